This design comes from an exercise in tuning for small area on the open sky130 flow, not from production work.
The RTL was checked by simulation tests, not by an equivalence proof against the original design.
Runs are listed by start time; runs that overlapped did not see each other's results, and the first one shown may already differ from the original design.
Not every run is shown, and edits may drop behaviour that the tests do not exercise. The clock port is modelled as an ideal driver; clocking choices that lean on that would not hold on a real chip.

$ cat flow/config.mk
export PLATFORM = sky130hd
export DESIGN_NAME = cache_system_2way
export DESIGN_NICKNAME = cache_system_2way
export VERILOG_FILES = /design/flow/design.v
export SDC_FILE = /design/flow/constraint.sdc
export NUM_CORES = 4
export LEC_CHECK = 0
export CAP_MARGIN = 20
export CORE_MARGIN = 2
export CORE_UTILIZATION = 40
export SLEW_MARGIN = 20
$ cat flow/constraint.sdc
create_clock -name core_clock -period 10.0 [get_ports {clk}]
set_input_delay 2.0000 -clock core_clock [delete_from_list [all_inputs] [get_ports {clk}]]
set_output_delay 2.0000 -clock core_clock [all_outputs]
set_load 0.01 [all_outputs]
$ cat flow/design.v
`timescale 1ns/1ps
module cache_system_2way #(
    parameter ADDR_WIDTH = 11,
    parameter DATA_WIDTH = 32,   
    parameter L1_BLOCK_SIZE  = 16,
    parameter L1_CACHE_SIZE  = 256,
    parameter L1_NUM_WAYS    = 2,
    parameter L1_NUM_SETS    = L1_CACHE_SIZE / (L1_BLOCK_SIZE * L1_NUM_WAYS),
    parameter L1_INDEX_WIDTH = clog2(L1_NUM_SETS),
    parameter L1_OFFSET_WIDTH= clog2(L1_BLOCK_SIZE),
    parameter L1_TAG_WIDTH   = ADDR_WIDTH - L1_INDEX_WIDTH - L1_OFFSET_WIDTH,
    parameter L2_BLOCK_SIZE  = 16,
    parameter L2_CACHE_SIZE  = 512,
    parameter L2_NUM_WAYS    = 2,
    parameter L2_NUM_SETS    = L2_CACHE_SIZE / (L2_BLOCK_SIZE * L2_NUM_WAYS),
    parameter L2_INDEX_WIDTH = clog2(L2_NUM_SETS),
    parameter L2_OFFSET_WIDTH= clog2(L2_BLOCK_SIZE),
    parameter L2_TAG_WIDTH   = ADDR_WIDTH - L2_INDEX_WIDTH - L2_OFFSET_WIDTH
)(
    input clk,                                       
    input rst,                                       
    input [ADDR_WIDTH-1:0] addr,                     
    input read,                                      
    input [DATA_WIDTH-1:0] mem_rdata,                
    output reg [DATA_WIDTH-1:0] read_data,           
    output reg l1_hit,                               
    output reg l2_hit                                
);
    function integer clog2;
        input integer value;
        integer i;
        begin
            clog2 = 0;
            for (i = value - 1; i > 0; i = i >> 1)
                clog2 = clog2 + 1;
        end
    endfunction
    function integer lru_select;
        input bit_val;
        begin
            if (bit_val) lru_select = 0;
            else lru_select = 1;
        end
    endfunction
    wire [L1_TAG_WIDTH-1:0]   l1_tag   = addr[ADDR_WIDTH-1 -: L1_TAG_WIDTH];
    wire [L1_INDEX_WIDTH-1:0] l1_index = addr[L1_OFFSET_WIDTH +: L1_INDEX_WIDTH];
    wire [L2_TAG_WIDTH-1:0]   l2_tag   = addr[ADDR_WIDTH-1 -: L2_TAG_WIDTH];
    wire [L2_INDEX_WIDTH-1:0] l2_index = addr[L2_OFFSET_WIDTH +: L2_INDEX_WIDTH];
    reg [DATA_WIDTH-1:0]    l1_data [0:L1_NUM_SETS-1][0:L1_NUM_WAYS-1];
    reg [L1_TAG_WIDTH-1:0]  l1_tags [0:L1_NUM_SETS-1][0:L1_NUM_WAYS-1];
    reg                     l1_valid[0:L1_NUM_SETS-1][0:L1_NUM_WAYS-1];
    reg                     l1_lru  [0:L1_NUM_SETS-1];  
    reg [DATA_WIDTH-1:0]    l2_data [0:L2_NUM_SETS-1][0:L2_NUM_WAYS-1];
    reg [L2_TAG_WIDTH-1:0]  l2_tags [0:L2_NUM_SETS-1][0:L2_NUM_WAYS-1];
    reg                     l2_valid[0:L2_NUM_SETS-1][0:L2_NUM_WAYS-1];
    reg                     l2_lru  [0:L2_NUM_SETS-1];  
    integer i, j, w;
    reg [DATA_WIDTH-1:0] mem_data;
    reg l1_found, l2_found;                          
    always @(posedge clk or posedge rst) begin
        if (rst) begin
            for (i = 0; i < L1_NUM_SETS; i = i + 1) begin
                l1_lru[i] <= 0;
                for (j = 0; j < L1_NUM_WAYS; j = j + 1) begin
                    l1_valid[i][j] <= 0;
                    l1_data[i][j]  <= 0;
                    l1_tags[i][j]  <= 0;
                end
            end
            for (i = 0; i < L2_NUM_SETS; i = i + 1) begin
                l2_lru[i] <= 0;
                for (j = 0; j < L2_NUM_WAYS; j = j + 1) begin
                    l2_valid[i][j] <= 0;
                    l2_data[i][j]  <= 0;
                    l2_tags[i][j]  <= 0;
                end
            end
            l1_hit <= 0;
            l2_hit <= 0;
            read_data <= 0;
        end else if (read) begin
            l1_hit <= 0;
            l2_hit <= 0;
            read_data <= 0;
            l1_found = 0;
            l2_found = 0;
            for (w = 0; w < L1_NUM_WAYS; w = w + 1) begin
                if (l1_valid[l1_index][w] && l1_tags[l1_index][w] == l1_tag) begin
                    l1_found = 1;
                    l1_hit <= 1;
                    read_data <= l1_data[l1_index][w];
                    l1_lru[l1_index] <= (w == 1);  
                end
            end
            if (!l1_found) begin
                for (w = 0; w < L2_NUM_WAYS; w = w + 1) begin
                    if (l2_valid[l2_index][w] && l2_tags[l2_index][w] == l2_tag) begin
                        l2_found = 1;
                        l2_hit <= 1;
                        read_data <= l2_data[l2_index][w];
                        j = lru_select(l1_lru[l1_index]);
                        l1_data[l1_index][j] <= l2_data[l2_index][w];
                        l1_tags[l1_index][j] <= l1_tag;
                        l1_valid[l1_index][j] <= 1;
                        l1_lru[l1_index] <= (j == 1);
                    end
                end
                if (!l2_found) begin
                    mem_data = mem_rdata;  
                    j = lru_select(l2_lru[l2_index]);
                    l2_data[l2_index][j] <= mem_data;
                    l2_tags[l2_index][j] <= l2_tag;
                    l2_valid[l2_index][j] <= 1;
                    l2_lru[l2_index] <= (j == 1);
                    j = lru_select(l1_lru[l1_index]);
                    l1_data[l1_index][j] <= mem_data;
                    l1_tags[l1_index][j] <= l1_tag;
                    l1_valid[l1_index][j] <= 1;
                    l1_lru[l1_index] <= (j == 1);
                    read_data <= mem_data;
                end
            end
        end
    end
endmodule
$ cat flow/run.sh
#!/bin/bash
# synth_recipe.tcl (not shown) runs the flow's synth.tcl, then flattens the netlist and writes it again
# the make line also repeats each setting of config.mk as NAME=value (left out here)
make -C /OpenROAD-flow-scripts/flow DESIGN_CONFIG=/design/flow/config.mk WORK_HOME=/design/flow/orfs CLKGATE_MAP_FILE= SYNTH_SCRIPT=/design/flow/synth_recipe.tcl finish
==> summary.txt, run 1 <==
- 1st-iter DRT viols: 7901
- Final Hold Viols: 0
- Syn_nets: 6743
- Status: complete, no violations
- Die ar.: 0.211 mm²
- Residual DRC: 0
- RR Startpoint: l1_tags[11][0]
- Critical path's top delay family: buffers and inverters
- Crit path cell chain: buf_6 -> buf_4 -> nand2b_1 -> o32ai_1 -> a2111oi_2 -> and3_1 -> or4_1 -> buf_4 -> nor3_4 -> buf_4 -> buf_4 -> mux2_2 -> o21ai_1 -> o21ai_0
- Slew margin rel.: 0.142
- Worst slew pin tran: 1.27 ns
- CP Capture Type: register
- Port buffer count: 75
- CP startpoint: addr[5]
- Die W: 459 µm
- Library cells used by synthesis: 107
- Count of buffer and inverter cells on the critical path: 5
- Synthesized flop and latch total: 1802
- Core Box Area: 0.205 mm²
- Fmax: 0.139 GHz
- Mapped Cells: 6697
- Highest cell delay on the worst timing path: 0.68 ns
- Setup TNS: 0 ns
- Ratio of cells with drive above 1 in the final layout: 0.289
- Cts repair resizes: 0
- Final-report max-slew violation count: 0
- Wire per inst: 33.3 µm
- GRT overflow: 0
- Area growth syn-to-layout: 11.9%
- Fin crit share: 0.721
- Final min period: 7.21 ns
- First-pass GRT wire length: 447000 µm
- Tot GR Track Use: 0.294
- Initial antenna violation count: 15
- # IOs: 80
- Die Ht: 459 µm
- HP Start: l2_valid[2]
- Htree depth: 4
- Max Cap Viol: 0
- Clock net sink count: 1802
- Clock latency on the worst-skew pair: 0.86 ns
- Most used cell along the critical path: buf_4
- Max Root-Sink Buffers: 3
- CTS Buf Count: 192
- Cell Area, Synth: 0.0828 mm²
- EDFF count, synth: 0
- Initial Utilization: 0.403
- Post-CTS setup buffers: 0
- CP startpoint kind: primary input
- Vias/cell: 6.41
- Hold buffer count at CTS: 0
- CP arrival: 7.88 ns
- Hold Path Class: register to register
- Post-route antenna net violation count: 0
- RSZ-0062 raised after global routing: no
- # rows: 166
- Number of global-route vias before repair: 59500
- Via Count: 60500
- Ys flop type: dfrtp_1
- Ys async rst share: 1.00
- Hpwl dp: 184000 µm
- Nets: 6622
- Routability Congestion: 0.898
- Mapped Avg Cell Area: 12.4 µm²
- Setup-failing EPs final: 0
- Crit-path max FO: 44
- Reg clk slew, reported paths: 0.06 ns
- WP data required: 10.67 ns
- Routed Wire Length: 314000 µm
- Slowest library cell on the worst path: o32ai_1
- Largest net degree at the start of global routing: 186
- CTS tree: yes
- DRT Pass-1 Iters: 8
- Sequential area share after synthesis: 0.545
- Root buffer cell: clkbuf_16
- Synth warn: 9
- WS Path Type: primary input to register
- Clk_skew: 0.0518 ns
- Final Core Density: 0.451
synth_stat cells, types with 19 or more instances:
cell | instances | area, µm²
and2_1 | 23 | 144
a21oi_1 | 151 | 756
nor3_1 | 48 | 240
buf_2 | 153 | 766
a31oi_1 | 62 | 388
a221oi_1 | 105 | 920
o2111ai_1 | 20 | 175
o21ai_1 | 42 | 210
a222oi_1 | 46 | 460
o221ai_1 | 25 | 219
o21ai_0 | 359 | 1800
a221o_1 | 19 | 190
buf_4 | 54 | 405
mux2i_1 | 109 | 1090
mux2_2 | 1073 | 12100
dfrtp_1 | 1802 | 45100
and3_1 | 35 | 219
buf_1 | 39 | 146
a22o_1 | 106 | 928
o22ai_1 | 48 | 300
nand4_1 | 45 | 282
buf_6 | 80 | 901
mux2_1 | 201 | 2260
nand2b_1 | 56 | 350
mux2_4 | 117 | 1760
o31ai_1 | 23 | 173
o211ai_1 | 25 | 188
nand3_1 | 75 | 375
mux4_2 | 24 | 541
nor2_1 | 178 | 668
inv_1 | 25 | 93.8
clkbuf_1 | 312 | 1170
a22oi_1 | 303 | 2270
nand2_1 | 587 | 2200
layout make-up:
cell class,instances,area (µm²)
sequential,1802,45100
antenna,8,20.0
clock buffer,292,5780
tap,2688,3360
inverter,26,103
fill,18400,113000
timing repair buffer,327,2940
clock inverter,62,846
multi-input combinational,4227,34500
path summary, 6_finish.rpt:
path	endpoint	slack, ns	depth (start not counted)
worst max-delay path	l1_data[8][12]	2.79	14
worst min-delay path	l2_valid[2]	0.46	1
worst max register to register	l2_data[28][1]	4.86	11
worst min register to register	l2_valid[2]	0.46	1
max in group asynchronous	l2_data[27][6]	6.34	5
min in group asynchronous	l1_data[12][7]	1.57	2
flip-flops by register name (all words and copies together) (netlist names), 8 cells and up:
signal and count:
l1_data 512, l1_lru 8, l1_tags 64, l1_valid 16, l2_data 1024, l2_lru 16
l2_tags 96, l2_valid 32, read_data 32
layout by cell type (no fill, tap or decap), drive strengths merged, types with 13 or more instances in the layout:
cell	synthesis	layout
dfrtp	1802	1802
o211ai	27	27
bufinv	0	14
nand2	612	612
nand3b	13	13
a21boi	17	17
clkbuf	315	294
a22o	106	106
a221oi	107	107
nand2b	56	56
clkdlybuf4s50	0	66
o21ai	403	403
buf	327	259
o22ai	48	48
o22a	14	14
o2111ai	20	20
nor2	181	181
mux2i	109	109
inv	25	27
nand3	80	80
a31oi	67	67
mux4	24	24
nor3	51	51
and3	35	35
o31ai	26	26
and2	25	25
clkinv	1	45
mux2	1391	1391
a221o	19	19
o221ai	27	27
nand4	45	45
a222oi	46	46
a22oi	304	304
nor2b	17	17
a21oi	153	153
cells by family (layout without fill, tap and decap cells):
logic type             after synthesis  in the layout  share of synthesized area
AO/OA/AOI/OAI                     1512           1512                      0.129
XOR/XNOR                            11             11                    0.00135
buffers and inverters              668            707                     0.0425
flip-flops                        1802           1802                      0.545
multiplexers                      1524           1524                      0.214
other                                0              8                          0
AND/OR/NAND/NOR                   1180           1180                     0.0682
stage by stage:
| stage | setup WS [ns] | hold WS (ns) | area [µm²] | instances |
|---|---|---|---|---|
| 4_1_cts | 3.01 | 0.461 | 92500 | 9418 |
| 5_1_grt | 2.71 | 0.475 | 92600 | 9426 |
| 3_3_place_gp | 2.18 | 0.442 | 85800 | 9063 |
| 2_1_floorplan | -17.00 | 0.425 | 82800 | 6697 |
| 3_5_place_dp | 2.14 | 0.447 | 85800 | 9064 |
| 6_report | 2.79 | 0.462 | 92600 | 9432 |
per-layer routing:
| layer | wire length, µm | vias up | global-route usage |
|---|---|---|---|
| met5 | 30 | - | 0 |
| met4 | 17100 | 6 | 0.138 |
| met3 | 31700 | 867 | 0.0695 |
| met2 | 138000 | 3276 | 0.448 |
| met1 | 127000 | 32000 | 0.395 |
| li1 | - | 24400 | - |
Power of run 1 is not shown: the default activity estimate is doubtful for this run.
==> run 2: changes to the inputs <==
==> flow/design.v (replaced) <==
`timescale 1ns/1ps
module cache_system_2way (
    input             clk,
    input             rst,
    input      [10:0] addr,
    input             read,
    input      [31:0] mem_rdata,
    output     [31:0] read_data,
    output reg        l1_hit,
    output reg        l2_hit
);
    wire [3:0] tg1 = addr[10:7];
    wire [2:0] i1  = addr[6:4];
    wire [2:0] tg2 = addr[10:8];
    wire [3:0] i2  = addr[7:4];
    reg [7:0]  m1, f1;
    reg [15:0] m2, f2;
    reg [3:0] t1_0 [0:7];
    reg [3:0] t1_1 [0:7];
    reg [2:0] t2_0 [0:15];
    reg [2:0] t2_1 [0:15];
    wire m1s = m1[i1];
    wire f1s = f1[i1];
    wire m2s = m2[i2];
    wire f2s = f2[i2];
    wire h1_0 = f1s & (t1_0[i1] == tg1);
    wire h1_1 = (f1s | m1s) & (t1_1[i1] == tg1);
    wire hit1 = h1_0 | h1_1;
    wire h2_0 = f2s & (t2_0[i2] == tg2);
    wire h2_1 = (f2s | m2s) & (t2_1[i2] == tg2);
    wire hit2 = h2_0 | h2_1;
    wire v1 = ~m1s;                  
    wire v2 = ~m2s;                  
    wire miss1 = read & ~hit1;       
    wire miss2 = miss1 & ~hit2;      
    reg        p_l2;                 
    reg  [4:0] p_idx;                
    reg        pend;                 
    reg  [3:0] pdst;
    always @(posedge clk or posedge rst) begin
        if (rst) begin
            m1 <= 8'd0;
            f1 <= 8'd0;
            m2 <= 16'd0;
            f2 <= 16'd0;
            l1_hit <= 1'b0;
            l2_hit <= 1'b0;
            p_l2 <= 1'b0;
            p_idx <= 5'd0;
            pend <= 1'b0;
        end else begin
            pend <= miss1;
            if (read) begin
                l1_hit <= hit1;
                l2_hit <= ~hit1 & hit2;
                if (hit1) begin
                    m1[i1] <= h1_1;
                    p_l2 <= 1'b0;
                    p_idx <= {1'b0, i1, h1_1};
                end else begin
                    m1[i1] <= v1;
                    f1[i1] <= f1s | m1s;
                    p_l2 <= 1'b1;
                    if (hit2) begin
                        p_idx <= {i2, h2_1};
                    end else begin
                        p_idx <= {i2, v2};
                        m2[i2] <= v2;
                        f2[i2] <= f2s | m2s;
                    end
                end
            end
        end
    end
    always @(posedge clk) begin
        if (miss1) begin
            pdst <= {i1, v1};
            if (v1) t1_1[i1] <= tg1;
            else    t1_0[i1] <= tg1;
        end
        if (miss2) begin
            if (v2) t2_1[i2] <= tg2;
            else    t2_0[i2] <= tg2;
        end
    end
    wire [31:0] d1 [0:15];
    wire [31:0] d2 [0:31];
    assign read_data = p_l2 ? d2[p_idx] : d1[p_idx[3:0]];
    genvar k;
    generate
        for (k = 0; k < 16; k = k + 1) begin : g_d1
            reg [31:0] q;
            assign d1[k] = q;
            if (k == 0) begin : g_rst
                always @(posedge clk or posedge rst)
                    if (rst)
                        q <= 32'd0;
                    else if (pend && pdst == k)
                        q <= read_data;
            end else begin : g_nrst
                always @(posedge clk)
                    if (pend && pdst == k)
                        q <= read_data;
            end
        end
        for (k = 0; k < 32; k = k + 1) begin : g_d2
            reg [31:0] q;
            assign d2[k] = q;
            always @(posedge clk)
                if (miss2 && {i2, v2} == k)
                    q <= mem_rdata;
        end
    endgenerate
endmodule
==> run 2 against run 1 <==
Against the previous run: fmax is 13% lower; global-route usage is 5.2 points lower; critical endpoint is now read_data[23]; final cell count is 34% lower; worst hold slack better by 0.028 ns; worst setup slack worse by 1.1 ns; largest cell class unchanged; via count is 36% lower; routed wire length is 34% lower; clock skew is 0.00099 ns lower; synthesized area is 20% lower; critical path type is now register to output port; utilization is 1.3 points higher.
==> summary.txt, run 2 <==
- Status: complete, no violations
- Routability Congestion: 0.820
- Cts repair resizes: 0
- CP startpoint kind: register
- Area share of the largest cell type after synthesis: 0.760
- Slowest library cell on the worst path: nor2_4
- # IOs: 80
- EDFF count, synth: 1668
- Biggest regs: g_d2.q: 1024 flops, g_d1.q: 512 flops
- Fmax: 0.120 GHz
- Clk_skew: 0.0508 ns
- DRT Pass-1 Iters: 6
- Final Hold Viols: 0
- Top cells by area, synth: edfxtp_1 76%, a22oi_1 6.2%, dfrtp_1 3.4%
- Max Cap Viol: 0
- WS Path Type: register to output port
- Mapped Avg Cell Area: 17.6 µm²
- Post-CTS setup buffers: 0
- Initial Utilization: 0.404
- Sequential area share after synthesis: 0.794
- Count leader, synth: edfxtp_1
- Crit path cell chain: nand2b_1 -> nor2_4 -> buf_4 -> a22oi_1 -> nand2_1 -> nor4_1 -> a21oi_1 -> nor2_1 -> nor2_1 -> clkdlybuf4s50_1
- Largest net degree at the start of global routing: 64
- HP Start: g_d1[0].q[23]
- Leading cell types in the layout, fill and taps excluded: 1668 x edfxtp_1, 543 x a22oi_1, 174 x clkbuf_16
- Critical path's top delay family: simple AND/OR/NAND/NOR gates
- Tot GR Track Use: 0.242
- RR Startpoint: m2[3]
- Synthesized flop and latch total: 1757
- Most used cell along the critical path: nor2_1
- CTS tree: yes
- Max Root-Sink Buffers: 3
- RSZ-0062 raised after global routing: no
- CP arrival: 6.31 ns
- 1st-iter DRT viols: 5688
- Htree depth: 4
- Nets: 3978
- Library cells used by synthesis: 82
- Wire per inst: 33.1 µm
- WP data required: 8.00 ns
- First-pass GRT wire length: 289000 µm
- Setup TNS: 0 ns
- Slew margin rel.: 0.180
- Syn_nets: 3795
- Hold buffer count at CTS: 0
- Clock net sink count: 1757
- Die W: 410 µm
- Root buffer cell: clkbuf_16
- Vias/cell: 6.24
- Post-route antenna net violation count: 0
- Hpwl dp: 114000 µm
- Area growth syn-to-layout: 15.0%
- Synth cell count leaders: 1668 x edfxtp_1, 543 x a22oi_1, 164 x nor2_1, 148 x clkbuf_1, 140 x nand2_1
- Synth warn: 1
- Hold Path Class: register to register
- Count of buffer and inverter cells on the critical path: 2
- Routed Wire Length: 207000 µm
- Most common cell after layout, fill and taps aside: edfxtp_1
- Largest reg by FF count: g_d2.q
- Port buffer count: 75
- Highest cell delay on the worst timing path: 0.85 ns
- Fin crit share: 0.831
- Clock latency on the worst-skew pair: 0.83 ns
- Ratio of cells with drive above 1 in the final layout: 0.162
- FF-to-FF setup slack: 4.80 ns
- GRT overflow: 0
- Setup-failing EPs final: 0
- Core Box Area: 0.163 mm²
- Number of global-route vias before repair: 37600
- Worst slew pin tran: 1.23 ns
- Final-report max-slew violation count: 0
- Die Ht: 410 µm
- Final min period: 8.31 ns
- Initial antenna violation count: 13
- CP startpoint: p_idx[2]
- Mapped Cells: 3743
- CP Capture Type: output port
- Crit-path max FO: 18
- Residual DRC: 0
- Die ar.: 0.168 mm²
- Ys async rst share: 0.0507
- # rows: 148
- Ys flop type: edfxtp_1
- Largest area contributor in the netlist: edfxtp_1
- Cell Area, Synth: 0.0659 mm²
- CTS Buf Count: 173
- Largest register FFs: 1024
- Reg clk slew, reported paths: 0.06 ns
- Via Count: 38900
-- run 2: cell types whose count changed in the layout (fill, tap and decap cells not counted), sizes merged, moves of 42 or more --
cell	before	now
a31oi	67	8
mux2	1391	112
dfrtp	1802	89
nand2	612	140
nand4	45	89
o21ai	403	19
a22o	106	62
nand2b	56	14
mux2i	109	39
buf	259	174
a22oi	304	543
a21oi	153	59
clkbuf	294	221
edfxtp	0	1668
-- run 2: metrics by stage --
step / cells / setup WS (ns) / area, µm² / hold slack, ns / util
CTS: 6240 / 1.78 / 75800 / 0.491 / 0.464
global placement: 5923 / 2.07 / 70200 / 0.461 / 0.431
floorplan: 3743 / 3.91 / 65900 / 0.449 / -
finish: 6244 / 1.69 / 75800 / 0.490 / 0.464
detailed placement: 5923 / 2.05 / 70200 / 0.473 / 0.431
global route: 6243 / 1.61 / 75800 / 0.497 / 0.464
-- run 2: kinds of logic (layout without fill, tap and decap cells) --
kind of cell	Yosys count	after routing	share of synthesized area
AO/OA/AOI/OAI	953	953	0.112
XOR/XNOR	11	11	0.00146
adder cells (fa/ha/maj)	6	6	0.00114
buffers and inverters	236	561	0.0155
flip-flops	1757	1757	0.794
multiplexers	160	160	0.0281
other	0	1	0
AND/OR/NAND/NOR	620	620	0.0477
-- run 2: per-layer routing --
| metal | vias up | routed length (µm) | track usage |
|---|---|---|---|
| met5 | - | 115 | 0 |
| met4 | 18 | 7880 | 0.0914 |
| met3 | 351 | 20300 | 0.0413 |
| met2 | 2247 | 97800 | 0.387 |
| met1 | 20400 | 80700 | 0.332 |
| li1 | 15900 | - | - |
-- run 2: final timing paths --
kind	endpoint	cells past startpoint
setup / recovery	read_data[23]	10
hold / removal	g_d1[0].q[23]	2
setup reg to reg	g_d2[25].q[8]	9
hold reg to reg	g_d1[0].q[23]	2
max in group asynchronous	p_idx[4]	3
min in group asynchronous	g_d1[0].q[6]	2
-- run 2: final cells by class --
| type | count | area, µm² |
|---|---|---|
| Sequential cell | 1757 | 52300 |
| Inverter | 19 | 73.8 |
| Timing Repair Buffer | 225 | 1850 |
| Clock buffer | 221 | 4580 |
| Multi-Input combinational cell | 1750 | 13300 |
| Antenna cell | 1 | 2.50 |
| Tap cell | 2175 | 2720 |
| Fill cell | 13700 | 87400 |
| Clock inverter | 96 | 928 |
-- run 2: worst min-delay path, stage by stage (launching register included) --
cell and delay, ns:
dfrtp_1 0.34, nand2_1 0.06, o31ai_1 0.06
Power of run 2 is not shown: the default activity estimate is doubtful for this run.
==> run 3: changes to the inputs <==
==> flow/design.v (replaced) <==
`timescale 1ns/1ps
module cache_system_2way (
    input             clk,
    input             rst,
    input      [10:0] addr,
    input             read,
    input      [31:0] mem_rdata,
    output     [31:0] read_data,
    output reg        l1_hit,
    output reg        l2_hit
);
    wire [2:0] tg2 = addr[10:8];     
    wire       b   = addr[7];        
    wire [2:0] s   = addr[6:4];      
    wire [3:0] i2  = addr[7:4];      
    reg [7:0]  m1, f1;               
    reg [15:0] m2, f2;               
    reg [95:0] pp;                   
    reg [23:0] po;                   
    reg [2:0] t2 [0:31];             
    reg [15:0] lb;                   
    reg [15:0] lw;                   
    reg [15:0] lo;                   
    reg [2:0] ot [0:7];              
    wire m1s = m1[s];
    wire f1s = f1[s];
    wire m2s = m2[i2];
    wire f2s = f2[i2];
    wire [11:0] pg = pp[s*12 +: 12];
    wire [2:0]  og = po[s*3 +: 3];
    wire [2:0] t2_0 = t2[{s, b, 1'b0}];
    wire [2:0] t2_1 = t2[{s, b, 1'b1}];
    wire tm0 = (t2_0 == tg2);
    wire tm1 = (t2_1 == tg2);
    wire h2_0 = f2s & tm0;
    wire h2_1 = (f2s | m2s) & tm1;
    wire hit2 = h2_0 | h2_1;
    wire otm = (ot[s] == tg2);
    wire lb0 = lb[{s, 1'b0}], lb1 = lb[{s, 1'b1}];
    wire lw0 = lw[{s, 1'b0}], lw1 = lw[{s, 1'b1}];
    wire lo0 = lo[{s, 1'b0}], lo1 = lo[{s, 1'b1}];
    wire h1_0 = f1s & (lb0 == b) & (lo0 ? otm : (lw0 ? tm1 : tm0));
    wire h1_1 = (f1s | m1s) & (lb1 == b) & (lo1 ? otm : (lw1 ? tm1 : tm0));
    wire hit1 = h1_0 | h1_1;
    wire v1 = ~m1s;                  
    wire v2 = ~m2s;                  
    wire u  = m1s;                   
    wire lo_h = h1_1 ? lo1 : lo0;
    wire lw_h = h1_1 ? lw1 : lw0;
    wire [2:0] slot_l1 = lo_h ? og : pg[{b, lw_h} * 3 +: 3];
    wire [2:0] slot_l2 = pg[{b, h2_1} * 3 +: 3];
    wire [2:0] slot_v  = pg[{b, v2} * 3 +: 3];
    wire lb_u = u ? lb1 : lb0;
    wire lw_u = u ? lw1 : lw0;
    wire lo_u = u ? lo1 : lo0;
    wire keep = (f1s | m1s) & ~lo_u & (lb_u == b) & (lw_u == v2);
    wire miss1 = read & ~hit1;
    wire miss2 = miss1 & ~hit2;
    wire [2:0] slot_w = keep ? og : slot_v;      
    reg [2:0] rg;                    
    reg [2:0] rk;                    
    always @(posedge clk or posedge rst) begin
        if (rst) begin
            m1 <= 8'd0;
            f1 <= 8'd0;
            m2 <= 16'd0;
            f2 <= 16'd0;
            pp <= {8{3'd3, 3'd2, 3'd1, 3'd0}};
            po <= {8{3'd4}};
            l1_hit <= 1'b0;
            l2_hit <= 1'b0;
            rg <= 3'd0;
            rk <= 3'd0;
        end else if (read) begin
            l1_hit <= hit1;
            l2_hit <= ~hit1 & hit2;
            rg <= s;
            if (hit1) begin
                m1[s] <= h1_1;
                rk <= slot_l1;
            end else begin
                m1[s] <= v1;
                f1[s] <= f1s | m1s;
                if (hit2) begin
                    rk <= slot_l2;
                end else begin
                    rk <= slot_w;
                    m2[i2] <= v2;
                    f2[i2] <= f2s | m2s;
                    if (keep) begin
                        pp[{s, b, v2} * 3 +: 3] <= og;
                        po[s*3 +: 3] <= slot_v;
                    end
                end
            end
        end
    end
    always @(posedge clk) begin
        if (miss1) begin
            lb[{s, v1}] <= b;
            lo[{s, v1}] <= 1'b0;
            lw[{s, v1}] <= hit2 ? h2_1 : v2;
        end
        if (miss2) begin
            t2[{s, b, v2}] <= tg2;
            if (keep) begin
                lo[{s, u}] <= 1'b1;
                ot[s] <= v2 ? t2_1 : t2_0;
            end
        end
    end
    wire [31:0] dq [0:39];
    assign read_data = dq[rg * 5 + rk];
    genvar g, k;
    generate
        for (g = 0; g < 8; g = g + 1) begin : g_grp
            for (k = 0; k < 5; k = k + 1) begin : g_slot
                reg [31:0] q;
                assign dq[g * 5 + k] = q;
                if (g == 0 && k == 0) begin : g_rst
                    always @(posedge clk or posedge rst)
                        if (rst)
                            q <= 32'd0;
                        else if (miss2 && s == g && slot_w == k)
                            q <= mem_rdata;
                end else begin : g_nrst
                    always @(posedge clk)
                        if (miss2 && s == g && slot_w == k)
                            q <= mem_rdata;
                end
            end
        end
    endgenerate
endmodule
==> run 3 against run 2 <==
Against the previous run: still clean; count of clock-buffer cells in the layout rose by 18; global-route usage rose by 1.9 points; routed wire length rose by 3.2%; cell area fell by 3.8%; sequential share of layout area fell by 3.7 points; first-iteration DRC count rose by 12%; clock skew rose by 0.032 ns; flip-flop and latch count fell by 133; critical endpoint is now read_data[19]; largest cell class unchanged; highest routed layer unchanged.
==> summary.txt, run 3 <==
- Worst slew pin tran: 1.20 ns
- Library cells used by synthesis: 83
- Root buffer cell: clkbuf_16
- CP Capture Type: output port
- Cell Area, Synth: 0.0631 mm²
- RSZ-0062 raised after global routing: no
- Hpwl dp: 118000 µm
- GRT overflow: 0
- Die Ht: 401 µm
- Leading cell types in the layout, fill and taps excluded: 1400 x edfxtp_1, 397 x a22oi_1, 183 x nand2_1
- Area growth syn-to-layout: 15.4%
- Ys async rst share: 0.128
- Port buffer count: 75
- Slowest library cell on the worst path: nor2_4
- Post-CTS setup buffers: 0
- WP data required: 8.00 ns
- # IOs: 80
- Reg2Reg Depth: 12
- Most common cell after layout, fill and taps aside: edfxtp_1
- Largest reg by FF count: g_grp.g_slot.q
- HP Start: lo[12]
- Status: complete, no violations
- Placed cell area: 0.0676 mm²
- Mapped Cells: 3833
- Core Box Area: 0.157 mm²
- Die W: 401 µm
- WS Path Type: register to output port
- Count leader, synth: edfxtp_1
- Crit path cell chain: ha_1 -> ha_1 -> fa_1 -> a21o_1 -> a21oi_1 -> nand2_1 -> nor2_4 -> buf_4 -> a22oi_1 -> nand4_1 -> nor4_1 -> nand4_1 -> clkdlybuf4s50_1
- Fin crit share: 0.851
- Crit-path max FO: 18
- Nets: 4112
- CP arrival: 6.51 ns
- Htree depth: 4
- Biggest regs: g_grp.g_slot.q: 1280 flops, pp: 96 flops, t2: 96 flops
- Sequential area share after synthesis: 0.754
- Synthesized flop and latch total: 1624
- Cts repair resizes: 0
- Post-route antenna net violation count: 0
- Max Root-Sink Buffers: 3
- First-pass GRT wire length: 299000 µm
- Fmax: 0.117 GHz
- Final Hold Viols: 0
- Initial Utilization: 0.403
- Largest area contributor in the netlist: edfxtp_1
- Clock latency on the worst-skew pair: 0.84 ns
- Final Core Density: 0.465
- Syn_nets: 3908
- CTS tree: yes
- Number of global-route vias before repair: 38700
- Ratio of cells with drive above 1 in the final layout: 0.175
- Critical path's top delay family: simple AND/OR/NAND/NOR gates
- Routed Wire Length: 213000 µm
- Routability Congestion: 0.845
- Reg clk slew, reported paths: 0.06 ns
- Synth warn: 1
- FF-to-FF setup slack: 4.34 ns
- Highest cell delay on the worst timing path: 1.06 ns
- R2r endpoint: g_grp[5].g_slot[4].q[9]
- Wire per inst: 34.2 µm
- Via Count: 40200
- Hold EP: lo[12]
- Count of buffer and inverter cells on the critical path: 2
- DRT Pass-1 Iters: 8
- Tot GR Track Use: 0.261
- EDFF count, synth: 1400
- Largest net degree at the start of global routing: 87
- CTS Buf Count: 165
- Final min period: 8.51 ns
- Max Cap Viol: 0
- 1st-iter DRT viols: 6372
- Initial antenna violation count: 7
- Setup TNS: 0 ns
- Setup-failing EPs final: 0
- Die ar.: 0.161 mm²
- # rows: 145
- Ys flop type: edfxtp_1
- Hold path depth: 1
- Largest register FFs: 1280
- Hold buffer count at CTS: 0
- Design area: 0.0729 mm²
- RR Startpoint: m2[13]
- Final-report max-slew violation count: 0
- Clock net sink count: 1624
- Clk_skew: 0.0831 ns
- Vias/cell: 6.44
- Mapped Avg Cell Area: 16.5 µm²
- CP startpoint kind: register
- Residual DRC: 0
- Hold Path Class: register to register
- Area share of the largest cell type after synthesis: 0.666
- Top cells by area, synth: edfxtp_1 67%, dfrtp_1 6.7%, a22oi_1 4.7%
- Slew margin rel.: 0.201
- Synth cell count leaders: 1400 x edfxtp_1, 397 x a22oi_1, 183 x nand2_1, 168 x dfrtp_1, 164 x clkbuf_1
run 3: cell types whose count changed after synthesis, sizes merged, moves of 40 or more:
cell    change
edfxtp    -268
a22oi     -146
a22o       +88
dfrtp      +79
mux2i      +57
nand2      +43
o21ai      +43
a21oi      -40
dfstp      +40
run 3: logic make-up after synthesis:
group           share of synthesized area
mux                                0.0463
simple gates                       0.0608
fa+ha+maj                         0.00587
flops                               0.754
compound gates                      0.115
xor+xnor                          0.00361
buf+inv                            0.0147
run 3: layout make-up:
class / instances / area [µm²]
fill: 13300 / 83700
sequential: 1624 / 47600
multi-input combinational: 1977 / 15100
clock buffer: 239 / 4590
tap: 2058 / 2570
timing repair buffer: 252 / 2180
clock inverter: 67 / 733
inverter: 17 / 71.3
antenna: 2 / 5.00
run 3: worst register-to-register path, stage by stage, from the launching register on:
cell and delay, ns:
dfrtp_1 0.38, mux2_2 0.30, a221o_1 0.30, a222oi_1 0.92
nand2_1 0.12, nand2_1 0.13, inv_2 0.11, xnor2_1 0.15
nand2_1 0.46, a31oi_1 0.38, nor3b_1 0.73, and4_2 0.94
buf_4 0.39
run 3: routing by layer:
layer	routed length, µm	GRT usage	up-vias
met5	23	0	-
met4	8610	0.0907	4
met3	24000	0.0507	491
met2	97500	0.406	2672
met1	83400	0.366	20800
li1	-	-	16200
run 3: worst max-delay path by stage:
stage                 start                        to  slack, ns  depth (start not counted)
CTS                   rg[0]             read_data[15]       1.49                         14
detailed placement  addr[5]  g_grp[5].g_slot[4].q[18]       1.99                         14
global route          rg[0]             read_data[14]       1.25                         14
floorplan           addr[4]   g_grp[1].g_slot[1].q[0]       2.15                         15
finish                rg[0]             read_data[19]       1.49                         13
global placement    addr[5]  g_grp[5].g_slot[3].q[26]       2.08                         15
run 3: metrics by stage:
step	hold WS, ns	setup slack (ns)	std cells
after floorplan	0.435	2.15	3833
after global placement	0.448	2.08	5925
after detailed placement	0.449	1.99	5928
after CTS	0.463	1.49	6234
after global routing	0.486	1.25	6235
final	0.458	1.49	6236
Power of run 3 is not shown: the default activity estimate is doubtful for this run.
==> run 4: changes to the inputs <==
--- a/flow/design.v
+++ b/flow/design.v
@@ -16,7 +16,6 @@
     reg [7:0]  m1, f1;               
     reg [15:0] m2, f2;               
     reg [95:0] pp;                   
-    reg [23:0] po;                   
     reg [2:0] t2 [0:31];             
     reg [15:0] lb;                   
     reg [15:0] lw;                   
@@ -27,7 +26,7 @@
     wire m2s = m2[i2];
     wire f2s = f2[i2];
     wire [11:0] pg = pp[s*12 +: 12];
-    wire [2:0]  og = po[s*3 +: 3];
+    wire [2:0]  og = pg[2:0] ^ pg[5:3] ^ pg[8:6] ^ pg[11:9] ^ 3'd4;
     wire [2:0] t2_0 = t2[{s, b, 1'b0}];
     wire [2:0] t2_1 = t2[{s, b, 1'b1}];
     wire tm0 = (t2_0 == tg2);
@@ -66,11 +65,10 @@
             m2 <= 16'd0;
             f2 <= 16'd0;
             pp <= {8{3'd3, 3'd2, 3'd1, 3'd0}};
-            po <= {8{3'd4}};
             l1_hit <= 1'b0;
             l2_hit <= 1'b0;
             rg <= 3'd0;
-            rk <= 3'd0;
+            rk <= 3'd7;              
         end else if (read) begin
             l1_hit <= hit1;
             l2_hit <= ~hit1 & hit2;
@@ -87,10 +85,8 @@
                     rk <= slot_w;
                     m2[i2] <= v2;
                     f2[i2] <= f2s | m2s;
-                    if (keep) begin
+                    if (keep)
                         pp[{s, b, v2} * 3 +: 3] <= og;
-                        po[s*3 +: 3] <= slot_v;
-                    end
                 end
             end
         end
@@ -109,25 +105,24 @@
             end
         end
     end
+    reg [31:0] rd_or;
     wire [31:0] dq [0:39];
-    assign read_data = dq[rg * 5 + rk];
+    integer n;
+    always @(*) begin
+        rd_or = 32'd0;
+        for (n = 0; n < 40; n = n + 1)
+            rd_or = rd_or | ({32{rg == n / 5 && rk == n % 5}} & dq[n]);
+    end
+    assign read_data = rd_or;
     genvar g, k;
     generate
         for (g = 0; g < 8; g = g + 1) begin : g_grp
             for (k = 0; k < 5; k = k + 1) begin : g_slot
                 reg [31:0] q;
                 assign dq[g * 5 + k] = q;
-                if (g == 0 && k == 0) begin : g_rst
-                    always @(posedge clk or posedge rst)
-                        if (rst)
-                            q <= 32'd0;
-                        else if (miss2 && s == g && slot_w == k)
-                            q <= mem_rdata;
-                end else begin : g_nrst
-                    always @(posedge clk)
-                        if (miss2 && s == g && slot_w == k)
-                            q <= mem_rdata;
-                end
+                always @(posedge clk)
+                    if (miss2 && s == g && slot_w == k)
+                        q <= mem_rdata;
             end
         end
     endgenerate
==> run 4 against run 3 <==
Against the previous run: critical path depth up 1; sequential share of layout area up 1.0 points; largest cell class unchanged; utilization down 0.26 points; highest routed layer unchanged.
==> summary.txt, run 4 <==
- Status: complete, no violations
- Largest reg by FF count: g_grp.g_slot.q
- Top cells by area, synth: edfxtp_1 70%, a22oi_1 5.1%, dfrtp_1 4.7%
- Worst slew pin tran: 1.16 ns
- Clock latency on the worst-skew pair: 0.82 ns
- Synth cell count leaders: 1432 x edfxtp_1, 419 x a22oi_1, 154 x a22o_1, 153 x nor2_1, 147 x clkbuf_1
- Library cells used by synthesis: 77
- CP startpoint kind: primary input
- Final-report max-slew violation count: 0
- Largest area contributor in the netlist: edfxtp_1
- CP startpoint: addr[7]
- Die W: 397 µm
- Hold buffer count at CTS: 0
- Fin crit share: 0.763
- Leading cell types in the layout, fill and taps excluded: 1432 x edfxtp_1, 419 x a22oi_1, 165 x clkbuf_16
- Ratio of cells with drive above 1 in the final layout: 0.162
- Cts repair resizes: 0
- Wire per inst: 34.7 µm
- RR Startpoint: m2[0]
- 1st-iter DRT viols: 5431
- Critical Path Sink: g_grp[4].g_slot[4].q[26]
- Mapped Cells: 3661
- Biggest regs: g_grp.g_slot.q: 1280 flops, pp: 96 flops, t2: 96 flops
- Ys flop type: edfxtp_1
- Count leader, synth: edfxtp_1
- Syn_nets: 3726
- Most common cell after layout, fill and taps aside: edfxtp_1
- Area growth syn-to-layout: 15.2%
- Setup TNS: 0 ns
- Max Cap Viol: 0
- Clock net sink count: 1600
- Final Core Density: 0.463
- Port buffer count: 75
- EDFF count, synth: 1432
- Reg clk slew, reported paths: 0.06 ns
- Root buffer cell: clkbuf_16
- Crit-path max FO: 46
- Cell Area, Synth: 0.0617 mm²
- Final Hold Viols: 0
- # IOs: 80
- Slew margin rel.: 0.218
- Area share of the largest cell type after synthesis: 0.697
- Sequential area share after synthesis: 0.765
- RSZ-0062 raised after global routing: no
- Fill count: 13100
- Largest net degree at the start of global routing: 81
- FF-to-FF setup slack: 3.93 ns
- WS Path Type: primary input to register
- Routability Congestion: 0.826
- Post-CTS setup buffers: 0
- Fmax: 0.131 GHz
- Post-route antenna net violation count: 0
- Ys async rst share: 0.0950
- R2r endpoint: g_grp[4].g_slot[4].q[26]
- Residual DRC: 0
- Clk_skew: 0.0739 ns
- Core Box Area: 0.154 mm²
- Setup-failing EPs final: 0
- DRT Pass-1 Iters: 6
- Htree depth: 4
- Vias/cell: 6.45
- Die ar.: 0.157 mm²
- Die Ht: 397 µm
- Synthesized flop and latch total: 1600
- Mapped Avg Cell Area: 16.8 µm²
- CP arrival: 8.05 ns
- Tot GR Track Use: 0.261
- Synth warn: 1
- Final min period: 7.63 ns
- Routed Wire Length: 208000 µm
- Number of global-route vias before repair: 37000
- WP data required: 10.42 ns
- Hpwl dp: 111000 µm
- CTS tree: yes
- Max Root-Sink Buffers: 3
- Hold path depth: 2
- Via Count: 38800
- GRT overflow: 0
- # rows: 144
- First-pass GRT wire length: 289000 µm
- Reg2Reg Depth: 11
- CTS Buf Count: 164
- CP Capture Type: register
- Nets: 3898
- Initial antenna violation count: 12
- Initial Utilization: 0.402
- Hold Path Class: register to register
- Worst Hold Slack: 0.446 ns
- Largest register FFs: 1280
==> run 4: changes by cell type after synthesis, moves of 25 or more <==
cell,change
nand3_1,-25
edfxtp_1,+32
nand2_1,-78
a222oi_1,-34
mux2_2,-26
dfrtp_1,-51
a221oi_1,+29
==> run 4: worst max-delay path, stage by stage <==
cell and delay [ns]:
buf_4 0.61, buf_4 0.46, o21ai_0 0.14, a21oi_1 0.15
nand2_1 0.26, o21ai_4 0.25, inv_2 0.30, or2_0 0.45
and3_1 0.33, or2_1 0.36, nor4_2 0.90, nand2_1 0.54
nor2_4 0.78, buf_4 0.46
==> run 4: layer usage <==
layer | up-vias | GRT usage | routed length (µm)
li1 | 15600 | - | -
met1 | 20200 | 0.356 | 79300
met2 | 2553 | 0.421 | 98000
met3 | 449 | 0.0519 | 23500
met4 | 12 | 0.0834 | 7420
met5 | - | 0 | 62
==> run 4: cell families (layout without fill, tap and decap cells) <==
group | Yosys count | after routing | share of synthesized area
adders and majority gates | 19 | 19 | 0.00385
and+or+nand+nor | 637 | 637 | 0.0536
DFF | 1600 | 1600 | 0.765
other | 0 | 1 | 0
muxes | 193 | 193 | 0.0363
buffers and inverters | 236 | 534 | 0.0158
xor gates and xnor gates | 27 | 27 | 0.00383
AOI/OAI and AO/OA | 949 | 949 | 0.122
==> run 4: cell type report <==
class,instances,area (µm²),share of cell area
Clock inverter,84,837,0.0118
Sequential cell,1600,47200,0.664
Multi-Input combinational cell,1825,14100,0.199
Antenna cell,1,2.50,0.0000352
Inverter,24,95.1,0.00134
Clock buffer,208,4310,0.0607
Tap cell,2044,2560,0.0360
Timing Repair Buffer,218,1930,0.0272
==> run 4: worst min-delay path by stage <==
stage | startpoint | end
global placement | lo[8] | lo[8]
CTS | lo[8] | lo[8]
finish | lo[8] | lo[8]
detailed placement | lo[8] | lo[8]
global route | lo[8] | lo[8]
floorplan | lo[8] | lo[8]
==> run 4: through the flow <==
| step | instance area, µm² | instances | setup WS (ns) |
|---|---|---|---|
| floorplan | 61700 | 3661 | 2.18 |
| global placement | 66000 | 5711 | 1.66 |
| detailed placement | 65900 | 5711 | 1.65 |
| CTS | 71100 | 6003 | 2.45 |
| global route | 71000 | 6003 | 2.19 |
| finish | 71000 | 6004 | 2.37 |
Power of run 4 is not shown: the default activity estimate is doubtful for this run.
==> run 5: changes to the inputs <==
==> flow/flow/run.sh (new file) <==
#!/bin/bash
# Own layout flow: the standard flow (standard.sh) with
#  * an area-oriented ABC script in the standard synthesis (flow/area.abc;
#    Yosys's abc command is wrapped so that only its -script argument changes,
#    registers are mapped by dfflibmap before ABC exactly as in standard.sh synth),
#  * clock tree options: no dummy loads, chosen clock buffers and clustering,
#  * a small buffer cell for the port buffers.
# Each tool's output goes to a log file in the work folder (make.log, and
# ORFS's per-step logs under orfs/logs/).
set -euo pipefail
W=$PWD
{
  echo "proc abc {args} {"
  echo "  set i [lsearch -exact \$args -script]"
  echo "  if {\$i >= 0} { lset args [expr {\$i + 1}] {$W/flow/area.abc} }"
  echo "  yosys abc {*}\$args"
  echo "}"
  cat "$W/synth_recipe.tcl"
} > "$W/flow_synth.tcl"

CTS="-sink_clustering_enable -repair_clock_nets -dont_use_dummy_load"
CTS="$CTS $(cat "$W/flow/cts_args.txt")"

bash "$W/standard.sh" \
  "SYNTH_SCRIPT=$W/flow_synth.tcl" \
  "CTS_ARGS=$CTS" \
  "BUFFER_PORTS_ARGS=-buffer_cell sky130_fd_sc_hd__buf_1" \
  "${FLOW_TARGET:-finish}" > "$W/make.log" 2>&1
==> flow/flow/area.abc (new file) <==
&get -n
&st
&syn2
&dch
&nf -R 1000 -p -F 8 -A 8
&put
topo
==> flow/flow/cts_args.txt (new file) <==
-sink_clustering_size 25 -sink_clustering_max_diameter 90 -buf_list {sky130_fd_sc_hd__clkbuf_16}
==> flow/standard.sh (new file) <==
#!/bin/bash
# synth_recipe.tcl (not shown) runs the flow's synth.tcl, then flattens the netlist and writes it again
# the make line also repeats each setting of config.mk as NAME=value (left out here)
make -C /OpenROAD-flow-scripts/flow DESIGN_CONFIG=/design/flow/config.mk WORK_HOME=/design/flow/orfs CLKGATE_MAP_FILE= SYNTH_SCRIPT=/design/flow/synth_recipe.tcl "${@:-finish}"
--- a/flow/config.mk
+++ b/flow/config.mk
@@ -5,7 +5,7 @@
 export SDC_FILE = /design/flow/constraint.sdc
 export NUM_CORES = 4
 export LEC_CHECK = 0
-export CAP_MARGIN = 20
+export CAP_MARGIN = 0
 export CORE_MARGIN = 2
-export CORE_UTILIZATION = 40
-export SLEW_MARGIN = 20
+export CORE_UTILIZATION = 72
+export SLEW_MARGIN = 0
removed: flow/run.sh
==> run 5 against run 4 <==
Against the previous run: cell area shrank 9.1%; worst hold slack gained 0.019 ns; die area shrank 46%; critical endpoint is now g_grp[6].g_slot[2].q[22]; worst setup slack lost 0.20 ns; count of clock-buffer cells in the layout shrank 134; flip-flop and latch count is the same.
==> summary.txt, run 5 <==
- Die W: 292 µm
- Biggest regs: g_grp.g_slot.q: 1280 flops, pp: 96 flops, t2: 96 flops
- Hold buffer count at CTS: 0
- Initial Utilization: 0.726
- Port buffer count: 75
- CP Capture Type: register
- Max Cap Viol: 0
- Core Box Area: 0.0821 mm²
- Final Hold Viols: 0
- HP Start: lo[7]
- Most common cell after layout, fill and taps aside: edfxtp_1
- Root buffer cell: clkbuf_16
- Largest register FFs: 1280
- Routed Wire Length: 154000 µm
- Clock latency on the worst-skew pair: 0.67 ns
- Reg clk slew, reported paths: 0.10 ns
- Most used cell along the critical path: buf_4
- CP startpoint kind: primary input
- Post-CTS setup buffers: 0
- Via Count: 36000
- Cts repair resizes: 0
- Syn_nets: 3547
- Fmax: 0.128 GHz
- Setup TNS: 0 ns
- Fill count: 4389
- Mapped Cells: 3482
- Mapped Avg Cell Area: 17.1 µm²
- WS Path Type: primary input to register
- Post-route antenna net violation count: 0
- CTS Buf Count: 74
- Critical path's top delay family: simple AND/OR/NAND/NOR gates
- EDFF count, synth: 1432
- Status: complete, no violations
- Slowest library cell on the worst path: nor2_4
- Initial antenna violation count: 7
- Max Root-Sink Buffers: 3
- CP arrival: 8.20 ns
- Highest cell delay on the worst timing path: 0.86 ns
- Ys flop type: edfxtp_1
- Top cells by area, synth: edfxtp_1 72%, dfrtp_1 4.9%, a222oi_1 3.7%
- Ys async rst share: 0.0950
- First-pass GRT wire length: 226000 µm
- # rows: 105
- Hpwl dp: 94200 µm
- Worst slew pin tran: 1.11 ns
- RR Startpoint: m2[10]
- Sequential area share after synthesis: 0.791
- Wire per inst: 31.8 µm
- Nets: 3828
- 1st-iter DRT viols: 6056
- Count leader, synth: edfxtp_1
- Synthesized flop and latch total: 1600
- Setup-failing EPs final: 0
- Cell Area, Synth: 0.0596 mm²
- Hold EP: lo[7]
- Final min period: 7.84 ns
- Clock net sink count: 1600
- Synth warn: 1
- Library cells used by synthesis: 45
- Tot GR Track Use: 0.365
- Crit-path max FO: 41
- WP data required: 10.36 ns
- CTS tree: yes
- R2r endpoint: g_grp[6].g_slot[2].q[22]
- GRT overflow: 0
- Residual DRC: 0
- Number of global-route vias before repair: 35400
- Die ar.: 0.0852 mm²
- Die Ht: 292 µm
- FF-to-FF setup slack: 4.46 ns
- RSZ-0062 raised after global routing: no
- Final-report max-slew violation count: 0
- Ratio of cells with drive above 1 in the final layout: 0.107
- Area share of the largest cell type after synthesis: 0.721
- Slew margin rel.: 0.250
- Count of buffer and inverter cells on the critical path: 4
- Leading cell types in the layout, fill and taps excluded: 1432 x edfxtp_1, 418 x nand2_1, 218 x a222oi_1
- Reg2Reg Depth: 11
- Hold path depth: 2
- # IOs: 80
- Largest area contributor in the netlist: edfxtp_1
- Htree depth: 3
- Area growth syn-to-layout: 8.24%
- Synth cell count leaders: 1432 x edfxtp_1, 418 x nand2_1, 218 x a222oi_1, 188 x a22oi_1, 185 x nor2_1
- Fin crit share: 0.784
- Largest net degree at the start of global routing: 81
- Crit path cell chain: clkbuf_4 -> buf_4 -> mux4_2 -> a21oi_1 -> a22o_1 -> buf_4 -> nand2b_1 -> nand2_1 -> nand2_1 -> nor2_1 -> nand3_1 -> nor2_4 -> buf_4
- Largest reg by FF count: g_grp.g_slot.q
- DRT Pass-1 Iters: 7
- Vias/cell: 7.45
- Routability Congestion: 0.993
- Clk_skew: 0.0767 ns
- Hold Path Class: register to register
## run 5: cell types whose count changed after synthesis, moves of 57 or more
cell      change
nand4_1      -57
a22oi_1     -231
a21oi_1      +68
a222oi_1    +217
a22o_1       -66
mux2i_1      -78
o21ai_0     +109
a221oi_1     -99
mux2_2       -93
clkbuf_1    -147
nand2_1     +313
## run 5: final cells by class
cell class	instances	area, µm²	share of cell area
flip-flops and latches	1600	47200	0.731
inverters	15	61.3	0.000950
multi-input cells	1867	12800	0.199
well taps	1070	1340	0.0207
clock buffers	74	1850	0.0287
repair buffers	205	1290	0.0200
diodes	6	15.0	0.000233
## run 5: worst max path at each step
stage	start	endpoint	slack, ns	depth (start not counted)
after floorplan	addr[6]	g_grp[5].g_slot[0].q[0]	1.63	14
after global placement	addr[4]	g_grp[6].g_slot[2].q[20]	1.72	13
after detailed placement	addr[4]	g_grp[6].g_slot[2].q[22]	1.50	13
after CTS	addr[4]	g_grp[6].g_slot[2].q[1]	2.20	13
after global routing	addr[4]	g_grp[6].g_slot[2].q[1]	1.87	13
final	addr[4]	g_grp[6].g_slot[2].q[22]	2.16	13
## run 5: kinds of logic after synthesis
family / share of synthesized area
fa+ha+maj: 0.00399
simple gates: 0.0696
mux: 0.0248
compound gates: 0.104
xor+xnor: 0.00573
flops: 0.791
buf+inv: 0.000944
## run 5: per-layer routing
| metal | routed length [µm] | global-route usage | vias to the layer above |
|---|---|---|---|
| li1 | - | - | 15000 |
| met1 | 55300 | 0.517 | 18100 |
| met2 | 73900 | 0.587 | 2596 |
| met3 | 18800 | 0.0616 | 346 |
| met4 | 5970 | 0.133 | 2 |
| met5 | 11 | 0 | - |
## run 5: tightest hold or removal path, cell delays in order (launching register included)
cell     delay (ns)
dfxtp_1        0.32
o21ai_0        0.06
nand2_1        0.05
## run 5: stage by stage
| step | hold slack [ns] | instances | setup slack, ns | utilization | instance area, µm² |
|---|---|---|---|---|---|
| 2_1_floorplan | 0.431 | 3482 | 1.63 | - | 59600 |
| 3_3_place_gp | 0.443 | 4757 | 1.72 | 0.764 | 62700 |
| 3_5_place_dp | 0.449 | 4757 | 1.50 | 0.764 | 62700 |
| 4_1_cts | 0.465 | 4831 | 2.20 | 0.786 | 64500 |
| 5_1_grt | 0.489 | 4834 | 1.87 | 0.786 | 64600 |
| 6_report | 0.466 | 4837 | 2.16 | 0.786 | 64600 |
Power of run 5 is not shown: the default activity estimate is doubtful for this run.
==> run 6: changes to the inputs <==
--- a/flow/config.mk
+++ b/flow/config.mk
@@ -7,5 +7,5 @@
 export LEC_CHECK = 0
 export CAP_MARGIN = 0
 export CORE_MARGIN = 2
-export CORE_UTILIZATION = 72
+export CORE_UTILIZATION = 80
 export SLEW_MARGIN = 0
==> run 6 against run 5 <==
Against the previous run: worst setup slack got worse by 0.63 ns; critical path type unchanged; first-iteration DRC count rose by 43%; worst hold slack got worse by 0.0019 ns; still clean on timing, DRC and antenna; critical endpoint is now g_grp[6].g_slot[0].q[3]; final cell count fell by 2.3%; cell area fell by 0.33%.
==> summary.txt, run 6 <==
- Die ar.: 0.0768 mm²
- Vias/cell: 8.12
- Htree depth: 3
- Setup-failing EPs final: 0
- Routed Wire Length: 170000 µm
- Ys flop type: edfxtp_1
- Tot GR Track Use: 0.450
- Count leader, synth: edfxtp_1
- Syn_nets: 3547
- Core Box Area: 0.0741 mm²
- Post-route antenna net violation count: 0
- Most used cell along the critical path: nand2_1
- Fin crit share: 0.847
- # IOs: 80
- HP Start: lo[1]
- Fill count: 2950
- Initial antenna violation count: 9
- Mapped Avg Cell Area: 17.1 µm²
- DRT Pass-1 Iters: 14
- Slowest library cell on the worst path: nor2_4
- Residual DRC: 0
- Final Core Density: 0.869
- Clk_skew: 0.0620 ns
- Max Root-Sink Buffers: 3
- R2r endpoint: g_grp[6].g_slot[0].q[3]
- Port buffer count: 75
- Highest cell delay on the worst timing path: 1.08 ns
- Worst slew pin tran: 1.18 ns
- Synth warn: 1
- Wire per inst: 36.0 µm
- Largest area contributor in the netlist: edfxtp_1
- Initial Utilization: 0.805
- First-pass GRT wire length: 249000 µm
- FF-to-FF setup slack: 4.34 ns
- Final Hold Viols: 0
- Largest register FFs: 1280
- Largest reg by FF count: g_grp.g_slot.q
- Die W: 277 µm
- 1st-iter DRT viols: 8690
- Crit path cell chain: clkbuf_4 -> clkinv_1 -> nand2_1 -> o21ai_0 -> nor3_1 -> nor2_1 -> a21oi_1 -> xor2_1 -> nor3_1 -> mux2i_1 -> nand2_1 -> o21ai_0 -> nor3b_1 -> a41oi_1 -> nand2_1 -> nor2_1 -> nand3_1 -> nor2_4
- Number of global-route vias before repair: 38100
- Leading cell types in the layout, fill and taps excluded: 1432 x edfxtp_1, 418 x nand2_1, 218 x a222oi_1
- Die Ht: 277 µm
- Setup TNS: 0 ns
- Sequential area share after synthesis: 0.791
- EDFF count, synth: 1432
- Placed insts: 4648
- Post-CTS setup buffers: 0
- Hold Path Class: register to register
- Area growth syn-to-layout: 7.89%
- Cts repair resizes: 0
- Ys async rst share: 0.0950
- Hold EP: lo[1]
- Area share of the largest cell type after synthesis: 0.721
- Clock net sink count: 1600
- GRT overflow: 0
- Clock latency on the worst-skew pair: 0.68 ns
- Critical path's top delay family: simple AND/OR/NAND/NOR gates
- Ratio of cells with drive above 1 in the final layout: 0.103
- Count of buffer and inverter cells on the critical path: 2
- Slew margin rel.: 0.209
- RSZ-0062 raised after global routing: no
- Mapped Cells: 3482
- Most common cell after layout, fill and taps aside: edfxtp_1
- Status: complete, no violations
- Hold buffer count at CTS: 0
- Library cells used by synthesis: 45
- CP Capture Type: register
- Final std cells w/o fill: 4724
- Hold path depth: 2
- CTS Buf Count: 73
- Via Count: 38400
- Final min period: 8.47 ns
- Final-report max-slew violation count: 0
- # rows: 100
- Largest net degree at the start of global routing: 82
- Synth cell count leaders: 1432 x edfxtp_1, 418 x nand2_1, 218 x a222oi_1, 188 x a22oi_1, 185 x nor2_1
- Nets: 3819
- Reg2Reg Depth: 16
- RR Startpoint: t2[0][1]
- Fmax: 0.118 GHz
- Synthesized flop and latch total: 1600
- CTS tree: yes
- Hpwl dp: 96700 µm
- Max Cap Viol: 0
- WS Path Type: primary input to register
- Routability Congestion: 0.927
- Cell Area, Synth: 0.0596 mm²
- Reg clk slew, reported paths: 0.09 ns
- Biggest regs: g_grp.g_slot.q: 1280 flops, pp: 96 flops, t2: 96 flops
- CP arrival: 8.72 ns
- CP startpoint kind: primary input
- Top cells by area, synth: edfxtp_1 72%, dfrtp_1 4.9%, a222oi_1 3.7%
- Crit-path max FO: 32
- Root buffer cell: clkbuf_16
- WP data required: 10.25 ns
==> run 6: cell families (layout without fill, tap and decap cells) <==
logic type,Yosys count,in the layout,share of synthesized area
flip-flops,1600,1600,0.791
AND/OR/NAND/NOR,924,924,0.0696
AO/OA/AOI/OAI,808,808,0.104
multiplexers,77,77,0.0248
XOR/XNOR,39,39,0.00573
adder cells (fa/ha/maj),19,19,0.00399
buffers and inverters,15,285,0.000944
other,0,3,0
==> run 6: per-layer routing <==
layer	wire length (µm)	up-vias	global-route usage	part of all wire
met5	41	-	0	0.00024
met4	13900	6	0.290	0.082
met3	27100	902	0.115	0.16
met2	78800	4206	0.700	0.46
met1	50300	18300	0.578	0.30
li1	-	15000	-	-
==> run 6: worst max-delay path by stage <==
| stage | start | to | depth (start not counted) |
|---|---|---|---|
| final | addr[4] | g_grp[6].g_slot[0].q[3] | 18 |
| after global routing | addr[4] | g_grp[6].g_slot[0].q[9] | 18 |
| after CTS | addr[4] | g_grp[6].g_slot[0].q[9] | 18 |
| after detailed placement | addr[4] | g_grp[6].g_slot[0].q[22] | 18 |
| after global placement | addr[4] | g_grp[6].g_slot[0].q[29] | 18 |
| after floorplan | addr[6] | g_grp[5].g_slot[0].q[0] | 14 |
==> run 6: area by class of cell <==
| cell class | instances | area [µm²] | share of cell area |
|---|---|---|---|
| repair buffers | 197 | 1240 | 0.0192 |
| inverters | 15 | 61.3 | 0.000953 |
| multi-input cells | 1867 | 12800 | 0.199 |
| clock buffers | 73 | 1830 | 0.0284 |
| diodes | 3 | 7.51 | 0.000117 |
| flip-flops and latches | 1600 | 47200 | 0.733 |
| well taps | 969 | 1210 | 0.0188 |
==> run 6: worst reg2reg max path: stages (launching register included) <==
cell      delay [ns]
edfxtp_1        0.42
mux4_2          0.50
nor3_1          0.19
a21oi_1         0.07
nand2_1         0.13
a21oi_1         0.07
xor2_1          0.15
nor3_1          0.12
mux2i_1         0.15
nand2_1         0.06
o21ai_0         0.12
nor3b_1         0.15
a41oi_1         0.28
nand2_1         0.37
nor2_1          0.69
nand3_1         0.69
nor2_4          1.08
==> run 6: through the flow <==
step,worst slack (ns),hold slack (ns),area [µm²]
2_1_floorplan,1.63,0.431,59600
3_3_place_gp,1.47,0.440,62500
3_5_place_dp,1.21,0.452,62500
4_1_cts,1.78,0.464,64300
5_1_grt,1.23,0.485,64300
6_report,1.53,0.464,64300
Power of run 6 is not shown: the default activity estimate is doubtful for this run.
==> run 7: changes to the inputs <==
--- a/flow/design.v
+++ b/flow/design.v
@@ -15,7 +15,7 @@
     wire [3:0] i2  = addr[7:4];      
     reg [7:0]  m1, f1;               
     reg [15:0] m2, f2;               
-    reg [95:0] pp;                   
+    reg [63:0] pc;                   
     reg [2:0] t2 [0:31];             
     reg [15:0] lb;                   
     reg [15:0] lw;                   
@@ -25,8 +25,21 @@
     wire f1s = f1[s];
     wire m2s = m2[i2];
     wire f2s = f2[i2];
-    wire [11:0] pg = pp[s*12 +: 12];
-    wire [2:0]  og = pg[2:0] ^ pg[5:3] ^ pg[8:6] ^ pg[11:9] ^ 3'd4;
+    wire [7:0] pcs = pc[s*8 +: 8];
+    wire [2:0] og  = (pcs[2:0] > 3'd4) ? 3'd4 : pcs[2:0];
+    wire [1:0] r0  = pcs[4:3];
+    wire [1:0] a1c = (pcs[6:5] == 2'd3) ? 2'd2 : pcs[6:5];
+    wire [1:0] r1  = a1c + {1'b0, a1c >= r0};
+    wire [1:0] rlo = (r0 < r1) ? r0 : r1;
+    wire [1:0] rhi = (r0 < r1) ? r1 : r0;
+    wire [1:0] x1  = {1'b0, pcs[7]} + {1'b0, {1'b0, pcs[7]} >= rlo};
+    wire [1:0] r2  = x1 + {1'b0, x1 >= rhi};
+    wire [1:0] r3  = r0 ^ r1 ^ r2;
+    wire [2:0] p0  = {1'b0, r0} + {2'b0, {1'b0, r0} >= og};
+    wire [2:0] p1  = {1'b0, r1} + {2'b0, {1'b0, r1} >= og};
+    wire [2:0] p2  = {1'b0, r2} + {2'b0, {1'b0, r2} >= og};
+    wire [2:0] p3  = {1'b0, r3} + {2'b0, {1'b0, r3} >= og};
+    wire [11:0] pg = {p3, p2, p1, p0};
     wire [2:0] t2_0 = t2[{s, b, 1'b0}];
     wire [2:0] t2_1 = t2[{s, b, 1'b1}];
     wire tm0 = (t2_0 == tg2);
@@ -56,6 +69,17 @@
     wire miss1 = read & ~hit1;
     wire miss2 = miss1 & ~hit2;
     wire [2:0] slot_w = keep ? og : slot_v;      
+    wire [1:0] ev = {b, v2};
+    wire [2:0] q0 = (ev == 2'd0) ? og : p0;
+    wire [2:0] q1 = (ev == 2'd1) ? og : p1;
+    wire [2:0] q2 = (ev == 2'd2) ? og : p2;
+    wire [2:0] q3 = (ev == 2'd3) ? og : p3;
+    wire [1:0] n0 = q0 - {2'b0, q0 > slot_v};
+    wire [1:0] n1 = q1 - {2'b0, q1 > slot_v};
+    wire [1:0] n2 = q2 - {2'b0, q2 > slot_v};
+    wire [1:0] c1 = n1 - {1'b0, n1 > n0};
+    wire [1:0] c2 = n2 - {1'b0, n2 > n0} - {1'b0, n2 > n1};
+    wire [7:0] pc_new = {c2[0], c1, n0, slot_v};
     reg [2:0] rg;                    
     reg [2:0] rk;                    
     always @(posedge clk or posedge rst) begin
@@ -64,7 +88,7 @@
             f1 <= 8'd0;
             m2 <= 16'd0;
             f2 <= 16'd0;
-            pp <= {8{3'd3, 3'd2, 3'd1, 3'd0}};
+            pc <= 64'd0;
             l1_hit <= 1'b0;
             l2_hit <= 1'b0;
             rg <= 3'd0;
@@ -86,7 +110,7 @@
                     m2[i2] <= v2;
                     f2[i2] <= f2s | m2s;
                     if (keep)
-                        pp[{s, b, v2} * 3 +: 3] <= og;
+                        pc[s*8 +: 8] <= pc_new;
                 end
             end
         end
==> run 7 against run 6 <==
Against the previous run: the layout now fails its checks (max-capacitance violations, max-slew violations, negative setup slack); via count is 4.0% higher; die area decreased by 1.2%; non-clock buffer count grew 81; critical path depth grew 21; worst setup slack got worse by 1.6 ns; worst hold slack improved by 0.023 ns; flip-flop and latch count shrank 32; utilization increased by 2.3 points; synthesized area down 1.2%; final cell count fell by 0.34%; first-iteration DRC count grew 11%; largest cell class unchanged.
==> summary.txt, run 7 <==
- Crit-path max FO: 18
- Final min period: 10.11 ns
- Wire per inst: 40.7 µm
- Synthesized flop and latch total: 1568
- Area share of the largest cell type after synthesis: 0.730
- Library cells used by synthesis: 49
- EDFF count, synth: 1432
- Mapped Avg Cell Area: 17.4 µm²
- Synth warn: 1
- # IOs: 80
- Number of global-route vias before repair: 39000
- Initial Utilization: 0.808
- Final Hold Viols: 0
- CTS tree: yes
- Post-route antenna net violation count: 0
- Sequential area share after synthesis: 0.786
- GRT overflow: 0
- Root buffer cell: clkbuf_16
- Hold buffer count at CTS: 0
- Routability Congestion: 0.977
- Top cells by area, synth: edfxtp_1 73%, dfrtp_1 5.0%, a222oi_1 3.8%
- Htree depth: 3
- Reg clk slew, reported paths: 0.09 ns
- Residual DRC: 0
- FF-to-FF setup slack: 1.00 ns
- Die ar.: 0.0758 mm²
- Die Ht: 275 µm
- Most common cell after layout, fill and taps aside: edfxtp_1
- 1st-iter DRT viols: 9681
- # rows: 99
- Count of buffer and inverter cells on the critical path: 8
- Count leader, synth: edfxtp_1
- Most used cell along the critical path: ha_1
- Leading cell types in the layout, fill and taps excluded: 1432 x edfxtp_1, 306 x nand2_1, 224 x a222oi_1
- Largest register FFs: 1280
- Largest net degree at the start of global routing: 85
- Slew margin rel.: -0.161
- Worst slew pin tran: 1.73 ns
- Ys async rst share: 0.0765
- Hold Path Class: register to register
- Ys flop type: edfxtp_1
- Fmax: 0.0990 GHz
- Area growth syn-to-layout: 10.4%
- CP startpoint kind: primary input
- Port buffer count: 75
- Setup TNS: -3.88 ns
- Setup WS post-layout: -0.105 ns
- Ratio of cells with drive above 1 in the final layout: 0.135
- Via Count: 39900
- Hpwl dp: 104000 µm
- Status: complete, but fails checks
- Synth cell count leaders: 1432 x edfxtp_1, 313 x nand2_1, 224 x a222oi_1, 190 x a22oi_1, 187 x nor2_1
- DRT Pass-1 Iters: 13
- Syn_nets: 3492
- Final-report max-slew violation count: 29
- Clock latency on the worst-skew pair: 0.69 ns
- CP arrival: 10.49 ns
- Fin crit share: 1.01
- WP data required: 10.39 ns
- Routed Wire Length: 192000 µm
- Die W: 275 µm
- Slowest library cell on the worst path: nor2_4
- Core Box Area: 0.0730 mm²
- First-pass GRT wire length: 272000 µm
- SO Viols: max-capacitance violations, max-slew violations, negative setup slack
- Max Root-Sink Buffers: 3
- Vias/cell: 8.47
- Critical path's top delay family: adder cells
- Setup-failing EPs final: 91
- CTS Buf Count: 73
- Clock net sink count: 1568
- Highest cell delay on the worst timing path: 0.67 ns
- Mapped Cells: 3394
- Max Cap Viol: 1
- Initial antenna violation count: 11
- Cell Area, Synth: 0.0589 mm²
- Pre-CTS setup slack: -0.736 ns
- Nets: 3845
- WS Path Type: primary input to register
- CP Capture Type: register
- Tot GR Track Use: 0.512
- Clk_skew: 0.124 ns
- Largest reg by FF count: g_grp.g_slot.q
- Largest area contributor in the netlist: edfxtp_1
- Biggest regs: g_grp.g_slot.q: 1280 flops, t2: 96 flops, pc: 64 flops
- Fill count: 2433
==> run 7: changes by cell type after synthesis, sizes merged, moves of 17 or more <==
cell,before,now
clkinv,15,44
ha,19,52
o21ai,152,169
dfstp,35,3
nand2,418,313
mux2i,7,26
a21oi,81,58
==> run 7: kinds of logic (layout without fill, tap and decap cells) <==
group / Yosys count / after routing / synth area share
other cells: 0 / 4 / 0
xor+xnor: 33 / 33 / 0.00491
buf+inv: 44 / 395 / 0.00280
simple gates: 796 / 796 / 0.0616
compound gates: 805 / 805 / 0.106
mux: 94 / 94 / 0.0275
flops: 1568 / 1568 / 0.786
fa+ha+maj: 54 / 54 / 0.0114
==> run 7: timing repair <==
item | CTS | global route
setup endpoints to repair | 10 | 465
setup buffers | 9 | 3
gates resized for setup | 15 | 53
pin swaps | 9 | 27
==> run 7: worst paths after layout <==
check | cells after the start | to | from
worst max-delay path | 39 | g_grp[0].g_slot[3].q[15] | addr[4]
worst min-delay path | 2 | lo[8] | lo[8]
worst max register to register | 38 | g_grp[0].g_slot[3].q[15] | pc[22]
worst min register to register | 2 | lo[8] | lo[8]
max in group asynchronous | 3 | pc[63] | rst
min in group asynchronous | 2 | pc[40] | rst
==> run 7: area by class of cell <==
cell class                 count  area [µm²]  share of cell area
timing repair buffer         278        2340              0.0361
tap                          959        1200              0.0184
antenna                        4        10.0            0.000154
multi-input combinational   1782       13200               0.202
inverter                      44         171             0.00264
sequential                  1568       46300               0.712
clock buffer                  73        1830              0.0281
==> run 7: worst min-delay path: stages (launching register included) <==
cell     delay, ns
dfxtp_1       0.30
o21ai_0       0.06
o21ai_0       0.07
==> run 7: metrics by stage <==
stage	cell area (µm²)	hold slack, ns	util	cells
global route	65000	0.507	0.891	4704
global placement	62800	0.459	0.861	4620
finish	65000	0.487	0.891	4708
floorplan	59100	0.440	-	3394
detailed placement	62800	0.470	0.861	4620
CTS	64800	0.484	0.888	4702
==> run 7: routing by layer <==
| metal | global-route usage | part of all wire | up-vias | wire [µm] |
|---|---|---|---|---|
| met3 | 0.182 | 0.18 | 1295 | 33800 |
| met2 | 0.771 | 0.44 | 5038 | 85200 |
| met4 | 0.375 | 0.10 | 12 | 19700 |
| met5 | 0.00125 | 0.00041 | - | 79 |
| li1 | - | - | 14900 | - |
| met1 | 0.620 | 0.28 | 18700 | 53000 |
Power of run 7 is not shown: the default activity estimate is doubtful for this run.
==> run 8: changes to the inputs <==
==> flow/flow/area.abc (replaced) <==
&get -n
&st
&dc2
&syn3
&dch
&nf -R 1000 -p -F 8 -A 8
&put
&get -n
&st
&dc2
&syn3
&dch
&nf -R 1000 -p -F 8 -A 8
&put
topo
--- a/flow/config.mk
+++ b/flow/config.mk
@@ -8,4 +8,5 @@
 export CAP_MARGIN = 0
 export CORE_MARGIN = 2
 export CORE_UTILIZATION = 80
+export PLACE_DENSITY = 0.85
 export SLEW_MARGIN = 0
==> run 8 against run 7 <==
Against the previous run: the flow now stops in 4_1_cts; synthesized cell count is essentially flat; synthesized area shrank 0.57%.
==> summary.txt, run 8 <==
- Max Root-Sink Buffers: 3
- Count leader, synth: edfxtp_1
- Die W: 275 µm
- Synthesized flop and latch total: 1568
- Routability Congestion: 0.967
- Syn_nets: 3495
- # rows: 99
- Port buffer count: 75
- Ys async rst share: 0.0765
- EDFF count, synth: 1432
- Library cells used by synthesis: 51
- Htree depth: 3
- Synth warn: 1
- Mapped Cells: 3397
- Area share of the largest cell type after synthesis: 0.734
- Run Error: [ERROR DPL-0033] detailed placement checks failed during check placement.
- # IOs: 80
- Hold buffer count at CTS: 0
- CTS Buf Count: 73
- Sequential area share after synthesis: 0.791
- Ys flop type: edfxtp_1
- Synth cell count leaders: 1432 x edfxtp_1, 321 x nand2_1, 245 x a222oi_1, 186 x a22oi_1, 184 x nor2_1
- Cell Area, Synth: 0.0586 mm²
- Root buffer cell: clkbuf_16
- Post-CTS setup buffers: 13
- Cts repair resizes: 65
- Hpwl dp: 119000 µm
- Initial Utilization: 0.806
- Top cells by area, synth: edfxtp_1 73%, dfrtp_1 5.0%, a222oi_1 4.2%
- Placed insts: 4688
- Failed at: 4_1_cts
- Clock net sink count: 1568
- Largest area contributor in the netlist: edfxtp_1
- Mapped Avg Cell Area: 17.2 µm²
- Status: aborted with a tool error
- Placed cell area: 0.0635 mm²
- Die Ht: 275 µm
==> run 8: changes by cell type after synthesis, sizes merged, moves of 15 or more <==
cell    delta
o22ai     +21
o21ai     -62
a22o      +18
mux2i     +27
a21oi     -15
mux4      -48
a222oi    +21
==> run 8: stage by stage <==
| stage | setup WS [ns] | TNS [ns] |
|---|---|---|
| after detailed placement | -0.988 | -77.06 |
| after floorplan | 0.0151 | 0 |
| after global placement | -0.607 | -5.12 |
==> run 8: logic make-up after synthesis <==
| kind of cell | after synthesis | share of synthesized area |
|---|---|---|
| flip-flops | 1568 | 0.791 |
| AND/OR/NAND/NOR | 819 | 0.0647 |
| AO/OA/AOI/OAI | 807 | 0.111 |
| multiplexers | 81 | 0.0154 |
| adder cells (fa/ha/maj) | 54 | 0.0114 |
| buffers and inverters | 36 | 0.00231 |
| XOR/XNOR | 32 | 0.00478 |
==> run 8: worst max-delay path by stage <==
stage | cells after the start | to
floorplan | 47 | pc[15]
global placement | 50 | pc[15]
detailed placement | 50 | pc[15]
==> run 9: changes to the inputs <==
==> flow/design.v: back to that of run 4 <==
==> flow/flow/area.abc (replaced) <==
&get -n
&st
&syn2
&dch
&nf -R 1000 -p -F 8 -A 8
&put
topo
==> flow/flow/cts_args.txt (replaced) <==
-sink_clustering_size 30 -sink_clustering_max_diameter 100 -buf_list {sky130_fd_sc_hd__clkbuf_16}
--- a/flow/config.mk
+++ b/flow/config.mk
@@ -8,5 +8,4 @@
 export CAP_MARGIN = 0
 export CORE_MARGIN = 2
 export CORE_UTILIZATION = 80
-export PLACE_DENSITY = 0.85
 export SLEW_MARGIN = 0
==> run 9 against run 8 <==
Against the previous run: now clean on timing, DRC and antenna; synthesized area is 1.8% higher; synthesized cell count is 2.5% higher.
==> summary.txt, run 9 <==
- Pre-CTS setup slack: 1.21 ns
- Slew margin rel.: 0.191
- Worst slew pin tran: 1.21 ns
- Tot GR Track Use: 0.440
- Initial antenna violation count: 4
- Synth warn: 1
- Routability Congestion: 0.927
- Hpwl dp: 96700 µm
- # rows: 100
- Slowest library cell on the worst path: nor2_4
- R2r endpoint: g_grp[6].g_slot[0].q[8]
- Setup WS post-layout: 1.50 ns
- Hold path depth: 2
- Max Root-Sink Buffers: 3
- Largest reg by FF count: g_grp.g_slot.q
- Clock net sink count: 1600
- Status: complete, no violations
- Largest net degree at the start of global routing: 82
- Fin crit share: 0.850
- CTS Buf Count: 59
- Ratio of cells with drive above 1 in the final layout: 0.100
- Synthesized flop and latch total: 1600
- EDFF count, synth: 1432
- Final min period: 8.50 ns
- Fill count: 3064
- Residual DRC: 0
- # IOs: 80
- Initial Utilization: 0.805
- Routed Wire Length: 167000 µm
- Area share of the largest cell type after synthesis: 0.721
- Biggest regs: g_grp.g_slot.q: 1280 flops, pp: 96 flops, t2: 96 flops
- Final-report max-slew violation count: 0
- Critical path's top delay family: simple AND/OR/NAND/NOR gates
- Synth cell count leaders: 1432 x edfxtp_1, 418 x nand2_1, 218 x a222oi_1, 188 x a22oi_1, 185 x nor2_1
- Number of global-route vias before repair: 37700
- Fmax: 0.118 GHz
- Reg clk slew, reported paths: 0.11 ns
- Reg2Reg Depth: 16
- Setup TNS: 0 ns
- Cts repair resizes: 0
- FF-to-FF setup slack: 4.33 ns
- GRT overflow: 0
- Syn_nets: 3547
- Htree depth: 2
- Ys flop type: edfxtp_1
- Die ar.: 0.0768 mm²
- Die Ht: 277 µm
- First-pass GRT wire length: 244000 µm
- Nets: 3805
- CP Capture Type: register
- Crit-path max FO: 32
- Cell Area, Synth: 0.0596 mm²
- Mapped Cells: 3482
- Die W: 277 µm
- Area growth syn-to-layout: 7.29%
- CP startpoint kind: primary input
- Most common cell after layout, fill and taps aside: edfxtp_1
- Max Cap Viol: 0
- Post-CTS setup buffers: 0
- HP Start: lo[6]
- Mapped Avg Cell Area: 17.1 µm²
- Sequential area share after synthesis: 0.791
- Ys async rst share: 0.0950
- WS Path Type: primary input to register
- CP arrival: 8.76 ns
- WP data required: 10.27 ns
- Setup-failing EPs final: 0
- CTS tree: yes
- Final Hold Viols: 0
- Hold EP: lo[6]
- Largest register FFs: 1280
- Leading cell types in the layout, fill and taps excluded: 1432 x edfxtp_1, 418 x nand2_1, 218 x a222oi_1
- Vias/cell: 8.05
- Clk_skew: 0.0926 ns
- Port buffer count: 75
- Root buffer cell: clkbuf_16
- Count of buffer and inverter cells on the critical path: 2
- Hold buffer count at CTS: 0
- Final Core Density: 0.864
- RSZ-0062 raised after global routing: no
- Hold Path Class: register to register
- Clock latency on the worst-skew pair: 0.72 ns
- Library cells used by synthesis: 45
- Count leader, synth: edfxtp_1
- Largest area contributor in the netlist: edfxtp_1
- DRT Pass-1 Iters: 10
- 1st-iter DRT viols: 8290
- Wire per inst: 35.4 µm
- Worst Hold Slack: 0.470 ns
- Via Count: 37900
- Highest cell delay on the worst timing path: 1.07 ns
- Post-route antenna net violation count: 0
- RR Startpoint: t2[2][1]
- Core Box Area: 0.0741 mm²
- Crit path cell chain: clkbuf_4 -> clkinv_1 -> nand2_1 -> o21ai_0 -> nor3_1 -> nor2_1 -> a21oi_1 -> xor2_1 -> nor3_1 -> mux2i_1 -> nand2_1 -> o21ai_0 -> nor3b_1 -> a41oi_1 -> nand2_1 -> nor2_1 -> nand3_1 -> nor2_4
- Most used cell along the critical path: nand2_1
- Top cells by area, synth: edfxtp_1 72%, dfrtp_1 4.9%, a222oi_1 3.7%
==> run 9: stage by stage <==
stage	instances	area (µm²)
2_1_floorplan	3482	59600
3_3_place_gp	4648	62500
3_5_place_dp	4648	62500
4_1_cts	4707	64000
5_1_grt	4708	64000
6_report	4708	64000
==> run 9: area by class of cell <==
cell class | instances | area [µm²] | share of cell area
clock buffers | 59 | 1480 | 0.0231
diodes | 1 | 2.50 | 0.0000391
flip-flops and latches | 1600 | 47200 | 0.737
inverters | 15 | 61.3 | 0.000958
multi-input cells | 1867 | 12800 | 0.201
repair buffers | 197 | 1240 | 0.0193
well taps | 969 | 1210 | 0.0189
==> run 9: kinds of logic (layout without fill, tap and decap cells) <==
kind of cell    count (synthesis)  in the layout  share of synthesized area
flops                        1600           1600                      0.791
simple gates                  924            924                     0.0696
compound gates                808            808                      0.104
mux                            77             77                     0.0248
xor+xnor                       39             39                    0.00573
fa+ha+maj                      19             19                    0.00399
buf+inv                        15            271                   0.000944
other cells                     0              1                          0
==> run 9: worst max path at each step <==
stage	from	to	depth (start not counted)
floorplan	addr[6]	g_grp[5].g_slot[0].q[0]	14
global placement	addr[4]	g_grp[6].g_slot[0].q[29]	18
detailed placement	addr[4]	g_grp[6].g_slot[0].q[22]	18
CTS	addr[4]	g_grp[6].g_slot[0].q[8]	18
global route	addr[4]	g_grp[6].g_slot[0].q[23]	18
finish	addr[4]	g_grp[6].g_slot[0].q[8]	18
==> run 9: metal layers <==
metal / vias to the layer above / track usage / part of all wire
met5: - / 0 / 0.00017
met4: 4 / 0.256 / 0.077
met3: 798 / 0.104 / 0.16
met2: 4014 / 0.700 / 0.47
met1: 18200 / 0.569 / 0.30
li1: 14900 / - / -
==> run 9: worst reg2reg max path, delay by kind of cell (launching register included) <==
family                    cells  cell delay [ns]
muxes                         2             0.64
xor gates and xnor gates      1             0.16
AOI/OAI and AO/OA             4             0.55
and+or+nand+nor               9             3.51
DFF                           1             0.42
Power of run 9 is not shown: the default activity estimate is doubtful for this run.

-- separate check: timing with driven ports --
The results above use ideal ports. As a check the final layouts listed here were re-extracted and re-timed, cells and wires unchanged.
Step 1, drivers: a clkbuf_16 drives clk and a buf_2 each remaining input, both assumed.
Step 2 moves the port delays by t, midway between the first and last clock arrival at a register: inputs arrive t later, outputs are due t later. That takes back most of the time a late clock gives input paths.
a / b / c = no drivers / after step 1 / after step 2; a / b = the first two.
run | t (ns) | setup slack, ns | worst slew at a driven data input, ns
run 1 | 0.925 | 2.789 / 2.839 / 1.914 | 0.11
run 2 | 0.889 | 1.689 / 1.601 / 2.022 | 0.18
run 3 | 0.879 | 1.486 / 1.404 / 1.878 | 0.12
run 4 | 0.855 | 2.366 / 2.320 / 1.465 | 0.13
run 5 | 0.702 | 2.162 / 2.207 / 1.506 | 0.17
run 6 | 0.720 | 1.534 / 1.577 / 0.857 | 0.14
run 7 | 0.698 | -0.105 / -0.102 / -0.800 | 0.10
run 9 | 0.738 | 1.503 / 1.545 / 0.807 | 0.10
For run 4, which loses most, drivers alone change the setup slack by -0.046 ns; drivers and shift together by -0.901 ns.
